What follows belongs to an exercise in optimizing a design on an open flow for small area, a short achievable clock period and few clock cycles; a production flow would make more cautious choices. In this exercise RTL edits were held to simulation tests only and were not proved equivalent to the original. Order is by start time. A run may have started before the one above it ended, and the first run may already hold edits. Some runs may be left out. An edit can pass the tests and still lose a function that they never use. Power is estimated from default activity; no workload was simulated.

==> design/flow/run.sh <==
#!/bin/bash
# synth_recipe.tcl (not shown) runs the flow's synth.tcl, then flattens the netlist and writes it again
# the make line also repeats each setting of config.mk as NAME=value (left out here)
make -C /OpenROAD-flow-scripts/flow DESIGN_CONFIG=/design/flow/config.mk WORK_HOME=/design/flow/orfs CLKGATE_MAP_FILE= SYNTH_SCRIPT=/design/flow/synth_recipe.tcl finish
==> design/flow/config.mk <==
export PLATFORM = sky130hd
export DESIGN_NAME = CPU
export DESIGN_NICKNAME = CPU
export VERILOG_FILES = /design/flow/design.v
export SDC_FILE = /design/flow/constraint.sdc
export NUM_CORES = 4
export LEC_CHECK = 0
export CAP_MARGIN = 20
export CORE_MARGIN = 2
export CORE_UTILIZATION = 40
export SLEW_MARGIN = 20
==> design/flow/constraint.sdc <==
create_clock -name core_clock -period 22.0 [get_ports {CLK}]
set_input_delay 4.4000 -clock core_clock [delete_from_list [all_inputs] [get_ports {CLK}]]
set_output_delay 4.4000 -clock core_clock [all_outputs]
set_load 0.01 [all_outputs]
==> design/flow/design.v <==
`timescale 1ns / 1ps
module CPU(
    input CLK,
    input RST,
    output [31:0] imem_addr,  
    input [31:0] imem_data,  
    output [31:0] dmem_addr,  
    output [31:0] dmem_wdata,  
    output dmem_we,  
    input [31:0] dmem_rdata,  
    output halted  
    );
    localparam [5:0] ADDU = 6'b000000, SUBU = 6'b000001, ADDIU = 6'b000010, OR = 6'b010000,
                     AND = 6'b010001, ORI = 6'b010010, SLL = 6'b011000, SLTU = 6'b100110,
                     SLTIU = 6'b100111, SW = 6'b110000, LW = 6'b110001, BEQ = 6'b110100,
                     JUMP = 6'b111000, JR = 6'b111001, JAL = 6'b111010, HALT = 6'b111111;
    reg [29:0] pc;
    wire [29:0] pc1 = pc + 30'd1;
    assign imem_addr = {pc, 2'b00};
    wire [5:0] f_op = imem_data[31:26];
    wire f_jmp = f_op == JUMP || f_op == JAL;
    reg [31:0] ir;
    reg [29:0] xpc1;
    reg xv;
    reg halt_r;
    reg [31:0] mres, mst;
    reg mwe, mld;
    reg [4:0] mdst;
    reg [31:0] wdat;
    reg [4:0] wdst;
    reg [31:0] rf [0:31];
    reg [31:0] rv;
    wire [5:0] op = ir[31:26];
    wire [4:0] rs = ir[25:21], rt = ir[20:16], rd = ir[15:11], sh = ir[10:6];
    wire [31:0] sx = {{16{ir[15]}}, ir[15:0]};
    wire [31:0] zx = {16'b0, ir[15:0]};
    wire i_addu = op == ADDU, i_subu = op == SUBU, i_or = op == OR, i_and = op == AND;
    wire i_sltu = op == SLTU, i_sll = op == SLL, i_addiu = op == ADDIU, i_ori = op == ORI;
    wire i_sltiu = op == SLTIU, i_lw = op == LW, i_sw = op == SW, i_beq = op == BEQ;
    wire i_jr = op == JR, i_jal = op == JAL, i_halt = op == HALT;
    wire r_type = i_addu | i_subu | i_or | i_and | i_sltu | i_sll;
    wire i_wrt = i_addiu | i_ori | i_sltiu | i_lw;
    wire use_rs = r_type & ~i_sll | i_wrt | i_sw | i_beq | i_jr;
    wire use_rt = r_type | i_sw | i_beq;
    wire [4:0] dst = r_type ? rd : i_wrt ? rt : i_jal ? 5'd31 : 5'd0;
    wire [31:0] rf_a = rv[rs] ? rf[rs] : 32'b0;
    wire [31:0] rf_b = rv[rt] ? rf[rt] : 32'b0;
    wire a_m = rs == mdst && mdst != 5'd0;
    wire b_m = rt == mdst && mdst != 5'd0;
    wire a_w = rs == wdst && wdst != 5'd0;
    wire b_w = rt == wdst && wdst != 5'd0;
    wire [31:0] A = a_m ? mres : a_w ? wdat : rf_a;
    wire [31:0] B = b_m ? mres : b_w ? wdat : rf_b;
    wire stall = xv & mld & (use_rs & a_m | use_rt & b_m);
    wire imm_op = i_addiu | i_ori | i_sltiu | i_lw | i_sw;
    wire [31:0] Bp = imm_op ? (i_ori ? zx : sx) : B;
    wire sub = i_subu | i_sltu | i_sltiu;
    wire [32:0] sum = {1'b0, A} + {1'b0, Bp ^ {32{sub}}} + {32'b0, sub};
    wire lt = ~sum[32];
    wire [31:0] res =
        (i_or | i_ori) ? (A | Bp) :
        i_and ? (A & B) :
        (i_sltu | i_sltiu) ? {31'b0, lt} :
        i_sll ? (B << sh) :
        i_jal ? {xpc1, 2'b00} :
        sum[31:0];
    wire go = xv & ~stall;
    wire x_halt = xv & i_halt;
    wire taken = i_beq & (A == B);
    wire redirect = go & (taken | i_jr);
    wire [29:0] target = i_jr ? A[31:2] : xpc1 + sx[29:0];
    always @(posedge CLK or posedge RST)
        if (RST) begin
            pc <= 30'b0;
            xv <= 1'b0;
            halt_r <= 1'b0;
            mwe <= 1'b0;
            mld <= 1'b0;
            mdst <= 5'b0;
            wdst <= 5'b0;
        end else begin
            if (x_halt) halt_r <= 1'b1;
            if (!(stall | x_halt | halt_r))
                pc <= redirect ? target : f_jmp ? {pc1[29:26], imem_data[25:0]} : pc1;
            if (!stall) xv <= ~(redirect | x_halt | halt_r);
            mwe <= go & i_sw;
            mld <= go & i_lw;
            mdst <= go ? dst : 5'd0;
            wdst <= mdst;
        end
    always @(posedge CLK) begin
        if (!stall) begin
            ir <= imem_data;
            xpc1 <= pc1;
        end
        mres <= res;
        mst <= B;
        wdat <= mld ? dmem_rdata : mres;
    end
    always @(posedge CLK or posedge RST)
        if (RST) rv <= 32'b0;
        else if (wdst != 5'd0) rv[wdst] <= 1'b1;
    always @(posedge CLK)
        if (wdst != 5'd0) rf[wdst] <= wdat;
    assign dmem_addr = mres;
    assign dmem_wdata = mst;
    assign dmem_we = mwe;
    assign halted = halt_r;
endmodule
==> results of run 1 <==
[area by class of cell]
class / instances / area, µm²
Tap cell: 2160 / 2700
Timing Repair Buffer: 299 / 2660
Sequential cell: 1268 / 36700
Inverter: 53 / 200
Clock inverter: 70 / 689
Clock buffer: 184 / 3780
Antenna cell: 2 / 5.00
Fill cell: 14000 / 86900
Multi-Input combinational cell: 2666 / 27000
[sequential cells by signal, indices dropped and copies added, names as in the netlist, named ones only]
register  count
ir           32
mdst          5
mwe           1
mld           1
halt_r        1
mres         32
xv            1
rv           32
wdst          5
wdat         32
mst          32
pc           30
xpc1         30
rf         1024
[worst reg2reg max path, cell delays in order (launching register included)]
cell and delay (ns):
dfxtp_4 0.88, buf_4 0.81, buf_4 0.74, and2_2 0.37
buf_4 0.60, a221oi_1 0.17, o21ai_0 0.15, nand4_1 0.33
a222oi_1 0.97, inv_2 0.15, ha_1 0.34, nor4_1 0.68
nand4_1 0.24, nor2_1 0.16, a21oi_1 0.18, nor2_1 0.19
buf_4 0.26, or2_2 0.47, o21ai_0 0.19, a31oi_1 0.15
o21ai_0 0.11
[power by group]
group / internal, W / switching [W] / total (W)
logic: 0.000615 / 0.000918 / 0.00153
clock network: 0.00132 / 0.00100 / 0.00233
registers: 0.00304 / 0.000343 / 0.00339
[worst max path at each step]
stage | endpoint | cells after the start
after floorplan | halt_r$_DFFE_PP0P_ | 1
after global placement | mres[29]$_DFF_P_ | 20
after detailed placement | mres[29]$_DFF_P_ | 23
after CTS | mres[29]$_DFF_P_ | 23
after global routing | mres[29]$_DFF_P_ | 23
final | pc[14]$_DFFE_PP0N_ | 20
[cells by family (layout without fill, tap and decap cells)]
kind of cell,count (synthesis),in the layout
AO/OA/AOI/OAI,793,793
XOR/XNOR,128,128
adder cells (fa/ha/maj),100,100
buffers and inverters,356,606
flip-flops,1268,1268
multiplexers,812,812
other,1,4
AND/OR/NAND/NOR,831,831
[metrics by stage]
step | total power (W) | setup slack (ns) | std cells | utilization
2_1_floorplan | 0.00415 | 15.66 | 4290 | -
3_3_place_gp | 0.00491 | 13.89 | 6444 | 0.431
3_5_place_dp | 0.00492 | 13.88 | 6444 | 0.431
4_1_cts | 0.00723 | 13.86 | 6698 | 0.459
5_1_grt | 0.00748 | 13.25 | 6700 | 0.459
6_report | 0.00725 | 13.72 | 6702 | 0.459
[cell usage in the layout (no fill, tap or decap), types with 22 or more instances in the layout]
cell / instances
dfxtp_1: 85
nand4_1: 31
a21o_1: 35
edfxtp_1: 1086
o221ai_1: 26
clkdlybuf4s50_1: 161
ha_1: 98
clkinv_1: 26
a22oi_1: 162
a221oi_1: 33
nor2_1: 200
o211ai_1: 23
nand2_1: 251
a31oi_1: 29
mux2i_1: 206
mux2_2: 72
clkbuf_1: 36
clkbuf_16: 143
o21ai_0: 139
nor3_1: 43
nand2b_1: 41
buf_4: 134
mux4_2: 534
nand3_1: 78
inv_1: 46
a21oi_1: 151
nor2_4: 36
xor2_1: 30
xnor2_1: 98
o21bai_1: 32
dfrtp_1: 75
or3_1: 23
and3_1: 22
[routing by layer]
| layer | vias up | GRT usage |
|---|---|---|
| met5 | - | 0 |
| met1 | 22900 | 0.375 |
| met2 | 2819 | 0.431 |
| met3 | 503 | 0.0603 |
| met4 | 2 | 0.116 |
| li1 | 17700 | - |
==> results.txt, run 1 <==
share of cells above drive strength 1 0.230; clock latency on the worst-skew pair roughly 0.8 ns; required time worst endpoint 22.65 ns; met3 WL 23.7 mm; routed via count 44000; Fin Hold WS 0.478 ns; RSZ-0062 raised after global routing no; maximum level of the CTS H-tree 4; multiplexer share of the synthesized area 0.230; Final Hold Viols 0; Synth Area in Adders 0.0196; CTS buffer count 138; DRC 0; final WL 230 mm; CP bufs+invs 5; Pre-antenna DRT Iters 6; synth top area cells edfxtp_1 50%, mux4_2 19%, dfxtp_1 3.3%; min Tclk post-route 8.28 ns; max layer used met5; XOR/XNOR share of the synthesized area 0.0173; crit path launch type register; Clock Path Buffers 3; largest family of logic cells by synthesized area multiplexers; root buffer cell clkbuf_16; DR WL met2 106 mm; hold path start mdst[4]$_DFF_PP0_; Final Slew Violations 0; cells after synthesis 4289; die area 0.165 mm²; Synth Area in Compound Gates 0.0838; die width 406 µm; GP Congestion 1.00; Synth Flop Type edfxtp_1; Final setup viols 0; initial core utilization 0.403; Ys Warns 1; Final Instance Area 0.0737 mm²; Core ar. 0.161 mm²; setup TNS 0 ns; Overflow after GRT 0; max_cap viols 0; I/O pins between 150 and 200; WP data arrival 8.93 ns; Vias/cell 6.56; FF+latch count, synth between 1000 and 1500; WHS Endpoint wdst[4]$_DFF_PP0_; antenna violations before repair 8; status no timing/DRC/antenna violations; EDFF count, synth 1086; critical path's top delay family buffers and inverters; post-synthesis simple-gate area fraction 0.0601; share of the synthesized area in the top cell type 0.504; Leak between 20 and 30 nW; Distinct cells, synth 84; Port Buffers ~160; slowest stage delay, CP 0.97 ns; DR iter-0 viols about 6500; period utilisation layout 0.376; Syn-to-layout area delta 13.9%; average cell area after synthesis 15.1 µm²; CP Class reg2reg; clock sinks 1268; Die Y 406 µm; Slew @ Worst Pin approximately 1.3 ns; worst-path cell chain buf_4 -> buf_4 -> and2_2 -> buf_4 -> a221oi_1 -> o21ai_0 -> nand4_1 -> a222oi_1 -> inv_2 -> ha_1 -> nor4_1 -> nand4_1 -> nor2_1 -> a21oi_1 -> nor2_1 -> buf_4 -> or2_2 -> o21ai_0 -> a31oi_1 -> o21ai_0; CTS tree done; first-pass GRT wire length 323 mm; DP HPWL about 140 mm; Power Density 98.4 mW/mm²; DP Area 0.0692 mm²; GR Util All Layers 0.276; skew final 0.0310 ns; asr flop ratio synth 0.0599; vias in the first global route 43000; CP max FO 37; Setup Fix Bufs, Post-CTS 0; most used cell, CP buf_4; Post-CTS Resized 0; FP Rows 147; CP max stage cell a222oi_1; sequential fraction of the synthesis area 0.566; WL per Instance 34.3 µm; most common library cells after synthesis 1086 x edfxtp_1, 534 x mux4_2, 252 x nand2_1; Nets 4592; # hold bufs at CTS 0; Reg2Reg Depth 20; Hold Path Depth 0; synthesized cell area about 0.065 mm²; clk slew on worst S/H paths 0.07 ns; M1 wire length 89.7 mm; Worst R2R End pc[14]$_DFFE_PP0N_; class of the worst hold path reg2reg; crit path capture type register; reg-to-reg slack, setup between 10 and 15 ns; post-synth top area cell edfxtp_1; ANT nets after route 0; largest net degree at the start of global routing 117; most common cell in the netlist edfxtp_1; Max VDD drop 81.4 µV; Slew HR 0.159; Max Freq 0.121 GHz
Testbench counts, summed over its fixed seeds: cycles 37,513.
==> run 2, diff against run 1 <==
==> design/flow/design.v (replaced) <==
`timescale 1ns / 1ps
module CPU(
    input CLK,
    input RST,
    output [31:0] imem_addr,  
    input [31:0] imem_data,  
    output [31:0] dmem_addr,  
    output [31:0] dmem_wdata,  
    output dmem_we,  
    input [31:0] dmem_rdata,  
    output halted  
    );
    localparam [5:0] ADDU = 6'b000000, SUBU = 6'b000001, ADDIU = 6'b000010, OR = 6'b010000,
                     AND = 6'b010001, ORI = 6'b010010, SLL = 6'b011000, SLTU = 6'b100110,
                     SLTIU = 6'b100111, SW = 6'b110000, LW = 6'b110001, BEQ = 6'b110100,
                     JUMP = 6'b111000, JR = 6'b111001, JAL = 6'b111010, HALT = 6'b111111;
    reg [29:0] pc;               
    reg [29:0] ras;              
    reg [31:0] dir;              
    reg [29:0] dpc;              
    reg dv;                      
    reg [31:0] xir;              
    reg [29:0] xpc1;             
    reg [31:0] xa, xb;           
    reg xfa, xfb;                
    reg [4:0] xdst;              
    reg xv;                      
    reg [31:0] mres, mst;        
    reg mwe, mld;                
    reg [4:0] mdst;              
    reg [31:0] wdat;             
    reg [4:0] wdst;              
    reg halt_r;
    reg [31:0] rf [0:31];        
    reg [31:0] rv;               
    assign imem_addr = {pc, 2'b00};
    wire [29:0] pc1 = pc + 30'd1;
    wire [5:0] f_op = imem_data[31:26];
    wire f_j = f_op == JUMP || f_op == JAL;
    wire f_jal = f_op == JAL;
    wire f_jr = f_op == JR;
    wire f_bt = f_op == BEQ && imem_data[25:21] == imem_data[20:16];
    wire [16:0] f_lo = {1'b0, pc1[15:0]} + {1'b0, imem_data[15:0]};
    wire [13:0] f_hi = pc1[29:16];
    wire [13:0] f_hip = f_hi + 14'd1;
    wire [13:0] f_him = f_hi - 14'd1;
    wire [29:0] f_btgt = {imem_data[15] ? (f_lo[16] ? f_hi : f_him) : (f_lo[16] ? f_hip : f_hi), f_lo[15:0]};
    wire [5:0] d_op = dir[31:26];
    wire [4:0] d_rs = dir[25:21], d_rt = dir[20:16], d_rd = dir[15:11];
    wire d_rtype = d_op == ADDU || d_op == SUBU || d_op == OR || d_op == AND || d_op == SLTU || d_op == SLL;
    wire d_iwrt = d_op == ADDIU || d_op == ORI || d_op == SLTIU || d_op == LW;
    wire d_use_rs = d_rtype && d_op != SLL || d_iwrt || d_op == SW || d_op == BEQ || d_op == JR;
    wire d_use_rt = d_rtype || d_op == SW || d_op == BEQ;
    wire [4:0] d_dst = d_rtype ? d_rd : d_iwrt ? d_rt : d_op == JAL ? 5'd31 : 5'd0;
    reg [31:0] rf_a, rf_b;
    integer i;
    always @* begin
        rf_a = 32'b0;
        rf_b = 32'b0;
        for (i = 1; i < 32; i = i + 1) begin
            rf_a = rf_a | (rf[i] & {32{rv[i] && d_rs == i}});
            rf_b = rf_b | (rf[i] & {32{rv[i] && d_rt == i}});
        end
    end
    wire a_x = d_rs == xdst && xdst != 5'd0;
    wire b_x = d_rt == xdst && xdst != 5'd0;
    wire a_m = d_rs == mdst && mdst != 5'd0;
    wire b_m = d_rt == mdst && mdst != 5'd0;
    wire a_w = d_rs == wdst && wdst != 5'd0;
    wire b_w = d_rt == wdst && wdst != 5'd0;
    wire [31:0] a_nm = a_w ? wdat : rf_a;
    wire [31:0] b_nm = b_w ? wdat : rf_b;
    wire [31:0] d_a = a_m & mld ? dmem_rdata : a_m ? mres : a_nm;
    wire [31:0] d_b = b_m & mld ? dmem_rdata : b_m ? mres : b_nm;
    wire d_replay = dv & xv & xir[31:26] == LW & (d_use_rs & a_x | d_use_rt & b_x);
    wire [5:0] op = xir[31:26];
    wire [4:0] sh = xir[10:6];
    wire [31:0] sx = {{16{xir[15]}}, xir[15:0]};
    wire [31:0] zx = {16'b0, xir[15:0]};
    wire i_or = op == OR, i_and = op == AND, i_sltu = op == SLTU, i_sll = op == SLL;
    wire i_subu = op == SUBU, i_addiu = op == ADDIU, i_ori = op == ORI, i_sltiu = op == SLTIU;
    wire i_lw = op == LW, i_sw = op == SW, i_beq = op == BEQ;
    wire i_jr = op == JR, i_jal = op == JAL, i_halt = op == HALT;
    wire [31:0] A = xfa ? mres : xa;
    wire [31:0] B = xfb ? mres : xb;
    wire imm_op = i_addiu | i_ori | i_sltiu | i_lw | i_sw;
    wire [31:0] Bp = imm_op ? (i_ori ? zx : sx) : B;
    wire sub = i_subu | i_sltu | i_sltiu;
    wire [32:0] sum = {1'b0, A} + {1'b0, Bp ^ {32{sub}}} + {32'b0, sub};
    wire lt = ~sum[32];
    wire [31:0] res =
        (i_or | i_ori) ? (A | Bp) :
        i_and ? (A & B) :
        (i_sltu | i_sltiu) ? {31'b0, lt} :
        i_sll ? (B << sh) :
        i_jal ? {xpc1, 2'b00} :
        sum[31:0];
    wire eq = A == B;
    wire [29:0] x_btgt = xpc1 + sx[29:0];
    wire x_mis = xv & (i_beq & (~dv | (eq ? x_btgt != dpc : xpc1 != dpc)) |
                       i_jr & (~dv | A[31:2] != dpc));
    wire [29:0] x_tgt = i_jr ? A[31:2] : eq ? x_btgt : xpc1;
    wire x_halt = xv & i_halt;
    wire kill = x_mis | x_halt | halt_r;
    always @(posedge CLK or posedge RST)
        if (RST) begin
            pc <= 30'b0;
            dv <= 1'b0;
            xv <= 1'b0;
            xdst <= 5'b0;
            mwe <= 1'b0;
            mld <= 1'b0;
            mdst <= 5'b0;
            wdst <= 5'b0;
            halt_r <= 1'b0;
        end else begin
            if (x_halt) halt_r <= 1'b1;
            pc <= x_mis ? x_tgt : d_replay ? dpc : f_j ? {pc1[29:26], imem_data[25:0]} :
                  f_bt ? f_btgt : f_jr ? ras : pc1;
            dv <= ~(kill | d_replay);
            xv <= dv & ~(kill | d_replay);
            xdst <= dv & ~(kill | d_replay) ? d_dst : 5'd0;
            mwe <= xv & i_sw;
            mld <= xv & i_lw;
            mdst <= xv ? xdst : 5'd0;
            wdst <= mdst;
        end
    always @(posedge CLK) begin
        if (f_jal) ras <= pc1;
        dir <= imem_data;
        dpc <= pc;
        xir <= dir;
        xpc1 <= dpc + 30'd1;
        xa <= d_a;
        xb <= d_b;
        xfa <= a_x;
        xfb <= b_x;
        mres <= res;
        mst <= B;
        wdat <= mld ? dmem_rdata : mres;
    end
    always @(posedge CLK or posedge RST)
        if (RST) rv <= 32'b0;
        else if (wdst != 5'd0) rv[wdst] <= 1'b1;
    always @(posedge CLK)
        if (wdst != 5'd0) rf[wdst] <= wdat;
    assign dmem_addr = mres;
    assign dmem_wdata = mst;
    assign dmem_we = mwe;
    assign halted = halt_r;
endmodule
==> run 2 against run 1 <==
Setup slack lost 0.23 ns. Critical endpoint is now pc[25]$_DFF_PP0_. Count of clock-buffer cells in the layout rose by 25. Routed wire length increased by 41%. Die area up 1.8%. Final cell count increased by 19%. Critical path type is now in2reg. Largest cell class unchanged. Area after synthesis is 1.9% higher. Clock skew rose by 0.045 ns. Maximum frequency is 2.7% lower. Critical path depth decreased by 5. Register-to-register slack better by 1.1 ns. Global-route usage rose by 9.2 points. Sequential power rose by 7.1%.
==> results.txt, run 2 <==
GR Util All Layers 0.369 (+0.0924); synth top area cells edfxtp_1 47%, dfxtp_1 8.4%, a22oi_1 6.9%; die area 0.168 mm² (+1.8%); FF+latch count, synth 1379 (+8.8%); worst-path cell chain clkdlybuf4s50_1 -> ha_1 -> fa_1 -> a211o_1 -> a2111oi_0 -> o311ai_0 -> a41o_1 -> nor4_1 -> nand4_1 -> o21ai_0 -> xnor2_1 -> o221ai_1 -> o21ai_0 -> a21boi_0 -> mux2i_1; CP Depth 15 (-25%); CP max FO 6 (-84%); root buffer cell clkbuf_16; most common cell in the netlist edfxtp_1; synthesized cell area 0.0659 mm² (+1.9%); Setup Fix Bufs, Post-CTS 0 (unchanged); commonest non-fill, non-tap cells in the layout 1022 x edfxtp_1, 607 x a22oi_1, 318 x nor2_1; Clock Path Buffers 3 (unchanged); min Tclk post-route 8.51 ns (+0.228 ns); Distinct cells, synth 85 (+1.2%); cells after synthesis 5635 (+31%); DP HPWL 188 mm (+30%); vias in the first global route 53300 (+24%); clock sinks 1379 (+8.8%); Slew HR 0.117 (-0.0422); RSZ-0062 raised after global routing no; Final setup viols 0 (unchanged); # hold bufs at CTS 0 (unchanged); CP bufs+invs 1 (-4); CTS buffer count 144 (+4.3%); Power Density 105 mW/mm² (+6.9%); met3 WL 54.0 mm (+130%); Core ar. 0.163 mm² (+1.6%); Final Slew Violations 0 (unchanged); Slew @ Worst Pin 1.29 ns (+0.0379 ns); largest net degree at the start of global routing 58 (-50%); Overflow after GRT 0 (unchanged); average cell area after synthesis 11.7 µm² (-22%); sequential fraction of the synthesis area 0.580 (+0.0140); share of cells above drive strength 1 0.0961 (-0.134); CP max stage cell nor4_1; routed via count 58300 (+33%); maximum level of the CTS H-tree 4 (unchanged); Die Y 410 µm (+0.92%); Syn-to-layout area delta 13.6%; required time worst endpoint 22.66 ns (about the same); Pre-antenna DRT Iters 15 (+9); CP Class in2reg; Port Buffers 161 (unchanged); DR WL met2 130 mm (+23%); crit path capture type register; die width 410 µm (+0.92%); Nets 5826 (+27%); GP Congestion 1.07 (+6.5%); Reg2Reg Depth 18 (-10%); first-pass GRT wire length 433 mm (+34%); commonest non-fill, non-tap cell in the layout edfxtp_1; Leak 26.5 nW (+5.6%); period utilisation layout 0.387 (+0.0104); status no timing/DRC/antenna violations; DRC 0 (unchanged); critical path's top delay family compound AO/OA/AOI/OAI gates; post-synth top area cell edfxtp_1; clk slew on worst S/H paths 0.06 ns (about the same); Post-CTS Resized 0 (unchanged); Synth Flop Type edfxtp_1; max layer used met5; max FFs per register 992 (-3.1%); most used cell, CP o21ai_0; antenna violations before repair 22 (+14); Ys Warns 1 (unchanged); Vias/cell 7.33 (+12%); EDFF count, synth 1022 (-5.9%); largest reg by FF count rf; skew final 0.0761 ns (+0.0451 ns); setup TNS 0 ns (unchanged); Hold Path Depth 0 (unchanged); final WL 323 mm (+41%); Max Freq 0.118 GHz (-2.7%); M1 wire length 113 mm (+26%); most common library cells after synthesis 1022 x edfxtp_1, 607 x a22oi_1, 383 x clkbuf_1; share of the synthesized area in the top cell type 0.466 (-0.0384); I/O pins 164 (unchanged); WP data arrival 9.17 ns (+0.24 ns); FP Rows 148 (+0.68%); clock latency on the worst-skew pair 0.84 ns (+0.04 ns); max_cap viols 0 (unchanged); Max VDD drop 58.1 µV (-29%); ANT nets after route 0 (unchanged); class of the worst hold path reg2reg; DR iter-0 viols 13500 (+110%); slowest stage delay, CP 0.66 ns (-0.31 ns); CTS tree done; initial core utilization 0.404 (+0.00105); post-route core utilization 0.459 (about the same); fillers 14600 (+4.8%); Final Hold Viols 0 (unchanged); asr flop ratio synth 0.0587 (-0.00120); WL per Instance 40.6 µm (+18%); crit path launch type primary input
run 2: cell count changes in the layout (fill, tap and decap cells not counted), sizes merged, moves of 73 or more:
cell / before / now
mux4: 534 / 5
a22oi: 162 / 607
dfxtp: 106 / 276
a21oi: 153 / 297
a22o: 12 / 147
a221oi: 34 / 163
nand3: 78 / 194
nand4: 31 / 142
nor2: 238 / 341
inv: 56 / 129
run 2: layer usage:
metal  global-route usage  vias to the layer above
met2                0.517                     6276
met1                0.468                    28000
met3                0.152                     1708
met4                0.230                       21
li1                     -                    22300
met5               0.0152                        -
run 2: final timing paths:
path                                start          endpoint  slack, ns
setup / recovery             imem_data[0]  pc[25]$_DFF_PP0_      13.49
hold / removal             dir[9]$_DFF_P_    xir[9]$_DFF_P_       0.33
setup reg to reg              xfa$_DFF_P_   pc[5]$_DFF_PP0_      14.87
hold reg to reg            dir[9]$_DFF_P_    xir[9]$_DFF_P_       0.33
max in group asynchronous             RST     mld$_DFF_PP0_      16.76
min in group asynchronous             RST  pc[16]$_DFF_PP0_       4.01
run 2: power by group:
group	switching (W)	internal (W)
registers	0.000504	0.00313
clock network	0.00112	0.00141
logic	0.00105	0.000670
run 2: per-stage QoR:
stage / total power, W / hold WS (ns) / setup WS [ns] / area [µm²] / cells
after floorplan: 0.00449 / 0.310 / 14.28 / 65900 / 5636
after global placement: 0.00530 / 0.314 / 12.84 / 69900 / 7669
after detailed placement: 0.00530 / 0.314 / 12.79 / 69900 / 7669
after CTS: 0.00777 / 0.327 / 13.58 / 74800 / 7938
after global routing: 0.00807 / 0.348 / 13.25 / 74800 / 7943
final: 0.00787 / 0.327 / 13.49 / 74800 / 7955
run 2: layout make-up:
type	instances	area, µm²	share of cell area
Sequential cell	1379	38200	0.511
Multi-Input combinational cell	3692	25800	0.345
Clock buffer	209	4190	0.0559
Tap cell	2175	2720	0.0364
Timing Repair Buffer	301	2660	0.0356
Clock inverter	60	701	0.00936
Inverter	122	459	0.00613
Antenna cell	17	42.5	0.000568
run 2: cells by family (layout without fill, tap and decap cells):
| group | Yosys count | count (layout) | share of synthesized area |
|---|---|---|---|
| flip-flops | 1379 | 1379 | 0.580 |
| XOR/XNOR | 254 | 254 | 0.0338 |
| other | 1 | 19 | 0.0000569 |
| multiplexers | 225 | 225 | 0.0364 |
| buffers and inverters | 565 | 692 | 0.0333 |
| AND/OR/NAND/NOR | 1330 | 1330 | 0.100 |
| AO/OA/AOI/OAI | 1761 | 1761 | 0.193 |
| adder cells (fa/ha/maj) | 120 | 120 | 0.0231 |
Testbench counts for the RTL of run 2, summed over its fixed seeds: cycles 34,702.
==> run 3, diff against run 2 <==
--- a/design/flow/design.v
+++ b/design/flow/design.v
@@ -26,9 +26,8 @@
     reg [4:0] xdst;              
     reg xv;                      
+    reg dpred, xpred;            
     reg [31:0] mres, mst;        
     reg mwe, mld;                
     reg [4:0] mdst;              
-    reg [31:0] wdat;             
-    reg [4:0] wdst;              
     reg halt_r;
     reg [31:0] rf [0:31];        
@@ -38,14 +37,12 @@
     wire [5:0] f_op = imem_data[31:26];
     wire f_j = f_op == JUMP || f_op == JAL;
-    wire f_jal = f_op == JAL;
     wire f_jr = f_op == JR;
-    wire f_bt = f_op == BEQ && imem_data[25:21] == imem_data[20:16];
-    wire [16:0] f_lo = {1'b0, pc1[15:0]} + {1'b0, imem_data[15:0]};
-    wire [13:0] f_hi = pc1[29:16];
-    wire [13:0] f_hip = f_hi + 14'd1;
-    wire [13:0] f_him = f_hi - 14'd1;
-    wire [29:0] f_btgt = {imem_data[15] ? (f_lo[16] ? f_hi : f_him) : (f_lo[16] ? f_hip : f_hi), f_lo[15:0]};
+    wire [6:0] f_lo = {1'b0, pc1[5:0]} + {1'b0, imem_data[5:0]};
+    wire f_bt = f_op == BEQ && imem_data[25:21] == imem_data[20:16] &&
+                imem_data[15:6] == 10'h000 && !f_lo[6];
+    wire [29:0] f_btgt = {pc1[29:6], f_lo[5:0]};
     wire [5:0] d_op = dir[31:26];
     wire [4:0] d_rs = dir[25:21], d_rt = dir[20:16], d_rd = dir[15:11];
+    wire [29:0] d_pc1 = dpc + 30'd1;
     wire d_rtype = d_op == ADDU || d_op == SUBU || d_op == OR || d_op == AND || d_op == SLTU || d_op == SLL;
     wire d_iwrt = d_op == ADDIU || d_op == ORI || d_op == SLTIU || d_op == LW;
@@ -67,10 +64,7 @@
     wire a_m = d_rs == mdst && mdst != 5'd0;
     wire b_m = d_rt == mdst && mdst != 5'd0;
-    wire a_w = d_rs == wdst && wdst != 5'd0;
-    wire b_w = d_rt == wdst && wdst != 5'd0;
-    wire [31:0] a_nm = a_w ? wdat : rf_a;
-    wire [31:0] b_nm = b_w ? wdat : rf_b;
-    wire [31:0] d_a = a_m & mld ? dmem_rdata : a_m ? mres : a_nm;
-    wire [31:0] d_b = b_m & mld ? dmem_rdata : b_m ? mres : b_nm;
+    wire [31:0] wdat = mld ? dmem_rdata : mres;
+    wire [31:0] d_a = a_m ? wdat : rf_a;
+    wire [31:0] d_b = b_m ? wdat : rf_b;
     wire d_replay = dv & xv & xir[31:26] == LW & (d_use_rs & a_x | d_use_rt & b_x);
     wire [5:0] op = xir[31:26];
@@ -98,8 +92,15 @@
     wire eq = A == B;
     wire [29:0] x_btgt = xpc1 + sx[29:0];
-    wire x_mis = xv & (i_beq & (~dv | (eq ? x_btgt != dpc : xpc1 != dpc)) |
-                       i_jr & (~dv | A[31:2] != dpc));
+    wire x_mis = xv & (i_beq & (eq ^ xpred) | i_jr & A[31:2] != dpc);
     wire [29:0] x_tgt = i_jr ? A[31:2] : eq ? x_btgt : xpc1;
     wire x_halt = xv & i_halt;
+    wire ovr = x_mis | d_replay;
+    wire [29:0] pc_ovr = x_mis ? x_tgt : dpc;
+    wire s_j = ~ovr & f_j;
+    wire s_bt = ~ovr & ~f_j & f_bt;
+    wire s_jr = ~ovr & ~f_j & ~f_bt & f_jr;
+    wire s_seq = ~ovr & ~f_j & ~f_bt & ~f_jr;
+    wire [29:0] pc_next = {30{ovr}} & pc_ovr | {30{s_j}} & {pc1[29:26], imem_data[25:0]} |
+                          {30{s_bt}} & f_btgt | {30{s_jr}} & ras | {30{s_seq}} & pc1;
     wire kill = x_mis | x_halt | halt_r;
     always @(posedge CLK or posedge RST)
@@ -112,10 +113,8 @@
             mld <= 1'b0;
             mdst <= 5'b0;
-            wdst <= 5'b0;
             halt_r <= 1'b0;
         end else begin
             if (x_halt) halt_r <= 1'b1;
-            pc <= x_mis ? x_tgt : d_replay ? dpc : f_j ? {pc1[29:26], imem_data[25:0]} :
-                  f_bt ? f_btgt : f_jr ? ras : pc1;
+            pc <= pc_next;
             dv <= ~(kill | d_replay);
             xv <= dv & ~(kill | d_replay);
@@ -124,12 +123,13 @@
             mld <= xv & i_lw;
             mdst <= xv ? xdst : 5'd0;
-            wdst <= mdst;
         end
     always @(posedge CLK) begin
-        if (f_jal) ras <= pc1;
+        if (d_op == JAL) ras <= d_pc1;
         dir <= imem_data;
         dpc <= pc;
         xir <= dir;
-        xpc1 <= dpc + 30'd1;
+        xpc1 <= d_pc1;
+        dpred <= f_j | f_bt | f_jr;
+        xpred <= dpred;
         xa <= d_a;
         xb <= d_b;
@@ -138,11 +138,10 @@
         mres <= res;
         mst <= B;
-        wdat <= mld ? dmem_rdata : mres;
     end
     always @(posedge CLK or posedge RST)
         if (RST) rv <= 32'b0;
-        else if (wdst != 5'd0) rv[wdst] <= 1'b1;
+        else if (mdst != 5'd0) rv[mdst] <= 1'b1;
     always @(posedge CLK)
-        if (wdst != 5'd0) rf[wdst] <= wdat;
+        if (mdst != 5'd0) rf[mdst] <= wdat;
     assign dmem_addr = mres;
     assign dmem_wdata = mst;
==> run 3 against run 2 <==
Register-to-register slack better by 1.2 ns. Clock skew is 0.0085 ns lower. Final cell count down 11%. Non-clock buffer count shrank 3. Via count shrank 9.5%. Largest cell class unchanged.
==> results.txt, run 3 <==
status no timing/DRC/antenna violations; crit path capture type output pin; DR iter-0 viols 11900 (-12%); reg-to-reg slack, setup 16.08 ns (+1.21 ns); required time worst endpoint 17.60 ns (-5.06 ns); antenna violations before repair 14 (-36%); Slew @ Worst Pin 1.26 ns (-0.0284 ns); share of cells above drive strength 1 0.113 (+0.0165); slowest stage delay, CP 0.69 ns (+0.03 ns); most common cell in the netlist edfxtp_1; vias in the first global route 49400 (-7.4%); FF+latch count, synth 1344 (-2.5%); sequential fraction of the synthesis area 0.606 (+0.0255); Nets 5048 (-13%); DP HPWL 171 mm (-8.9%); Hold Path Depth 0 (unchanged); commonest non-fill, non-tap cells in the layout 1022 x edfxtp_1, 462 x a221oi_1, 454 x a22o_1; FP Rows 144 (-2.7%); synthesized cell area 0.0619 mm² (-6.0%); Final Slew Violations 0 (unchanged); CP Class reg2out; root buffer cell clkbuf_16; WL per Instance 43.3 µm (+6.6%); Max Freq 0.152 GHz (+29%); Die Y 397 µm (-3.0%); first-pass GRT wire length 408 mm (-5.9%); maximum level of the CTS H-tree 4 (unchanged); max_cap viols 0 (unchanged); critical path's top delay family flip-flops; GP Congestion 0.971 (-9.2%); EDFF count, synth 1022 (unchanged); Pre-antenna DRT Iters 13 (-2); Synth Flop Type edfxtp_1; asr flop ratio synth 0.0565 (-0.00219); Final Instance Area 0.0708 mm² (-5.3%); period utilisation layout 0.299 (-0.0879); clock sinks 1344 (-2.5%); initial core utilization 0.402 (-0.00144); Worst R2R End mres[24]$_DFF_P_; final WL 305 mm (-5.6%); Core ar. 0.154 mm² (-5.7%); clock latency on the worst-skew pair 0.83 ns (about the same); setup TNS 0 ns (unchanged); non-filler instance count after layout 7046 (-11%); commonest non-fill, non-tap cell in the layout edfxtp_1; hold path start dir[10]$_DFF_P_; largest reg by FF count rf; cells after synthesis 4815 (-15%); Distinct cells, synth 88 (+3.5%); DRC 0 (unchanged); Placed Cells 6777 (-12%); RSZ-0062 raised after global routing no; I/O pins 164 (unchanged); ANT nets after route 0 (unchanged); Power Density 95.9 mW/mm² (-8.8%); Ys Warns 1 (unchanged); die width 397 µm (-3.0%); Syn-to-layout area delta 14.4%; WHS Endpoint xir[10]$_DFF_P_; most common library cells after synthesis 1022 x edfxtp_1, 462 x a221oi_1, 454 x a22o_1; Max VDD drop 62.8 µV (+8.1%); total chip power 0.00679 W (-14%); CP bufs+invs 1 (unchanged); Reg2Reg Depth 16 (-2); CTS tree done; clk slew on worst S/H paths 0.06 ns (about the same); post-route core utilization 0.460 (+0.00163); skew final 0.0676 ns (-0.00852 ns); Post-CTS Resized 0 (unchanged); WP data arrival 2.17 ns (-7.00 ns); Clock Path Buffers 3 (unchanged); CP max FO 6 (unchanged); die area 0.158 mm² (-6.0%); routed via count 52800 (-9.5%); Final Hold Viols 0 (unchanged); DP Area 0.0661 mm² (-5.5%); # hold bufs at CTS 0 (unchanged); largest net degree at the start of global routing 65 (+12%); min Tclk post-route 6.57 ns (-1.93 ns); Final setup viols 0 (unchanged); max FFs per register 992 (unchanged); class of the worst hold path reg2reg; worst-path cell chain clkdlybuf4s50_1; post-synth top area cell edfxtp_1; launch point of the worst reg-to-reg path xir[27]$_DFF_P_; Overflow after GRT 0 (unchanged); Leak 24.6 nW (-7.1%); fillers 13700 (-6.2%); average cell area after synthesis 12.9 µm² (+10%); CP max stage cell dfxtp_1; GR Util All Layers 0.374 (+0.00544); Setup Fix Bufs, Post-CTS 0 (unchanged); Slew HR 0.136 (+0.0195); Vias/cell 7.49 (+2.2%); crit path launch type register; Port Buffers 161 (unchanged); synth top area cells edfxtp_1 50%, dfxtp_1 8.0%, a221oi_1 6.5%; CTS buffer count 138 (-4.2%); share of the synthesized area in the top cell type 0.496 (+0.0298)
-- run 3: changes by cell type in the layout (fill, tap and decap cells not counted), sizes merged, moves of 71 or more --
| cell | previous run | this run |
|---|---|---|
| o21ai | 174 | 97 |
| a22o | 147 | 454 |
| a221oi | 163 | 462 |
| nand3 | 194 | 78 |
| a21oi | 297 | 183 |
| mux2i | 177 | 106 |
| nor2 | 341 | 139 |
| a22oi | 607 | 39 |
-- run 3: cell type report --
type                       instances  area (µm²)  share of cell area
sequential                      1344       37500               0.530
timing repair buffer             298        2650              0.0374
clock inverter                    81        1000              0.0141
tap                             2044        2560              0.0361
clock buffer                     175        3720              0.0525
antenna                           12        30.0            0.000424
inverter                         105         395             0.00558
multi-input combinational       2987       23000               0.324
-- run 3: metal layers --
metal	global-route usage	up-vias	part of all wire
li1	-	19900	-
met4	0.273	18	0.099
met2	0.552	5575	0.42
met1	0.436	25600	0.33
met3	0.155	1724	0.16
met5	0.0112	-	0.0013
-- run 3: cells by family (layout without fill, tap and decap cells) --
logic type | Yosys count | count (layout) | synth area share
multiplexers | 180 | 180 | 0.0356
adder cells (fa/ha/maj) | 108 | 108 | 0.0222
flip-flops | 1344 | 1344 | 0.606
buffers and inverters | 485 | 659 | 0.0303
XOR/XNOR | 189 | 189 | 0.0267
AND/OR/NAND/NOR | 929 | 929 | 0.0764
AO/OA/AOI/OAI | 1579 | 1579 | 0.203
other | 1 | 14 | 0.0000606
-- run 3: how the worst max path moves through the flow --
stage,startpoint,endpoint,slack [ns],depth (start not counted)
after global placement,imem_data[0],pc[2]$_DFF_PP0_,14.78,14
after floorplan,RST,dv$_DFF_PP0_,15.66,1
after CTS,mres[16]$_DFF_P_,dmem_addr[16],15.35,1
after detailed placement,imem_data[0],pc[2]$_DFF_PP0_,14.89,14
after global routing,imem_data[0],pc[3]$_DFF_PP0_,15.38,14
final,mres[16]$_DFF_P_,dmem_addr[16],15.43,1
-- run 3: report_power, final --
part	switching (W)	total, W	internal (W)
logic	0.000688	0.00109	0.000406
registers	0.000255	0.00322	0.00297
clock network	0.00109	0.00247	0.00139
total	0.00203	0.00679	0.00476
-- run 3: metrics by stage --
stage	worst slack, ns	hold slack, ns
6_report	15.43	0.326
5_1_grt	15.38	0.347
4_1_cts	15.35	0.326
3_5_place_dp	14.89	0.312
3_3_place_gp	14.78	0.313
2_1_floorplan	15.66	0.310
Testbench counts for the RTL of run 3, summed over its fixed seeds: cycles 34,766.
==> run 4, diff against run 3 <==
==> design/flow/flow/run.sh (new file) <==
#!/bin/bash
set -euo pipefail
export SETUP_SLACK_MARGIN=16
bash standard.sh finish > flow_make.log 2>&1
==> design/flow/standard.sh (new file) <==
#!/bin/bash
# synth_recipe.tcl (not shown) runs the flow's synth.tcl, then flattens the netlist and writes it again
# the make line also repeats each setting of config.mk as NAME=value (left out here)
make -C /OpenROAD-flow-scripts/flow DESIGN_CONFIG=/design/flow/config.mk WORK_HOME=/design/flow/orfs CLKGATE_MAP_FILE= SYNTH_SCRIPT=/design/flow/synth_recipe.tcl "${@:-finish}"
removed: design/flow/run.sh
==> run 4 against run 3 <==
Sequential share of layout area decreased by 0.20 points. Hold slack improved by 0.0012 ns. Critical path type is now in2reg. Clock power about the same. Register-to-register slack improved by 0.02 ns. Setup slack improved by 0.58 ns. Design area increased by 0.69%. Final cell count increased by 0.65%.
==> results.txt, run 4 <==
status no timing/DRC/antenna violations; commonest non-fill, non-tap cells in the layout 1022 x edfxtp_1, 462 x a221oi_1, 454 x a22o_1; # hold bufs at CTS 0 (unchanged); crit path capture type register; clock sinks 1344 (unchanged); CTS buffer count 141 (+2.2%); share of the synthesized area in the top cell type 0.496 (unchanged); switching share of power 0.302 (+0.00342); XOR/XNOR share of the synthesized area 0.0267 (unchanged); CP max FO 31 (+25); routed via count 53100 (+0.58%); sequential power share 0.470 (-0.005); Worst R2R End pc[24]$_DFF_PP0_; Port Buffers 161 (unchanged); Leak 25.3 nW (+2.7%); Synth Area in Adders 0.0222 (unchanged); FP Rows 144 (unchanged); required time worst endpoint 22.38 ns (+4.78 ns); asr flop ratio synth 0.0565 (unchanged); final WL 311 mm (+1.8%); largest reg by FF count rf; non-filler instance count after layout 7092 (+0.65%); Die Y 397 µm (unchanged); most common library cells after synthesis 1022 x edfxtp_1, 462 x a221oi_1, 454 x a22o_1; Slew @ Worst Pin 1.37 ns (+0.110 ns); Distinct cells, synth 88 (unchanged); Pre-antenna DRT Iters 13 (unchanged); sequential fraction of the synthesis area 0.606 (unchanged); I/O pins 164 (unchanged); Final Slew Violations 0 (unchanged); GP Congestion 0.984 (+1.3%); Final setup viols 0 (unchanged); DR iter-0 viols 11700 (-1.8%); ANT nets after route 0 (unchanged); die width 397 µm (unchanged); Max Freq 0.167 GHz (+9.7%); GR Util All Layers 0.380 (+0.00531); met1 Usage GRT 0.438 (+0.00209); synth top area cells edfxtp_1 50%, dfxtp_1 8.0%, a221oi_1 6.5%; DP HPWL 177 mm (+3.3%); EDFF count, synth 1022 (unchanged); share of cells above drive strength 1 0.133 (+0.0208); WP data arrival 6.37 ns (+4.20 ns); Final Hold Viols 0 (unchanged); RSZ-0062 raised after global routing no; Clock Power Share 0.364 (about the same); period utilisation layout 0.272 (-0.0264); multiplexer share of the synthesized area 0.0356 (unchanged); GR peak layer met2; switching power 0.00207 W (+2.0%); largest family of logic cells by synthesized area compound AO/OA/AOI/OAI gates; Overflow after GRT 0 (unchanged); cells after synthesis 4815 (unchanged); Vias/cell 7.48 (about the same); synthesized cell area 0.0619 mm² (unchanged); FF+latch count, synth 1344 (unchanged); WHS Endpoint xir[10]$_DFF_P_; launch point of the worst reg-to-reg path xfa$_DFF_P_; Fin Hold WS 0.327 ns (+0.00123 ns); combinational fraction of design power 0.166 (+0.005); Ys Warns 1 (unchanged); die area 0.158 mm² (unchanged); antenna violations before repair 23 (+9); Clock Path Buffers 3 (unchanged); DRC 0 (unchanged); GR Util met2 0.563 (+0.0102); setup TNS 0 ns (unchanged); initial core utilization 0.402 (unchanged); clock latency on the worst-skew pair 0.83 ns (about the same); largest net degree at the start of global routing 52 (-20%); post-synth top area cell edfxtp_1; Nets 5100 (+1.0%); Max VDD drop 62.4 µV (-0.59%); WL per Instance 43.8 µm (+1.1%); Core ar. 0.154 mm² (unchanged); root buffer cell clkbuf_16; average cell area after synthesis 12.9 µm² (unchanged); Placed Cells 6787 (+0.15%); Setup WS post-layout 16.01 ns (+0.581 ns); CTS tree done; Power Density 96.0 mW/mm² (+0.13%); hold path start dir[10]$_DFF_P_; Reg2Reg Depth 16 (unchanged); met3 Use GR 0.152 (-0.00279); min Tclk post-route 5.99 ns (-0.581 ns); crit path launch type primary input; class of the worst hold path reg2reg; max_cap viols 0 (unchanged); commonest non-fill, non-tap cell in the layout edfxtp_1; first-pass GRT wire length 414 mm (+1.4%); Hold Path Depth 0 (unchanged); reg-to-reg slack, setup 16.10 ns (+0.02 ns); skew final 0.0450 ns (-0.0226 ns); Syn-to-layout area delta 15.2%; maximum level of the CTS H-tree 4 (unchanged); Synth Area in Compound Gates 0.203 (unchanged); post-route core utilization 0.464 (+0.00317); Slew HR 0.0798 (-0.0564); dpl ws 14.72 ns (-0.173 ns); most common cell in the netlist edfxtp_1; clk slew on worst S/H paths 0.06 ns (about the same); Int Pwr 0.00478 W (+0.32%); post-synthesis simple-gate area fraction 0.0764 (unchanged); Synth Flop Type edfxtp_1; vias in the first global route 49800 (+0.85%); max FFs per register 992 (unchanged); CP Class in2reg
==> run 4: what timing repair did <==
item,in CTS,in global routing
setup buffers,35,2
resized for setup,176,15
pin swaps,0,1
cloned,1,1
endpoints found under the setup margin,135,124
==> run 4: worst max-delay path: stages <==
cell	delay, ns
clkdlybuf4s50_1	0.57
mux2i_1	0.75
inv_1	0.63
==> run 4: worst max path at each step <==
stage / start / endpoint / slack [ns] / cells past startpoint
6_report: dmem_rdata[17] / rf[20][17]$_DFFE_PP_ / 16.01 / 3
5_1_grt: mres[7]$_DFF_P_ / dmem_addr[7] / 16.01 / 1
4_1_cts: mres[16]$_DFF_P_ / dmem_addr[16] / 15.80 / 1
3_5_place_dp: imem_data[28] / pc[24]$_DFF_PP0_ / 14.72 / 7
3_3_place_gp: imem_data[30] / pc[24]$_DFF_PP0_ / 14.78 / 7
2_1_floorplan: imem_data[0] / pc[3]$_DFF_PP0_ / 16.00 / 13
==> run 4: area by class of cell <==
class | instances | area, µm²
clock inverter | 80 | 966
tap | 2044 | 2560
clock buffer | 175 | 3780
fill | 13700 | 82500
antenna | 10 | 25.0
sequential | 1344 | 37600
timing repair buffer | 345 | 2910
multi-input combinational | 2989 | 23100
inverter | 105 | 400
==> run 4: power groups by stage <==
| stage | clock network (W) | registers (W) | logic (W) |
|---|---|---|---|
| 3_5_place_dp | 0 | 0.00327 | 0.00105 |
| 2_1_floorplan | 0 | 0.00313 | 0.000639 |
| 6_report | 0.00249 | 0.00322 | 0.00114 |
| 3_3_place_gp | 0 | 0.00328 | 0.00104 |
| 4_1_cts | 0.00249 | 0.00320 | 0.00110 |
| 5_1_grt | 0.00258 | 0.00321 | 0.00120 |
==> run 4: cells by family after synthesis <==
family,count (synthesis)
other,1
DFF,1344
AOI/OAI and AO/OA,1579
muxes,180
and+or+nand+nor,929
buffers and inverters,485
adders and majority gates,108
xor gates and xnor gates,189
==> run 4: routing by layer <==
layer	vias to the layer above	share of wire
li1	19900	-
met1	25900	0.32
met2	5549	0.42
met3	1702	0.15
met4	38	0.098
met5	-	0.0015
==> run 4: per-stage QoR <==
step           cell area (µm²)  total power [W]
6_report                 71300          0.00685
5_1_grt                  71300          0.00699
4_1_cts                  71200          0.00678
3_5_place_dp             66100          0.00432
3_3_place_gp             66100          0.00432
2_1_floorplan            61900          0.00377
==> run 5, diff against run 4 <==
==> design/flow/flow/run.sh (replaced) <==
#!/bin/bash
set -euo pipefail
export SETUP_SLACK_MARGIN=16.4
export BUFFER_PORTS_ARGS="-buffer_cell sky130_fd_sc_hd__buf_2"
bash standard.sh finish > flow_make.log 2>&1
==> run 5 against run 4 <==
Critical path type is now reg2out. Still clean on timing, DRC and antenna. Routed wire length down 1.7%. Area after synthesis unchanged. Sequential power about the same. Critical path depth down 2.
==> results.txt, run 5 <==
status no timing/DRC/antenna violations; largest reg by FF count rf; commonest non-fill, non-tap cell in the layout edfxtp_1; FP Rows 144 (unchanged); FF+latch count, synth 1344 (unchanged); Vias/cell 7.46 (-0.28%); CP Class reg2out; Pre-antenna DRT Iters 12 (-1); most common cell in the netlist edfxtp_1; Port Buffers 161 (unchanged); CP Depth 1 (-2); CTS tree done; synthesized cell area 0.0619 mm² (unchanged); reg-to-reg slack, setup 16.55 ns (+0.45 ns); die width 397 µm (unchanged); Slew HR 0.184 (+0.104); Core ar. 0.154 mm² (unchanged); GR Util All Layers 0.375 (-0.00493); Final setup viols 0 (unchanged); total chip power 0.00683 W (-0.23%); Synth Flop Type edfxtp_1; I/O pins 164 (unchanged); dpl ws 15.23 ns (+0.516 ns); Ys Warns 1 (unchanged); WHS Endpoint xir[8]$_DFF_P_; post-synth top area cell edfxtp_1; Hold Path Depth 0 (unchanged); vias in the first global route 50100 (+0.65%); die area 0.158 mm² (unchanged); routed via count 53000 (-0.066%); CP bufs+invs 1 (-1); Power Density 95.8 mW/mm² (-0.20%); worst-path cell chain buf_6; hold path start dir[8]$_DFF_P_; Overflow after GRT 0 (unchanged); root buffer cell clkbuf_16; final WL 305 mm (-1.7%); required time worst endpoint 17.60 ns (-4.78 ns); launch point of the worst reg-to-reg path xfa$_DFF_P_; Setup WS post-layout 16.19 ns (+0.177 ns); clk slew on worst S/H paths 0.06 ns (about the same); commonest non-fill, non-tap cells in the layout 1022 x edfxtp_1, 462 x a221oi_1, 454 x a22o_1; Distinct cells, synth 88 (unchanged); average cell area after synthesis 12.9 µm² (unchanged); Synth Area in Compound Gates 0.203 (unchanged); WP data arrival 1.41 ns (-4.96 ns); skew final 0.0560 ns (+0.0110 ns); initial core utilization 0.402 (unchanged); DR iter-0 viols 12300 (+5.3%); setup TNS 0 ns (unchanged); largest family of logic cells by synthesized area compound AO/OA/AOI/OAI gates; RSZ-0062 raised after global routing yes; most common library cells after synthesis 1022 x edfxtp_1, 462 x a221oi_1, 454 x a22o_1; cells after synthesis 4815 (unchanged); Max Freq 0.172 GHz (+3.0%); Final Hold Viols 0 (unchanged); WL per Instance 43.0 µm (-1.9%); share of the synthesized area in the top cell type 0.496 (unchanged); DRC 0 (unchanged); Reg2Reg Depth 16 (unchanged); post-synthesis simple-gate area fraction 0.0764 (unchanged); ANT nets after route 0 (unchanged); Placed Cells 6770 (-0.25%); clock latency on the worst-skew pair 0.83 ns (about the same); Leak 25.2 nW (-0.39%); CP max FO 2 (-94%); slowest stage delay, CP 0.46 ns (-0.29 ns); DP HPWL 168 mm (-4.9%); antenna violations before repair 10 (-57%); Worst R2R End pc[22]$_DFF_PP0_; maximum level of the CTS H-tree 4 (unchanged); Final Slew Violations 0 (unchanged); critical path's top delay family flip-flops; Syn-to-layout area delta 15.2% (about the same); Nets 5119 (+0.37%); non-filler instance count after layout 7107 (+0.21%); GP Congestion 1.01 (+2.7%); share of cells above drive strength 1 0.177 (+0.0437); max FFs per register 992 (unchanged); sequential fraction of the synthesis area 0.606 (unchanged); crit path capture type output pin; # hold bufs at CTS 0 (unchanged); largest net degree at the start of global routing 67 (+29%); multiplexer share of the synthesized area 0.0356 (unchanged); Die Y 397 µm (unchanged); EDFF count, synth 1022 (unchanged); period utilisation layout 0.264 (-0.00805); Slew @ Worst Pin 1.22 ns (-0.155 ns); XOR/XNOR share of the synthesized area 0.0267 (unchanged); class of the worst hold path reg2reg; first-pass GRT wire length 410 mm (-0.88%); clock sinks 1344 (unchanged); CTS buffer count 136 (-3.5%); max_cap viols 0 (unchanged); Synth Area in Adders 0.0222 (unchanged); Max VDD drop 89.0 µV (+43%); synth top area cells edfxtp_1 50%, dfxtp_1 8.0%, a221oi_1 6.5%; Clock Path Buffers 3 (unchanged); CP max stage cell dfrtp_2; min Tclk post-route 5.81 ns (-0.177 ns); asr flop ratio synth 0.0565 (unchanged); crit path launch type register
==> run 5: cell counts after synthesis <==
Identical to the previous run, type by type.
==> run 5: worst max-delay path by stage <==
| stage | from | endpoint | slack (ns) |
|---|---|---|---|
| 2_1_floorplan | imem_data[0] | pc[3]$_DFF_PP0_ | 16.07 |
| 3_3_place_gp | imem_data[6] | pc[3]$_DFF_PP0_ | 15.32 |
| 3_5_place_dp | imem_data[6] | pc[3]$_DFF_PP0_ | 15.23 |
| 4_1_cts | pc[26]$_DFF_PP0_ | imem_addr[28] | 16.17 |
| 5_1_grt | pc[12]$_DFF_PP0_ | imem_addr[14] | 16.19 |
| 6_report | pc[26]$_DFF_PP0_ | imem_addr[28] | 16.19 |
==> run 5: power breakdown <==
part	internal [W]	switching [W]	total (W)	leakage [nW]
clock	0.00132	0.00107	0.00239	2.18
combinational	0.000457	0.000759	0.00122	10.6
sequential	0.00298	0.000242	0.00322	12.4
total	0.00476	0.00207	0.00683	25.2
==> run 5: stage by stage <==
step / util / area [µm²] / hold WS, ns
finish: 0.463 / 71300 / 0.325
global route: 0.463 / 71300 / 0.328
CTS: 0.462 / 71100 / 0.331
detailed placement: 0.425 / 65300 / 0.318
global placement: 0.425 / 65300 / 0.311
floorplan: - / 62100 / 0.310
==> run 5: kinds of logic after synthesis <==
group	count (synthesis)
mux	180
xor+xnor	189
simple gates	929
fa+ha+maj	108
flops	1344
compound gates	1579
other cells	1
buf+inv	485
==> run 5: worst reg2reg max path, delay by kind of cell, from the launching register on <==
| kind | cells | cell delay [ns] |
|---|---|---|
| buffers and inverters | 4 | 1.24 |
| xor gates and xnor gates | 1 | 0.23 |
| AOI/OAI and AO/OA | 3 | 0.55 |
| and+or+nand+nor | 6 | 2.04 |
| muxes | 1 | 0.67 |
| adders and majority gates | 1 | 0.32 |
| DFF | 1 | 0.32 |
==> run 5: area by class of cell <==
class	count	area [µm²]
diodes	8	20.0
inverters	105	398
repair buffers	369	2900
fillers	13600	82600
clock inverters	72	853
flip-flops and latches	1344	37700
well taps	2044	2560
clock buffers	176	3660
multi-input cells	2989	23200
==> run 5: what timing repair did <==
action	CTS	global route
buffers inserted	70	9
gates resized for setup	216	21
gates cloned	2	0
endpoints found under the setup margin	150	293
pin swaps	4	6
==> run 5: per-layer routing <==
metal | vias to the layer above | track usage | wire length [µm]
met5 | - | 0.00393 | 234
met4 | 12 | 0.278 | 29800
met3 | 1724 | 0.157 | 48000
met2 | 5602 | 0.553 | 128000
met1 | 25700 | 0.433 | 99300
li1 | 20000 | - | -
==> run 6, diff against run 5 <==
==> design/flow/flow/run.sh (replaced) <==
#!/bin/bash
set -euo pipefail
export SETUP_SLACK_MARGIN=16.4
export BUFFER_PORTS_ARGS="-buffer_cell sky130_fd_sc_hd__buf_2"
export CTS_ARGS="-sink_clustering_enable -repair_clock_nets -dont_use_dummy_load"
bash standard.sh finish > flow_make.log 2>&1
==> run 6 against run 5 <==
Total power down 5.5%. Routed wire length fell by 0.16%. Global-route usage about the same. First-iteration DRC count down 6.5%. Final cell count is 1.5% lower. Hold slack gained 0.0081 ns. Die area is the same.
==> results.txt, run 6 <==
status no timing/DRC/antenna violations; launch point of the worst reg-to-reg path xfa$_DFF_P_; max_cap viols 0 (unchanged); Final Hold Viols 0 (unchanged); FF+latch count, synth 1344 (unchanged); Vias/cell 7.54 (+1.1%); Final Slew Violations 0 (unchanged); clock sinks 1344 (unchanged); routed via count 52800 (-0.45%); sequential fraction of the synthesis area 0.606 (unchanged); hold path start dir[8]$_DFF_P_; Power Density 92.0 mW/mm² (-4.0%); ANT nets after route 0 (unchanged); DRC 0 (unchanged); min Tclk post-route 5.77 ns (-0.0492 ns); Syn-to-layout area delta 13.4%; switching power 0.00194 W (-6.5%); crit path capture type output pin; Ys Warns 1 (unchanged); fillers 13700 (+0.57%); DP HPWL 168 mm (unchanged); most common library cells after synthesis 1022 x edfxtp_1, 462 x a221oi_1, 454 x a22o_1; max FFs per register 992 (unchanged); synthesized cell area 0.0619 mm² (unchanged); worst setup path start pc[12]$_DFF_PP0_; largest net degree at the start of global routing 67 (unchanged); Clock Path Buffers 3 (unchanged); combinational fraction of design power 0.189 (+0.011); period utilisation layout 0.262 (-0.00224); CP max stage cell dfrtp_2; FP Rows 144 (unchanged); Int Pwr 0.00452 W (-5.1%); crit path launch type register; clock latency on the worst-skew pair 0.82 ns (about the same); Port Buffers 161 (unchanged); skew final 0.101 ns (+0.0445 ns); average cell area after synthesis 12.9 µm² (unchanged); CP bufs+invs 1 (unchanged); die width 397 µm (unchanged); dpl ws 15.23 ns (unchanged); Synth Flop Type edfxtp_1; Pre-antenna DRT Iters 10 (-2); switching share of power 0.300 (-0.00318); Leak 24.7 nW (-2.1%); CTS tree done; post-synth top area cell edfxtp_1; slowest stage delay, CP 0.45 ns (about the same); Overflow after GRT 0 (unchanged); synth top area cells edfxtp_1 50%, dfxtp_1 8.0%, a221oi_1 6.5%; class of the worst hold path reg2reg; worst-path cell chain buf_6; Final setup viols 0 (unchanged); Slew HR 0.190 (+0.00663); share of cells above drive strength 1 0.168 (-0.00884); CP max FO 6 (+4); final WL 305 mm (-0.16%); vias in the first global route 49800 (-0.60%); WL per Instance 43.6 µm (+1.4%); GP Congestion 1.01 (unchanged); Slew @ Worst Pin 1.21 ns (-0.00987 ns); GR Util All Layers 0.374 (about the same); initial core utilization 0.402 (unchanged); WP data arrival 1.37 ns (-0.04 ns); setup TNS 0 ns (unchanged); # hold bufs at CTS 0 (unchanged); I/O pins 164 (unchanged); maximum level of the CTS H-tree 4 (unchanged); critical path's top delay family flip-flops; Nets 5122 (+0.059%); CP Class reg2out; Fin Hold WS 0.333 ns (+0.00811 ns); root buffer cell clkbuf_16; clk slew on worst S/H paths 0.06 ns (about the same); antenna violations before repair 9 (-1); commonest non-fill, non-tap cell in the layout edfxtp_1; cells after synthesis 4815 (unchanged); Distinct cells, synth 88 (unchanged); Max VDD drop 88.1 µV (-1.0%); DR iter-0 viols 11500 (-6.5%); asr flop ratio synth 0.0565 (unchanged); Die Y 397 µm (unchanged); die area 0.158 mm² (unchanged); first-pass GRT wire length 409 mm (-0.15%); required time worst endpoint 17.60 ns (about the same); largest reg by FF count rf; EDFF count, synth 1022 (unchanged); CTS buffer count 136 (unchanged); Setup WS post-layout 16.23 ns (+0.0492 ns); share of the synthesized area in the top cell type 0.496 (unchanged); RSZ-0062 raised after global routing yes; commonest non-fill, non-tap cells in the layout 1022 x edfxtp_1, 462 x a221oi_1, 454 x a22o_1; most common cell in the netlist edfxtp_1; sequential power share 0.499 (+0.027); Core ar. 0.154 mm² (unchanged); Max Freq 0.173 GHz (+0.85%); Clock Power Share 0.312 (-0.038)
==> run 6: cell counts after synthesis <==
No cell type changed its count.
==> run 6: stage by stage <==
step                 util  area, µm²  cells  power [W]
floorplan               -      62100   4816    0.00378
global placement    0.425      65300   6770    0.00428
detailed placement  0.425      65300   6770    0.00428
CTS                 0.455      70000   6976    0.00637
global route        0.456      70200   6991    0.00660
finish              0.456      70200   7000    0.00646
==> run 6: timing repair <==
item,4_1_cts,5_1_grt
setup endpoints to repair,181,223
hold endpoints to repair,0,0
gates resized for setup,218,21
cloned,2,2
setup buffers,68,12
pin swaps,4,7
==> run 6: kinds of logic (layout without fill, tap and decap cells) <==
logic type | count (synthesis) | in the layout | synth area share
multiplexers | 180 | 180 | 0.0356
buffers and inverters | 485 | 613 | 0.0303
adder cells (fa/ha/maj) | 108 | 108 | 0.0222
AND/OR/NAND/NOR | 929 | 931 | 0.0764
XOR/XNOR | 189 | 189 | 0.0267
flip-flops | 1344 | 1344 | 0.606
AO/OA/AOI/OAI | 1579 | 1579 | 0.203
other | 1 | 12 | 0.0000606
==> run 6: cell type report <==
class	instances	area, µm²	area share
diodes	10	25.0	0.000356
clock buffers	136	3400	0.0485
inverters	105	405	0.00577
multi-input cells	2989	23200	0.331
flip-flops and latches	1344	37700	0.537
well taps	2044	2560	0.0364
repair buffers	370	2900	0.0413
repair inverters	2	15.0	0.000214
==> run 6: path summary, 6_finish.rpt <==
path | to | slack (ns) | cells past startpoint
worst min register to register | xir[8]$_DFF_P_ | 0.33 | 0
worst max-delay path | imem_addr[14] | 16.23 | 1
max in group asynchronous | mld$_DFF_PP0_ | 17.11 | 3
min in group asynchronous | pc[4]$_DFF_PP0_ | 3.58 | 2
worst min-delay path | xir[8]$_DFF_P_ | 0.33 | 0
worst max register to register | pc[22]$_DFF_PP0_ | 16.52 | 16
==> run 6: power by group through the flow <==
stage	sequential [W]	clock, W	combinational, W
CTS	0.00321	0.00200	0.00116
global placement	0.00329	0	0.000992
detailed placement	0.00328	0	0.00100
finish	0.00322	0.00201	0.00122
global route	0.00322	0.00209	0.00129
floorplan	0.00313	0	0.000646
==> run 6: per-layer routing <==
layer	share of wire	GRT usage
met5	0.0010	0.00666
met4	0.094	0.273
met3	0.16	0.156
met2	0.42	0.557
met1	0.32	0.432
==> run 7, diff against run 6 <==
==> design/flow/flow/run.sh (replaced) <==
#!/bin/bash
set -euo pipefail
export SETUP_SLACK_MARGIN=16.4
export BUFFER_PORTS_ARGS="-buffer_cell sky130_fd_sc_hd__buf_2"
export CTS_ARGS="-sink_clustering_enable -repair_clock_nets -dont_use_dummy_load -sink_clustering_size 24 -sink_clustering_max_diameter 100"
bash standard.sh finish > flow_make.log 2>&1
==> run 7 against run 6 <==
Combinational power barely moved. Global-route usage fell by 0.29 points. Core utilization fell by 1.2 points. Total power fell by 10%. Maximum frequency rose by 0.84%. Die area did not move. Non-clock buffer count rose by 1. Critical path depth did not move. Count of clock-buffer cells in the layout fell by 67. Routed wire length fell by 0.55%. Setup slack improved by 0.048 ns. Critical endpoint is now imem_addr[28]. Largest power group unchanged.
==> results.txt, run 7 <==
status no timing/DRC/antenna violations; vias in the first global route 49300 (-1.1%); WL per Instance 43.7 µm (+0.44%); RSZ-0062 raised after global routing yes; DR iter-0 viols 12300 (+6.7%); Clock Path Buffers 3 (unchanged); fillers 13900 (+1.2%); asr flop ratio synth 0.0565 (unchanged); commonest non-fill, non-tap cell in the layout edfxtp_1; Pre-antenna DRT Iters 10 (unchanged); first-pass GRT wire length 406 mm (-0.71%); min Tclk post-route 5.72 ns (-0.0480 ns); launch point of the worst reg-to-reg path xfa$_DFF_P_; most common library cells after synthesis 1022 x edfxtp_1, 462 x a221oi_1, 454 x a22o_1; max_cap viols 0 (unchanged); period utilisation layout 0.260 (-0.00218); root buffer cell clkbuf_16; ANT nets after route 0 (unchanged); FP Rows 144 (unchanged); Power Density 84.8 mW/mm² (-7.7%); Slew @ Worst Pin 1.17 ns (-0.0317 ns); Slew HR 0.212 (+0.0213); Int Pwr 0.00399 W (-12%); CP max stage cell dfrtp_2; Synth Flop Type edfxtp_1; met3 WL 48.5 mm (-0.76%); Worst R2R End pc[22]$_DFF_PP0_; Final Hold Viols 0 (unchanged); post-route core utilization 0.445 (-0.0117); CP max FO 2 (-4); Hold Path Depth 0 (unchanged); Clock Power Share 0.238 (-0.074); Max VDD drop 61.9 µV (-30%); Ys Warns 1 (unchanged); largest reg by FF count rf; die area 0.158 mm² (unchanged); largest net degree at the start of global routing 67 (unchanged); required time worst endpoint 17.60 ns (about the same); Syn-to-layout area delta 10.5%; DRC 0 (unchanged); Storage cell area 0.0377 mm² (about the same); final WL 303 mm (-0.55%); commonest non-fill, non-tap cells in the layout 1022 x edfxtp_1, 462 x a221oi_1, 454 x a22o_1; synthesized cell area 0.0619 mm² (unchanged); Port Buffers 161 (unchanged); Overflow after GRT 0 (unchanged); Leak 23.8 nW (-3.4%); M1 wire length 98.4 mm (+0.13%); worst-path cell chain buf_6; synth top area cells edfxtp_1 50%, dfxtp_1 8.0%, a221oi_1 6.5%; CP Class reg2out; Distinct cells, synth 88 (unchanged); maximum level of the CTS H-tree 3 (-1); critical path's top delay family flip-flops; post-synth top area cell edfxtp_1; WHS Endpoint xir[7]$_DFF_P_; Die Y 397 µm (unchanged); antenna violations before repair 11 (+2); FF+latch count, synth 1344 (unchanged); GP Congestion 1.01 (unchanged); share of cells above drive strength 1 0.156 (-0.0127); sequential fraction of the synthesis area 0.606 (unchanged); share of the synthesized area in the top cell type 0.496 (unchanged); I/O pins 164 (unchanged); Final setup viols 0 (unchanged); Nets 5056 (-1.3%); hold path start dir[7]$_DFF_P_; routed via count 52200 (-1.1%); cells after synthesis 4815 (unchanged); class of the worst hold path reg2reg; DR WL met2 127 mm (-1.1%); slowest stage delay, CP 0.47 ns (+0.02 ns); # hold bufs at CTS 0 (unchanged); Placed Cells 6770 (unchanged); Final Slew Violations 0 (unchanged); WP data arrival 1.32 ns (-0.05 ns); skew final 0.0761 ns (-0.0244 ns); multi-input logic area 0.0232 mm² (about the same); clock sinks 1344 (unchanged); die width 397 µm (unchanged); switching power 0.00182 W (-6.1%); EDFF count, synth 1022 (unchanged); average cell area after synthesis 12.9 µm² (unchanged); Core ar. 0.154 mm² (unchanged); Vias/cell 7.54 (about the same); clock latency on the worst-skew pair 0.72 ns (-0.10 ns); Max Freq 0.175 GHz (+0.84%); reg-to-reg slack, setup 16.60 ns (+0.08 ns); initial core utilization 0.402 (unchanged); clk slew on worst S/H paths 0.09 ns (+0.03 ns); crit path capture type output pin; DP HPWL 168 mm (unchanged); GR Util All Layers 0.371 (-0.00295); max layer used met5; most common cell in the netlist edfxtp_1; CTS buffer count 69 (-49%); CTS tree done; CP bufs+invs 1 (unchanged); max FFs per register 992 (unchanged); combinational fraction of design power 0.208 (+0.019); sequential power share 0.554 (+0.055); switching share of power 0.313 (+0.0132); crit path launch type register; Reg2Reg Depth 16 (unchanged); setup TNS 0 ns (unchanged); non-filler instance count after layout 6931 (-0.99%)
-- run 7: logic make-up after synthesis --
family	Yosys count	synth area share
compound gates	1579	0.203
xor+xnor	189	0.0267
fa+ha+maj	108	0.0222
buf+inv	485	0.0303
flops	1344	0.606
mux	180	0.0356
other cells	1	0.0000606
simple gates	929	0.0764
-- run 7: worst reg2reg max path, stage by stage (launching register included) --
cell and delay (ns):
dfxtp_2 0.33, buf_6 0.40, mux2i_1 0.52, inv_1 0.33, ha_1 0.39, nor4_1 0.32
nand4_1 0.33, or2_4 0.52, xnor2_1 0.23, nand3_1 0.13, a21boi_4 0.14, buf_4 0.42
or2_2 0.47, nor2_4 0.13, buf_4 0.19, a221oi_1 0.30, o21ai_1 0.14
-- run 7: stage by stage --
step	setup WS (ns)	instance area, µm²	hold slack, ns	total power (W)
6_report	16.28	68400	0.339	0.00580
5_1_grt	16.26	68400	0.347	0.00594
4_1_cts	16.26	68200	0.339	0.00571
3_5_place_dp	15.23	65300	0.318	0.00428
3_3_place_gp	15.32	65300	0.311	0.00428
2_1_floorplan	16.07	62100	0.310	0.00378
-- run 7: cell type report --
| type | count | share of cell area |
|---|---|---|
| inverter | 105 | 0.00596 |
| multi-input combinational | 2989 | 0.339 |
| clock buffer | 69 | 0.0252 |
| timing repair buffer | 371 | 0.0407 |
| sequential | 1344 | 0.551 |
| timing repair inverter | 2 | 0.000183 |
| antenna | 7 | 0.000256 |
| tap | 2044 | 0.0374 |
-- run 7: repair_timing --
action / in CTS / in global routing
buffers inserted: 68 / 13
gates cloned: 2 / 2
endpoints found under the setup margin: 209 / 251
endpoints found under the hold margin: 0 / 0
pin swaps: 4 / 7
resized for setup: 182 / 25
-- run 7: per-layer routing --
layer | track usage | vias to the layer above
met5 | 0.00908 | -
met4 | 0.268 | 14
met3 | 0.151 | 1642
met2 | 0.552 | 5549
met1 | 0.432 | 25300
li1 | - | 19700
-- run 7: worst max-delay path by stage --
stage / startpoint / endpoint / cells past startpoint
after floorplan: imem_data[0] / pc[3]$_DFF_PP0_ / 13
after global placement: imem_data[6] / pc[3]$_DFF_PP0_ / 9
after detailed placement: imem_data[6] / pc[3]$_DFF_PP0_ / 9
after CTS: pc[26]$_DFF_PP0_ / imem_addr[28] / 1
after global routing: pc[26]$_DFF_PP0_ / imem_addr[28] / 1
final: pc[26]$_DFF_PP0_ / imem_addr[28] / 1
-- run 7: power by group through the flow --
stage | registers [W] | clock network, W | logic [W]
after global routing | 0.00321 | 0.00145 | 0.00128
after floorplan | 0.00313 | 0 | 0.000646
after global placement | 0.00329 | 0 | 0.000992
final | 0.00322 | 0.00138 | 0.00121
after detailed placement | 0.00328 | 0 | 0.00100
after CTS | 0.00320 | 0.00136 | 0.00114
==> run 8, diff against run 7 <==
--- a/design/flow/config.mk
+++ b/design/flow/config.mk
@@ -8,4 +8,4 @@
 export CAP_MARGIN = 20
 export CORE_MARGIN = 2
-export CORE_UTILIZATION = 40
+export CORE_UTILIZATION = 55
 export SLEW_MARGIN = 20
==> run 8 against run 7 <==
Hold slack got worse by 0.0099 ns. Design area is 1.1% lower. Register-to-register slack got worse by 0.05 ns. Final cell count down 7.5%. Core utilization grew 16 points. Area after synthesis is the same. Still clean. Maximum frequency up 0.19%. Total power is 0.43% lower. Clock skew grew 0.022 ns. Global-route usage up 13 points. Largest cell class unchanged.
==> results.txt, run 8 <==
WL per Instance 46.5 µm (+6.2%); Slew @ Worst Pin 1.30 ns (+0.129 ns); setup TNS 0 ns (unchanged); Max VDD drop 79.3 µV (+28%); I/O pins 164 (unchanged); Pre-antenna DRT Iters 10 (unchanged); initial core utilization 0.553 (+0.150); Core ar. 0.112 mm² (-27%); DP HPWL 173 mm (+2.6%); share of cells above drive strength 1 0.159 (+0.00300); commonest non-fill, non-tap cells in the layout 1022 x edfxtp_1, 462 x a221oi_1, 454 x a22o_1; Clock Power Share 0.239 (about the same); Max Freq 0.175 GHz (+0.19%); CP Class in2reg; Slew HR 0.125 (-0.0865); share of the synthesized area in the top cell type 0.496 (unchanged); status no timing/DRC/antenna violations; clock latency on the worst-skew pair 0.72 ns (about the same); Port Buffers 161 (unchanged); Power Density 85.4 mW/mm² (+0.64%); final WL 298 mm (-1.8%); cells after synthesis 4815 (unchanged); CTS buffer count 69 (unchanged); CP max FO 31 (+29); worst-path cell chain buf_2 -> mux2i_1 -> inv_1; CP max stage cell mux2i_1; first-pass GRT wire length 398 mm (-2.0%); DRC 0 (unchanged); post-synth top area cell edfxtp_1; Overflow after GRT 0 (unchanged); GP Congestion 1.02 (+0.55%); hold path start dir[0]$_DFF_P_; clock sinks 1344 (unchanged); Int Pwr 0.00399 W (about the same); synth top area cells edfxtp_1 50%, dfxtp_1 8.0%, a221oi_1 6.5%; class of the worst hold path reg2reg; Syn-to-layout area delta 9.34%; Synth Flop Type edfxtp_1; Nets 5071 (+0.30%); die width 340 µm (-15%); Ys Warns 1 (unchanged); die area 0.115 mm² (-27%); commonest non-fill, non-tap cell in the layout edfxtp_1; skew final 0.0985 ns (+0.0225 ns); Leak 24.0 nW (+0.46%); switching power 0.00179 W (-1.4%); RSZ-0062 raised after global routing yes; synthesized cell area 0.0619 mm² (unchanged); Final setup viols 0 (unchanged); antenna violations before repair 17 (+6); crit path launch type primary input; Final Slew Violations 0 (unchanged); Distinct cells, synth 88 (unchanged); largest net degree at the start of global routing 66 (-1.5%); launch point of the worst reg-to-reg path xfa$_DFF_P_; ANT nets after route 0 (unchanged); root buffer cell clkbuf_16; Die Y 340 µm (-15%); slowest stage delay, CP 0.74 ns (+0.27 ns); GR Util All Layers 0.501 (+0.129); period utilisation layout 0.259 (-0.000495); worst setup path start dmem_rdata[10]; DR iter-0 viols 11600 (-6.0%); max FFs per register 992 (unchanged); FP Rows 123 (-15%); maximum level of the CTS H-tree 3 (unchanged); sequential power share 0.552 (-0.002); Vias/cell 8.24 (+9.3%); Final Hold Viols 0 (unchanged); average cell area after synthesis 12.9 µm² (unchanged); CTS tree done; FF+latch count, synth 1344 (unchanged); Clock Path Buffers 3 (unchanged); largest reg by FF count rf; required time worst endpoint 22.24 ns (+4.64 ns); most common library cells after synthesis 1022 x edfxtp_1, 462 x a221oi_1, 454 x a22o_1; max_cap viols 0 (unchanged); most common cell in the netlist edfxtp_1; combinational fraction of design power 0.210 (+0.002); crit path capture type register; routed via count 52800 (+1.1%); sequential fraction of the synthesis area 0.606 (unchanged); WP data arrival 5.94 ns (+4.62 ns); asr flop ratio synth 0.0565 (unchanged); switching share of power 0.310 (-0.00304); # hold bufs at CTS 0 (unchanged); EDFF count, synth 1022 (unchanged); min Tclk post-route 5.71 ns (-0.0109 ns); clk slew on worst S/H paths 0.09 ns (about the same); Fin Hold WS 0.329 ns (-0.00990 ns); vias in the first global route 48800 (-0.95%)
-- run 8: power by group through the flow --
| stage | clock (W) | sequential (W) | combinational [W] |
|---|---|---|---|
| 3_5_place_dp | 0 | 0.00326 | 0.00101 |
| 4_1_cts | 0.00137 | 0.00318 | 0.00114 |
| 6_report | 0.00138 | 0.00319 | 0.00121 |
| 5_1_grt | 0.00144 | 0.00318 | 0.00128 |
| 3_3_place_gp | 0 | 0.00326 | 0.00100 |
| 2_1_floorplan | 0 | 0.00313 | 0.000646 |
-- run 8: worst paths after layout --
check	end	slack, ns	cells past startpoint
hold reg to reg	xir[0]$_DFF_P_	0.33	0
min in group asynchronous	pc[3]$_DFF_PP0_	3.71	2
hold / removal	xir[0]$_DFF_P_	0.33	0
setup reg to reg	pc[24]$_DFF_PP0_	16.55	15
max in group asynchronous	pc[24]$_DFF_PP0_	17.07	3
setup / recovery	rf[13][10]$_DFFE_PP_	16.29	3
-- run 8: area by class of cell --
cell class | count | area, µm²
diodes | 15 | 37.5
clock buffers | 69 | 1730
fillers | 9028 | 44300
inverters | 105 | 408
multi-input cells | 2988 | 23200
flip-flops and latches | 1344 | 37700
well taps | 1500 | 1880
repair buffers | 387 | 2790
repair inverters | 2 | 15.0
-- run 8: cells by family after synthesis --
group                      synth area share
AOI/OAI and AO/OA                     0.203
DFF                                   0.606
and+or+nand+nor                      0.0764
buffers and inverters                0.0303
xor gates and xnor gates             0.0267
muxes                                0.0356
adders and majority gates            0.0222
other                             0.0000606
-- run 8: what timing repair did --
action | in CTS | in global routing
resized for setup | 151 | 31
gates cloned | 0 | 3
pin swaps | 1 | 10
hold endpoints to repair | 0 | 0
buffers inserted | 57 | 18
endpoints found under the setup margin | 171 | 231
-- run 8: critical path: cells and delay by family --
family,cells,cell delay (ns)
buffers and inverters,2,0.79
multiplexers,1,0.74
-- run 8: per-layer routing --
layer | wire (µm) | track usage | up-vias
li1 | - | - | 19800
met1 | 96400 | 0.594 | 25400
met2 | 123000 | 0.729 | 5768
met3 | 46300 | 0.197 | 1802
met4 | 31800 | 0.389 | 28
met5 | 434 | 0.0180 | -
-- run 8: through the flow --
step | setup WS (ns) | area (µm²) | std cells | power [W] | utilization
4_1_cts | 16.30 | 67400 | 6373 | 0.00568 | 0.601
6_report | 16.29 | 67700 | 6410 | 0.00578 | 0.604
2_1_floorplan | 16.07 | 62100 | 4816 | 0.00378 | -
3_5_place_dp | 15.34 | 64700 | 6247 | 0.00427 | 0.578
3_3_place_gp | 15.39 | 64700 | 6247 | 0.00426 | 0.578
5_1_grt | 16.29 | 67700 | 6396 | 0.00590 | 0.604
==> run 9, diff against run 8 <==
--- a/design/flow/config.mk
+++ b/design/flow/config.mk
@@ -8,4 +8,4 @@
 export CAP_MARGIN = 20
 export CORE_MARGIN = 2
-export CORE_UTILIZATION = 55
+export CORE_UTILIZATION = 60
 export SLEW_MARGIN = 20
==> run 9 against run 8 <==
Total power down 0.67%. Count of clock-buffer cells in the layout shrank 1. Final cell count down 2.3%. Hold slack improved by 0.0070 ns. First-iteration DRC count increased by 14%. Global-route usage rose by 2.5 points. Clock power barely moved. Design area down 0.56%. Core utilization rose by 5.6 points. Combinational power about the same. Sequential share of layout area grew 0.29 points. Sequential cell count unchanged. Largest power group unchanged.
==> results.txt, run 9 <==
Vias/cell 8.50 (+3.1%); commonest non-fill, non-tap cell in the layout edfxtp_1; Pre-antenna DRT Iters 13 (+3); I/O pins 164 (unchanged); slowest stage delay, CP 0.76 ns (+0.02 ns); worst-path cell chain buf_2 -> mux2i_1 -> inv_1; Syn-to-layout area delta 8.73%; vias in the first global route 48800 (-0.027%); Clock Path Buffers 3 (unchanged); Slew @ Worst Pin 1.39 ns (+0.0857 ns); GR Util All Layers 0.526 (+0.0255); Ys Warns 1 (unchanged); die width 325 µm (-4.2%); die area 0.106 mm² (-8.2%); clock sinks 1344 (unchanged); CP max stage cell mux2i_1; skew final 0.112 ns (+0.0138 ns); DRC 0 (unchanged); first-pass GRT wire length 386 mm (-3.0%); FF+latch count, synth 1344 (unchanged); post-synth top area cell edfxtp_1; max FFs per register 992 (unchanged); final WL 287 mm (-3.5%); Distinct cells, synth 88 (unchanged); Final Slew Violations 0 (unchanged); RSZ-0062 raised after global routing yes; Final setup viols 0 (unchanged); largest net degree at the start of global routing 60 (-9.1%); WL per Instance 45.9 µm (-1.3%); share of cells above drive strength 1 0.156 (-0.00287); Leak 23.8 nW (-0.47%); CP max FO 31 (unchanged); routed via count 53200 (+0.77%); cells after synthesis 4815 (unchanged); clock latency on the worst-skew pair 0.72 ns (about the same); DP HPWL 164 mm (-4.8%); most common cell in the netlist edfxtp_1; most common library cells after synthesis 1022 x edfxtp_1, 462 x a221oi_1, 454 x a22o_1; Core ar. 0.102 mm² (-8.9%); asr flop ratio synth 0.0565 (unchanged); FP Rows 117 (-4.9%); min Tclk post-route 5.68 ns (-0.0275 ns); Slew HR 0.0676 (-0.0576); Port Buffers 161 (unchanged); fillers 7526 (-17%); Final Hold Viols 0 (unchanged); Nets 5065 (-0.12%); setup TNS 0 ns (unchanged); CP Class in2reg; EDFF count, synth 1022 (unchanged); Synth Flop Type edfxtp_1; class of the worst hold path reg2reg; largest reg by FF count rf; initial core utilization 0.607 (+0.0542); CTS tree done; WP data arrival 5.97 ns (+0.03 ns); Max VDD drop 86.2 µV (+8.7%); Overflow after GRT 0 (unchanged); sequential fraction of the synthesis area 0.606 (unchanged); Max Freq 0.176 GHz (+0.48%); average cell area after synthesis 12.9 µm² (unchanged); # hold bufs at CTS 0 (unchanged); GP Congestion 1.02 (+0.77%); share of the synthesized area in the top cell type 0.496 (unchanged); period utilisation layout 0.258 (-0.00125); DR iter-0 viols 13200 (+14%); crit path capture type register; Placed Cells 6115 (-2.1%); max_cap viols 0 (unchanged); clk slew on worst S/H paths 0.09 ns (about the same); non-filler instance count after layout 6263 (-2.3%); ANT nets after route 0 (unchanged); antenna violations before repair 16 (-1); Die Y 325 µm (-4.2%); commonest non-fill, non-tap cells in the layout 1022 x edfxtp_1, 462 x a221oi_1, 454 x a22o_1; synth top area cells edfxtp_1 50%, dfxtp_1 8.0%, a221oi_1 6.5%; status no timing/DRC/antenna violations; required time worst endpoint 22.29 ns (+0.05 ns); crit path launch type primary input; synthesized cell area 0.0619 mm² (unchanged); Power Density 85.3 mW/mm² (-0.11%); root buffer cell clkbuf_16; CTS buffer count 68 (-1.4%); maximum level of the CTS H-tree 3 (unchanged)
run 9: cell families (layout without fill, tap and decap cells):
family,Yosys count,after routing,share of synthesized area
buffers and inverters,485,556,0.0303
multiplexers,180,180,0.0356
other,1,8,0.0000606
AO/OA/AOI/OAI,1579,1579,0.203
AND/OR/NAND/NOR,929,931,0.0764
adder cells (fa/ha/maj),108,108,0.0222
flip-flops,1344,1344,0.606
XOR/XNOR,189,189,0.0267
run 9: power breakdown:
part	internal [W]	switching (W)	leakage [nW]	total, W
combinational	0.000438	0.000762	10.6	0.00120
clock	0.000555	0.000803	0.838	0.00136
sequential	0.00297	0.000209	12.4	0.00318
run 9: worst max-delay path: cells and delay by family:
kind	cells	cell delay, ns
mux	1	0.76
buf+inv	2	0.79
run 9: cell type report:
type / count / area [µm²] / share of cell area
Antenna cell: 6 / 15.0 / 0.000223
Clock buffer: 68 / 1700 / 0.0253
Inverter: 105 / 418 / 0.00621
Multi-Input combinational cell: 2989 / 23100 / 0.343
Sequential cell: 1344 / 37700 / 0.559
Tap cell: 1368 / 1710 / 0.0254
Timing Repair Buffer: 378 / 2660 / 0.0395
Timing Repair inverter: 5 / 37.5 / 0.000558
run 9: worst paths after layout:
kind,startpoint,end,slack (ns),cells past startpoint
setup / recovery,dmem_rdata[4],rf[13][4]$_DFFE_PP_,16.32,3
setup reg to reg,xfa$_DFF_P_,pc[24]$_DFF_PP0_,16.61,16
min in group asynchronous,RST,pc[27]$_DFF_PP0_,3.77,2
hold / removal,dir[5]$_DFF_P_,xir[5]$_DFF_P_,0.34,0
max in group asynchronous,RST,pc[24]$_DFF_PP0_,16.96,3
hold reg to reg,dir[5]$_DFF_P_,xir[5]$_DFF_P_,0.34,0
run 9: per-stage QoR:
step                      utilization  power, W  setup WS (ns)  area, µm²  hold slack (ns)
after global placement          0.633   0.00425          15.44      64500            0.318
final                           0.660   0.00574          16.32      67300            0.336
after floorplan                     -   0.00378          16.07      62100            0.310
after detailed placement        0.633   0.00425          15.35      64500            0.318
after global routing            0.660   0.00586          16.32      67300            0.340
after CTS                       0.657   0.00563          16.33      67000            0.338
run 9: metal layers:
metal / up-vias / GRT usage / wire [µm]
li1: 19700 / - / -
met1: 25200 / 0.626 / 89900
met2: 6185 / 0.738 / 115000
met3: 2084 / 0.235 / 49900
met4: 34 / 0.420 / 32100
met5: - / 0.0145 / 422
run 9: timing repair:
action | CTS | global route
setup buffers | 56 | 11
resized for setup | 120 | 42
endpoints found under the hold margin | 0 | 0
setup endpoints to repair | 108 | 297
pin swaps | 3 | 9
gates cloned | 1 | 6

static timing again, ports no longer ideal:
No port has a modelled driver above. Below, the same layouts with a new extraction and two added sets of constraints.
Step 1 (the two cells are an assumption about what drives the block):
set clk [get_ports {CLK}]
set_driving_cell -lib_cell sky130_fd_sc_hd__clkbuf_16 $clk
set_driving_cell -lib_cell sky130_fd_sc_hd__buf_2 [delete_from_list [all_inputs] $clk]
Step 2 adds t to the input delays and takes it off the output delays; t is the mean of the earliest and latest rising clock arrival at the registers after step 1. Input paths then give back, and output paths get back, about the clock's delay inside the block.
Three values: ideal ports, drivers, drivers and shift; two values: the first two.
run | shift t [ns] | setup slack, ns | hold slack, ns | worst register clock-pin slew, ns | pins driven straight from the clock port
run 1 | 0.879 | 13.721 / 13.721 / 13.721 | 0.478 / 0.478 / 0.478 | 0.07 / 0.07 | 1
run 2 | 0.885 | 13.493 / 13.553 / 12.668 | 0.327 / 0.327 / 0.327 | 0.07 / 0.07 | 1
run 3 | 0.872 | 15.427 / 15.347 / 14.805 | 0.326 / 0.326 / 0.326 | 0.07 / 0.07 | 1
run 4 | 0.887 | 16.008 / 15.944 / 15.180 | 0.327 / 0.327 / 0.327 | 0.08 / 0.08 | 1
run 5 | 0.881 | 16.185 / 16.104 / 15.590 | 0.325 / 0.325 / 0.325 | 0.07 / 0.07 | 1
run 6 | 0.852 | 16.234 / 16.154 / 15.562 | 0.333 / 0.333 / 0.333 | 0.07 / 0.07 | 1
run 7 | 0.775 | 16.282 / 16.202 / 15.595 | 0.339 / 0.339 / 0.339 | 0.10 / 0.10 | 1
run 8 | 0.743 | 16.293 / 16.237 / 15.607 | 0.329 / 0.329 / 0.329 | 0.11 / 0.11 | 1
run 9 | 0.747 | 16.321 / 16.251 / 15.627 | 0.336 / 0.336 / 0.336 | 0.10 / 0.10 | 1
After both steps setup and hold are still met in every run listed. The setup slack of run 4, which loses most, moves by -0.064 ns with the drivers and by -0.828 ns with both steps.
